This design comes from an exercise in tuning for a short achievable clock period and few clock cycles on the open sky130 flow, not from production work. RTL that was checked went through simulation tests only; none was proved equivalent to the original. Runs are listed by start time; runs that overlapped did not see each other's results, and the first one shown may already differ from the original design. Not every run is shown, and edits may drop behaviour that the tests do not exercise. The RTL of run 1 was laid out without a check of its function.

==> flow/design.v <==
`timescale 1ns / 1ps
module ImmGen(
     input [31:7] din,
    input [2:0]  immsel,
    output reg [31:0] imm
    );
    always @(*) begin
        case(immsel)
            3'b000: imm = {{20{din[31]}} , din[31:20]};
            3'b100: imm = {{20{din[31]}} , din[31:25] , din[11:7]};
            3'b001: imm = {{20{din[31]}} , din[7] , din[30:25] , din[11:8] , 1'b0};
            3'b010: imm = {din[31:12] , 12'b0};
            3'b011: imm = {{12{din[31]}} , din[19:12] , din[20], din[30:21], 1'b0};
            3'b101: imm = {27'b0, din[24:20]};
            default: imm = {{20{din[31]}} , din[31:20]};
        endcase
    end
endmodule
`timescale 1ns / 1ps
module Module_ALU(
    input [31:0] dataA,
    input [31:0] dataB,
    input [3:0] ALU_Sel,
    output reg [31:0] result,
    output reg     bool
    );
    always @(*) begin
        case(ALU_Sel) 
            4'b0000:    result = dataA + dataB;
            4'b0001:    result = dataA - dataB;
            4'b0010:    result = dataA & dataB;
            4'b0011:     result = dataA | dataB;
            4'b0100:    result = dataA ^ dataB;
            4'b0101:    result = dataA << dataB[4:0];
            4'b0110:    result = dataA >> dataB[4:0];
            4'b0111:    result = $signed(dataA) >>> dataB[4:0];        
            default:     result = dataA + dataB;
        endcase
    end
    always @(*) begin
        case(ALU_Sel)
            4'b1000:    bool = (dataA == dataB);
            4'b1001:    bool = (dataA != dataB);
            4'b1010:    bool = ($signed(dataA) >= $signed(dataB));
            4'b1011:    bool = ($signed(dataA) < $signed(dataB));
            default:     bool = 1'b0;
        endcase
    end
endmodule
`timescale 1ns / 1ps
module Module_NPC(
    input [31:0] pc,
    input [31:0] offset,
    input br,
    input [31:0] regpc,
    input [2:0] op,
    output reg  [31:0] npc,
    output wire [31:0] pc4
    );
    assign pc4 = pc + 4;
    always@(*) begin
        case (op)
            3'b001: npc = pc4;
            3'b010:   begin
                if(br) npc = pc + offset;
                else   npc = pc4;
            end
            3'b011: npc = pc + offset;
            3'b100:     npc = regpc;
            default:           npc = pc4;
         endcase
    end
endmodule
`timescale 1ns / 1ps
module ProgramCounter(
    input  clk ,
    input  rst,
    input [31:0] imm_pc,         
    input  jmp,                 
    input  stall,              
    output reg [31:0] pc
    );
    wire [31:0] next_pc = jmp ? imm_pc : pc+4;
    always @(posedge clk or posedge rst) begin
        if(rst)           pc <= 0;
        else if(stall & ~jmp)   pc <= pc;
        else              pc <= next_pc;
    end
endmodule
`timescale 1ns / 1ps
module RegisterFile(
    input [4:0] rs1,
    input [4:0] rs2,
    input [4:0] rd,
    input       wen,
    input [31:0] wdata,
    input       rst,
    output [31:0] data1,
    output [31:0] data2,
    input clk
    );
    reg [31:0] registers [31:0];
    assign data1 = (rs1 == 5'b00000) ? 32'b0: registers[rs1];
    assign data2 = (rs2 == 5'b00000) ? 32'b0: registers[rs2];
    integer i;
    always@(posedge clk or posedge rst) begin
        if(rst) begin
            for(i = 0; i < 32; i = i + 1) begin
                registers[i] <= 32'b0;
            end
        end
        else if(wen)
            registers[rd] <= wdata;
    end
endmodule
`timescale 1ns / 1ps
module ControlLogic(
    input [31:0]     inst,
    output reg [2:0] npc_op,
    output reg      RegWEn,
    output reg [2:0] ImmSel,
    output reg [3:0] ALU_Sel,
    output reg       MemWEn,
    output reg       aluD2Sel,
    output reg [1:0] WBSel 
    );
    wire [6:0] opcode;
    wire [2:0] func3;
    wire [6:0] func7;
    assign opcode = inst[6:0];
    assign func7 = inst[31:25];
    assign func3 = inst[14:12];
    always @(*) begin
        npc_op = 3'b000; RegWEn = 1'b0; ImmSel = 3'b000; ALU_Sel = 4'b0000;
        MemWEn = 1'b0; aluD2Sel = 1'b0; WBSel = 2'b00;
        case(inst[6:0])
            7'b0110011: begin    
                case({inst[14:12],inst[31:25]})
                    10'b000_0000000:begin  npc_op = 3'b001;RegWEn = 1'b1; ImmSel = 3'b000;   ALU_Sel = 4'b0000;    MemWEn = 1'b0;    aluD2Sel = 1'b0;    WBSel = 2'b00;  end
                    10'b000_0100000:begin  npc_op = 3'b001;RegWEn = 1'b1; ImmSel = 3'b000;   ALU_Sel = 4'b0001;    MemWEn = 1'b0;    aluD2Sel = 1'b0;    WBSel = 2'b00;  end
                    10'b111_0000000:begin  npc_op = 3'b001;RegWEn = 1'b1; ImmSel = 3'b000;   ALU_Sel = 4'b0010;    MemWEn = 1'b0;    aluD2Sel = 1'b0;    WBSel = 2'b00;  end
                    10'b110_0000000:begin  npc_op = 3'b001;RegWEn = 1'b1; ImmSel = 3'b000;   ALU_Sel = 4'b0011 ;    MemWEn = 1'b0;    aluD2Sel = 1'b0;    WBSel = 2'b00;  end
                    10'b100_0000000:begin  npc_op = 3'b001;RegWEn = 1'b1; ImmSel = 3'b000;   ALU_Sel = 4'b0100;    MemWEn = 1'b0;    aluD2Sel = 1'b0;    WBSel = 2'b00;  end
                    10'b001_0000000:begin  npc_op = 3'b001;RegWEn = 1'b1; ImmSel = 3'b000;   ALU_Sel = 4'b0101;    MemWEn = 1'b0;    aluD2Sel = 1'b0;    WBSel = 2'b00;  end
                    10'b101_0000000:begin  npc_op = 3'b001;RegWEn = 1'b1; ImmSel = 3'b000;   ALU_Sel = 4'b0110;    MemWEn = 1'b0;    aluD2Sel = 1'b0;    WBSel = 2'b00;  end
                    10'b101_0100000:begin  npc_op = 3'b001;RegWEn = 1'b1; ImmSel = 3'b000;   ALU_Sel = 4'b0111;    MemWEn = 1'b0;    aluD2Sel = 1'b0;    WBSel = 2'b00;  end
                endcase
            end
            7'b0010011:begin   
                casez({inst[14:12],inst[31:25]})
                    10'b000_???????: begin  npc_op = 3'b001; RegWEn = 1'b1;  ImmSel = 3'b000;        ALU_Sel = 4'b0000;  MemWEn = 1'b0;  aluD2Sel = 1'b1; WBSel = 2'b00;  end
                    10'b111_???????: begin  npc_op = 3'b001; RegWEn = 1'b1;  ImmSel = 3'b000;        ALU_Sel = 4'b0010;  MemWEn = 1'b0;  aluD2Sel = 1'b1; WBSel = 2'b00;  end
                    10'b110_???????: begin  npc_op = 3'b001; RegWEn = 1'b1;  ImmSel = 3'b000;        ALU_Sel = 4'b0011 ;  MemWEn = 1'b0;  aluD2Sel = 1'b1; WBSel = 2'b00;  end
                    10'b100_???????: begin  npc_op = 3'b001; RegWEn = 1'b1;  ImmSel = 3'b000;        ALU_Sel = 4'b0100;  MemWEn = 1'b0;  aluD2Sel = 1'b1; WBSel = 2'b00;  end
                    10'b001_0000000:begin  npc_op = 3'b001; RegWEn = 1'b1; ImmSel = 3'b101;  ALU_Sel = 4'b0101;  MemWEn = 1'b0;  aluD2Sel = 1'b1; WBSel = 2'b00;  end
                    10'b101_0000000:begin  npc_op = 3'b001; RegWEn = 1'b1; ImmSel = 3'b101;  ALU_Sel = 4'b0110;  MemWEn = 1'b0;  aluD2Sel = 1'b1; WBSel = 2'b00;  end
                    10'b101_0100000:begin  npc_op = 3'b001; RegWEn = 1'b1; ImmSel = 3'b101;  ALU_Sel = 4'b0111;  MemWEn = 1'b0;  aluD2Sel = 1'b1; WBSel = 2'b00;  end
                endcase
            end
            7'b0000011: begin  
                case(inst[14:12])
                    3'b010: begin  npc_op =3'b001;  RegWEn = 1'b1;  ImmSel = 3'b000;   ALU_Sel = 4'b0000;   MemWEn = 1'b0;  aluD2Sel = 1'b1;  WBSel = 2'b01;   end
                endcase
            end
            7'b1100111: begin   
                case(inst[14:12])
                    3'b000: begin  npc_op = 3'b100; RegWEn = 1'b1;   ImmSel = 3'b000;  ALU_Sel = 4'b0000;  MemWEn = 1'b0; aluD2Sel = 1'b1; WBSel =  2'b10;  end    
                endcase
            end
            7'b0100011: begin   
                case(inst[14:12])
                    3'b010:begin npc_op = 3'b001; RegWEn = 1'b0;  ImmSel = 3'b100; ALU_Sel = 4'b0000; MemWEn = 1'b1;  aluD2Sel = 1'b1;    WBSel =  2'b00;  end
                endcase
            end
            7'b1100011:begin     
                case(inst[14:12])
                    3'b000: begin npc_op = 3'b010; RegWEn = 1'b0;   ImmSel = 3'b001;  ALU_Sel = 4'b1000;  MemWEn = 1'b0; aluD2Sel = 1'b0; WBSel =  2'b10;  end
                    3'b001: begin npc_op = 3'b010; RegWEn = 1'b0;   ImmSel = 3'b001;  ALU_Sel = 4'b1001;  MemWEn = 1'b0; aluD2Sel = 1'b0; WBSel =  2'b10;  end
                    3'b100: begin npc_op = 3'b010; RegWEn = 1'b0;   ImmSel = 3'b001;  ALU_Sel = 4'b1011;  MemWEn = 1'b0; aluD2Sel = 1'b0; WBSel =  2'b10;  end
                    3'b101: begin npc_op = 3'b010; RegWEn = 1'b0;   ImmSel = 3'b001;  ALU_Sel = 4'b1010;  MemWEn = 1'b0; aluD2Sel = 1'b0; WBSel =  2'b10;  end
                endcase
            end
            7'b0110111: begin   
                npc_op = 3'b001;  RegWEn = 1'b1;    ImmSel = 3'b010; ALU_Sel = 4'b0000;  MemWEn = 1'b0; aluD2Sel = 1'b0;  WBSel = 2'b11;
            end
            7'b1101111:begin    
                npc_op = 3'b011;  RegWEn = 1'b1;  ImmSel = 3'b011;  ALU_Sel = 4'b0000;    MemWEn = 1'b0;   aluD2Sel = 1'b0;  WBSel = 2'b10;
            end
            default: begin
                npc_op = 3'b000;        
                RegWEn = 1'b0;
                ImmSel = 3'b000;
                ALU_Sel = 4'b0000;
                MemWEn = 1'b0;                 
                aluD2Sel = 1'b0;
                WBSel = 2'b00;
            end
        endcase
    end
endmodule
`timescale 1ns / 1ps
module myCPU (
    input  wire         cpu_rst,
    input  wire         cpu_clk,
    output wire [13:0]  inst_addr,
    input  wire [31:0]  inst,
    output wire [31:0]  Bus_addr,
    input  wire [31:0]  Bus_rdata,
    output wire         Bus_we,
    output wire [31:0]  Bus_wdata
);
    wire  [4:0]        ID_rd, EX_rd, MEM_rd, WB_rd;                          
    wire  [31:0]       EX_d2RF, MEM_d2RF, WB_d2RF;                           
    wire  [31:0]       EX_ALUres, MEM_ALUres, WB_ALUres;
    wire               EX_ALUbool;
    wire  [31:0]       EX_pc4,    MEM_pc4, WB_pc4;
    wire  [31:0]       ID_imm, EX_imm, MEM_imm,WB_imm;
    wire  [31:0]       ID_regdata2, EX_regdata2, MEM_regdata2;           
    wire  [31:0]       ID_regdata1, EX_regdata1;  
    wire  [1:0]        ID_WBSel,  EX_WBSel,  MEM_WBSel, WB_WBSel;
    wire  [31:0]       IF_pc, ID_pc, EX_pc;                      
    wire [31:0] EX_npc;
    wire is_jump;
    wire pipeline_flush;                     
    wire pipeline_stop;
    wire  [31:0]       IF_inst, ID_inst;
    assign IF_inst = inst;                   
    wire [2:0]         ID_npc_op, EX_npc_op;                            
    wire               ID_RegWEn, EX_RegWEn, MEM_RegWEn, WB_RegWEn;           
    wire [2:0]         ID_ImmSel;                            
    wire  [3:0]        ID_ALU_Sel, EX_ALU_Sel;                
    wire               ID_MemWEn, EX_MemWEn, MEM_MemWEn;                     
    wire               ID_aluD2Sel, EX_aluD2Sel;             
    wire [1:0] WBSel;                                        
    wire [4:0] ID_rs1,ID_rs2;
    assign ID_rs1 = ID_inst[19:15];
    assign ID_rs2 = ID_inst[24:20];      
    ProgramCounter PC (
        .clk   (cpu_clk),
        .rst   (cpu_rst),
        .jmp   (is_jump),            
        .stall (pipeline_stop),
        .imm_pc(EX_npc),
        .pc    (IF_pc)
    );
       assign inst_addr = IF_pc[15:2];
    reg [63:0]  IF_ID_REG;         
    always @(posedge cpu_clk or posedge cpu_rst) begin
        if(cpu_rst)        IF_ID_REG <= 0;
        else if(pipeline_flush)    IF_ID_REG <= 0;
        else if(pipeline_stop)     IF_ID_REG <= IF_ID_REG;
        else                       IF_ID_REG <= {IF_inst, IF_pc};
    end
    assign ID_inst = IF_ID_REG[63:32];
    assign ID_pc = IF_ID_REG[31:0];
    RegisterFile RF (
        .rs1           (ID_inst[19:15]),
        .rs2           (ID_inst[24:20]),         
        .rd            (WB_rd),             
        .wen           (WB_RegWEn),                        
        .wdata         (WB_d2RF),              
        .rst           (cpu_rst),
        .clk           (cpu_clk),   
        .data1         (ID_regdata1),                                
        .data2         (ID_regdata2)                             
    );
    ImmGen ImmGenerator (
        .din          (ID_inst[31:7]),
        .immsel       (ID_ImmSel),            
        .imm          (ID_imm)             
    );
    ControlLogic Control (
        .inst          (ID_inst),
        .npc_op        (ID_npc_op),   
        .RegWEn        (ID_RegWEn),
        .ImmSel        (ID_ImmSel),
        .ALU_Sel       (ID_ALU_Sel),
        .MemWEn        (ID_MemWEn),
        .aluD2Sel      (ID_aluD2Sel),
        .WBSel         (ID_WBSel)
    );
    reg [154:0] ID_EX_REG;         
    always @(posedge cpu_clk or posedge cpu_rst) begin
        if(cpu_rst)          ID_EX_REG <= 0;
        else if(pipeline_flush || pipeline_stop)   ID_EX_REG <= 0;
        else                      ID_EX_REG <= {ID_inst[11:7], ID_WBSel, ID_aluD2Sel, ID_MemWEn, ID_ALU_Sel, ID_RegWEn, ID_npc_op, ID_inst[24:15], ID_imm, ID_regdata2, ID_regdata1, ID_pc };
    end 
    assign EX_pc               = ID_EX_REG[31:0];
    assign EX_regdata1         = ID_EX_REG[63:32];
    assign EX_regdata2         = ID_EX_REG[95:64];
    assign EX_imm              = ID_EX_REG[127:96];
    assign EX_npc_op           = ID_EX_REG[140:138];
    assign EX_RegWEn           = ID_EX_REG[141];
    assign EX_ALU_Sel          = ID_EX_REG[145:142];
    assign EX_MemWEn           = ID_EX_REG[146];
    assign EX_aluD2Sel         = ID_EX_REG[147];
    assign EX_WBSel            = ID_EX_REG[149:148];
    assign EX_rd               = ID_EX_REG[154:150];
    wire [31:0] aludata1;
    wire [31:0] aludata2;
    assign aludata1 = EX_regdata1;
    assign aludata2 = (EX_aluD2Sel == 1'b0)? EX_regdata2: EX_imm;
    Module_ALU alu (
        .dataA              (aludata1),          
        .dataB              (aludata2),          
        .ALU_Sel            (EX_ALU_Sel),         
        .result             (EX_ALUres),          
        .bool               (EX_ALUbool)           
    );
    Module_NPC NPC (
        .pc           (EX_pc),
        .offset       (EX_imm),          
        .br           (EX_ALUbool),             
        .regpc        (EX_ALUres),
        .op           (EX_npc_op),
        .npc          (EX_npc),
        .pc4          (EX_pc4)             
    );
    assign is_jump = (EX_npc!=EX_pc4);            
    assign pipeline_flush = is_jump;             
    wire rs1_ID_EX_hazard = (EX_rd == ID_rs1) & EX_RegWEn & EX_rd != 0;
    wire rs2_ID_EX_hazard = (EX_rd == ID_rs2) & EX_RegWEn & EX_rd != 0;
    wire rs1_ID_MEM_hazard = (MEM_rd == ID_rs1) & MEM_RegWEn & MEM_rd != 0;
    wire rs2_ID_MEM_hazard = (MEM_rd == ID_rs2) & MEM_RegWEn & MEM_rd != 0;
    wire rs1_ID_WB_hazard = (WB_rd == ID_rs1) & WB_RegWEn & WB_rd != 0;
    wire rs2_ID_WB_hazard = (WB_rd == ID_rs2) & WB_RegWEn & WB_rd !=0;
    assign  pipeline_stop = rs1_ID_EX_hazard | rs2_ID_EX_hazard | rs1_ID_MEM_hazard | rs2_ID_MEM_hazard |rs1_ID_WB_hazard |rs2_ID_WB_hazard;
    reg [136:0] EX_MEM_REG;                                    
    always@(posedge cpu_clk or posedge cpu_rst) begin
        if(cpu_rst)                EX_MEM_REG <= 0;
        else                      EX_MEM_REG <= {EX_rd, EX_MemWEn, EX_WBSel, EX_RegWEn, EX_pc4, EX_imm, EX_ALUres, EX_regdata2 };
    end
    assign MEM_regdata2      = EX_MEM_REG[31:0];
    assign MEM_ALUres        = EX_MEM_REG[63:32];
    assign MEM_imm           = EX_MEM_REG[95:64];
    assign MEM_pc4           = EX_MEM_REG[127:96];
    assign MEM_RegWEn        = EX_MEM_REG[128];
    assign MEM_WBSel         = EX_MEM_REG[130:129];
    assign MEM_MemWEn        =  EX_MEM_REG[131];
    assign MEM_rd            = EX_MEM_REG[136:132];
    assign  Bus_we = MEM_MemWEn;
    assign  Bus_wdata = MEM_regdata2;
    assign  Bus_addr = MEM_ALUres;
    reg [135:0] MEM_WB_REG;                                 
    always @(posedge cpu_clk or posedge cpu_rst) begin
        if(cpu_rst)            MEM_WB_REG <= 0;
        else                   MEM_WB_REG <={MEM_rd, MEM_WBSel, MEM_RegWEn, MEM_pc4, MEM_imm, MEM_ALUres, Bus_rdata };
    end
    wire [31:0] WB_Memrdata;
    reg [31:0] WB_data_W2RF;
    assign WB_ALUres = MEM_WB_REG[63:32];
    assign WB_imm = MEM_WB_REG[95:64];
    assign WB_Memrdata = MEM_WB_REG[31:0];
    assign WB_pc4 = MEM_WB_REG[127:96];
    assign WB_RegWEn = MEM_WB_REG[128];
    assign WB_WBSel = MEM_WB_REG[130:129];
    assign WB_rd = MEM_WB_REG[135:131];
    always @(*) begin
        case(WB_WBSel)
            2'b00:  WB_data_W2RF = WB_ALUres;
            2'b01:  WB_data_W2RF = WB_Memrdata;   
            2'b10: WB_data_W2RF = WB_pc4;          
            2'b11:  WB_data_W2RF = WB_imm;       
        endcase
    end
    assign WB_d2RF =  WB_data_W2RF;
endmodule
==> flow/run.sh <==
#!/bin/bash
# synth_recipe.tcl (not shown) runs the flow's synth.tcl, then flattens the netlist and writes it again
# the make line also repeats each setting of config.mk as NAME=value (left out here)
make -C /OpenROAD-flow-scripts/flow DESIGN_CONFIG=/design/flow/config.mk WORK_HOME=/design/flow/orfs CLKGATE_MAP_FILE= SYNTH_SCRIPT=/design/flow/synth_recipe.tcl finish
==> flow/config.mk <==
export PLATFORM = sky130hd
export DESIGN_NAME = myCPU
export DESIGN_NICKNAME = myCPU
export VERILOG_FILES = /design/flow/design.v
export SDC_FILE = /design/flow/constraint.sdc
export NUM_CORES = 4
export LEC_CHECK = 0
export CAP_MARGIN = 40
export CORE_MARGIN = 2
export CORE_UTILIZATION = 30
export PLACE_DENSITY = 0.5
export SLEW_MARGIN = 40
==> flow/constraint.sdc <==
create_clock -name core_clock -period 10.0 [get_ports {cpu_clk}]
set_input_delay 2.0000 -clock core_clock [delete_from_list [all_inputs] [get_ports {cpu_clk}]]
set_output_delay 2.0000 -clock core_clock [all_outputs]
set_load 0.01 [all_outputs]
==> results of run 1 <==
## cells by family (layout without fill, tap and decap cells)
family / count (synthesis) / count (layout) / share of synthesized area (%)
compound gates: 2927 / 2927 / 24.39
simple gates: 2515 / 2515 / 14.13
flops: 1506 / 1506 / 47.62
buf+inv: 987 / 992 / 5.154
mux: 322 / 322 / 5.099
fa+ha+maj: 134 / 134 / 2.147
xor+xnor: 132 / 132 / 1.461
other cells: 0 / 12 / 0
## sequential cells by signal, indices dropped and copies added (netlist names)
signal        cells
ID_EX_REG       145
EX_MEM_REG      137
PC.pc            32
RF.registers    992
IF_ID_REG        64
MEM_WB_REG      136
## worst min path at each step
stage,startpoint,endpoint,cells after the start
after floorplan,ID_EX_REG[148],EX_MEM_REG[129],0
after global placement,EX_MEM_REG[125],MEM_WB_REG[125],0
after detailed placement,EX_MEM_REG[111],MEM_WB_REG[111],0
after CTS,EX_MEM_REG[91],MEM_WB_REG[91],0
after global routing,EX_MEM_REG[91],MEM_WB_REG[91],0
final,EX_MEM_REG[91],MEM_WB_REG[91],0
## layer usage
layer | track usage (%) | up-vias
met5 | 0.1600 | -
met3 | 10.80 | 1613
li1 | - | 31060
met2 | 48.19 | 5618
met4 | 19.83 | 36
met1 | 40.74 | 38310
## synthesized netlist by cell type (131+ instances only)
master    number
nand2_1     1328
clkbuf_1     640
nand4_1      170
mux2i_1      215
a22oi_1      352
inv_1        176
nor3_1       209
nor2_1       376
dfrtp_1     1506
nand3_1      168
o21ai_0     1151
a221oi_1     274
a21oi_1      348
a22o_1       259
ha_1         131
## worst max-delay path: stages (launching register included)
cell and delay, ns:
dfrtp_4 0.77, buf_4 0.40, mux2i_4 0.30, buf_4 0.61, ha_1 0.42, nor4_1 0.30
nand4_1 0.40, nor2_1 0.47, mux2_2 0.44, or4_1 0.84, a21oi_2 0.48, o22ai_1 0.15
or4_1 0.51, or4_1 0.57, a2111oi_2 0.39, buf_4 0.22, nand3_4 0.29, buf_12 0.33
nor3_1 0.33
## cell type report
cell class / count / area [um2]
clock buffers: 263 / 5142
flip-flops and latches: 1506 / 37700
fillers: 26550 / 170000
clock inverters: 56 / 918.4
multi-input cells: 6030 / 38720
inverters: 180 / 679.4
repair buffers: 493 / 4711
well taps: 3515 / 4398
diodes: 12 / 30.03
## through the flow
stage	util, %	hold slack (ns)
3_5_place_dp	32.78	0.3347
2_1_floorplan	-	0.3312
6_report	35.19	0.3242
5_1_grt	35.18	0.3284
4_1_cts	35.10	0.3188
3_3_place_gp	32.46	0.3321
==> impl_metrics.toml, run 1 <==
[placement]
dp_hpwl_um = 293300
place_inst = 11720
place_area_mm2 = 0.08599
place_ws_ns = 1.730
gp_congestion = 1.022
io_buffers = 144

[worst_setup_path]
worst_ep_required_time_ns = 10.72
r2r_slack_ns = 1.45
rr_endpoint = "ID_EX_REG[48]"
critical_path_class = "register to register"
worstSetupStartpointType = "register"
cp_max_fo = 66
startpoint = "ID_EX_REG[147]"
reg2reg_depth = 18
endpoint = "ID_EX_REG[48]"
arrival_ns = 9.26
worstReg2RegStart = "ID_EX_REG[147]"
setup.worst_path.end_class = "register"

[run]
maxCapViolCount = 0

[outcome]
status = "complete, no violations"

[timing]
period_minus_slack_ns = 8.545
tightest_slew_ns = 0.9782
skew_ns = 0.07664
min_period_over_period_pct = 85.45
setup_viol = 0
max-slew-margin-rel_pct = 34.57
worst_slack_ns = 1.455
rsz0062_at_grt = "no"
finalHoldViolCount = 0
clock.fmax_ghz = 0.1170
drv_slew = 0
fin_setup_tns_ns = 0

[clock_network]
cts_sinks = 1506
holdBufCountCts = 0
cts_buffer_depth = 3
cts-root-buf = "clkbuf_16"
path_clk_slew_ns = 0.08
cts_resized = 0
htreeDepth = 4
tritoncts = "built"
clkLatencyLatePin_ns = 0.88
cts_made_buffers = 174
cts_setup_buffers = 0

[final_layout]
areaGrowthSynthToFinish_pct = 16.63
fin_area_mm2 = 0.09230
fin_nets = 8585
final_cell_mix = "dfrtp_1 (1499), nand2_1 (1304), o21ai_0 (1112), a22oi_1 (352), a21oi_1 (346)"
layout-drive-gt1-share_pct = 11.50
layout_commonest_cell = "dfrtp_1"
final_cells = 12060

[yosys]
synth_edf_count = 0
ys.flop_type = "dfrtp_1"
avgSynthCellArea_um2 = 9.285
synth_nets = 8723
ys_types = 99
synth.top_cell.area_share_pct = 47.62
synth.area.top_cells = "dfrtp_1 (48%), o21ai_0 (7.3%), nand2_1 (6.3%)"
synth_seq_cells = 1506
yosysSeqAreaShare_pct = 47.62
syn_inst = 8523
ys_async_sr_fraction_pct = 100.0
syn_area_mm2 = 0.07914
yosys.area.top_type = "dfrtp_1"
synth_warnings = 8

[detailed_routing]
drtAntennaViolNets = 0
drt-met1-wl_um = 171300
routed.top_layer = "met5"
dr_wl_met3_um = 52890
route.detailed.drc = 0
num_vias = 76630
drt_wl_total_um = 449900
wire_per_inst_um = 37.32
dr_wl_met2_um = 192200
firstDrtPassIters = 12
first_iter_violations = 11510
drt-vias-per-instance = 6.357

[floorplanning]
std_cell_rows = 188
core_region_area_mm2 = 0.2623
start_util_pct = 30.17
die_w_um = 517.6
chipHeight_um = 517.6
dieArea_mm2 = 0.2679
ios = 145

[global_routing]
track_usage_pct = 32.49
antenna_found_initial = 38
grt_max_degree = 152
grt_pass1_vias = 72210
grt_remaining_overflow = 0
grt_pass1_wl_um = 614700

[worst_hold_path]
min_path_type = "register to register"
Power of run 1 is not shown: the default activity estimate is doubtful for this run.
==> run 2: changes to the inputs <==
==> flow/design.v (replaced) <==
`timescale 1ns / 1ps
module myCPU (
    input  wire         cpu_rst,
    input  wire         cpu_clk,
    output wire [13:0]  inst_addr,
    input  wire [31:0]  inst,
    output wire [31:0]  Bus_addr,
    input  wire [31:0]  Bus_rdata,
    output wire         Bus_we,
    output wire [31:0]  Bus_wdata
);
    reg  [13:0] pc;
    reg  [31:0] x_a, x_b, x_s, x_c;    
    reg         x_a1, x_a2, x_b1, x_b2, x_s1, x_s2, x_sl;   
    reg         x_wen, x_ld, x_st, x_br, x_jalr;
    reg  [4:0]  x_rd;
    reg  [8:0]  x_op;                  
    reg  [2:0]  x_f3;
    reg         x_pred;
    reg  [13:0] x_alt;
    reg  [31:0] m_res, m_addr, m_sdata;
    reg         m_wen, m_ld, m_we;
    reg  [4:0]  m_rd;
    reg  [31:0] w_val;
    reg  [31:0] rf [1:31];
    wire [6:0] opc = inst[6:0];
    wire [4:0] rd  = inst[11:7];
    wire [2:0] f3  = inst[14:12];
    wire [4:0] rs1 = inst[19:15];
    wire [4:0] rs2 = inst[24:20];
    wire d_r    = (opc == 7'b0110011);
    wire d_i    = (opc == 7'b0010011);
    wire d_ld   = (opc == 7'b0000011);
    wire d_st   = (opc == 7'b0100011);
    wire d_br   = (opc == 7'b1100011);
    wire d_lui  = (opc == 7'b0110111);
    wire d_jal  = (opc == 7'b1101111);
    wire d_jalr = (opc == 7'b1100111);
    wire use1 = d_r | d_i | d_ld | d_st | d_br | d_jalr;
    wire use2 = d_r | d_br;
    wire d_wen = (d_r | d_i | d_ld | d_lui | d_jal | d_jalr) & (rd != 5'd0);
    wire [31:0] imm_i = {{20{inst[31]}}, inst[31:20]};
    wire [31:0] imm_s = {{20{inst[31]}}, inst[31:25], inst[11:7]};
    wire [13:0] off_b = {{4{inst[31]}}, inst[7], inst[30:25], inst[11:9]};
    wire [13:0] off_j = {inst[15:12], inst[20], inst[30:22]};
    wire [31:0] r1 = (rs1 == 5'd0) ? 32'd0 : rf[rs1];
    wire [31:0] r2 = (rs2 == 5'd0) ? 32'd0 : rf[rs2];
    wire [14:0] pc1  = {1'b0, pc} + 15'd1;
    wire [13:0] tg_b = pc + off_b;
    wire [13:0] tg_j = pc + off_j;
    wire        back = d_br & inst[31];
    wire        pred = d_jal | back;
    wire alu  = d_r | d_i;
    wire sh_r = (f3 == 3'b101);
    wire sub  = d_r & inst[30] & (f3 == 3'b000);
    wire [8:0] d_op;
    assign d_op[0] = (alu & (f3 == 3'b000) & ~sub) | d_ld | d_st;
    assign d_op[1] = sub;
    assign d_op[2] = alu & (f3 == 3'b111);
    assign d_op[3] = alu & (f3 == 3'b110);
    assign d_op[4] = alu & (f3 == 3'b100);
    assign d_op[5] = alu & (f3 == 3'b001);
    assign d_op[6] = alu & sh_r & ~inst[30];
    assign d_op[7] = alu & sh_r & inst[30];
    assign d_op[8] = d_lui | d_jal | d_jalr;
    wire [31:0] d_c = d_lui ? {inst[31:12], 12'd0} : {15'd0, pc1, 2'b00};
    wire hx1 = x_wen & (rs1 == x_rd);
    wire hx2 = x_wen & (rs2 == x_rd);
    wire hm1 = m_wen & (rs1 == m_rd);
    wire hm2 = m_wen & (rs2 == m_rd);
    wire stall = x_ld & ((use1 & hx1) | (use2 & hx2));
    wire        redir;
    wire [13:0] redir_pc;
    wire fvalid = ~redir & ~stall;
    always @(posedge cpu_clk or posedge cpu_rst) begin
        if (cpu_rst) begin
            pc <= 14'd0;
        end else if (redir) begin
            pc <= redir_pc;
        end else if (!stall) begin
            if (d_jal)     pc <= tg_j;
            else if (back) pc <= tg_b;
            else           pc <= pc1[13:0];
        end
    end
    assign inst_addr = pc;
    always @(posedge cpu_clk or posedge cpu_rst) begin
        if (cpu_rst) begin
            x_wen <= 1'b0; x_ld <= 1'b0; x_st <= 1'b0; x_br <= 1'b0; x_jalr <= 1'b0;
            x_a <= 32'd0; x_b <= 32'd0; x_s <= 32'd0; x_c <= 32'd0;
            x_a1 <= 1'b0; x_a2 <= 1'b0; x_b1 <= 1'b0; x_b2 <= 1'b0;
            x_s1 <= 1'b0; x_s2 <= 1'b0; x_sl <= 1'b0;
            x_rd <= 5'd0; x_op <= 9'd0; x_f3 <= 3'd0; x_pred <= 1'b0; x_alt <= 14'd0;
        end else begin
            x_wen  <= d_wen  & fvalid;
            x_ld   <= d_ld   & fvalid;
            x_st   <= d_st   & fvalid;
            x_br   <= d_br   & fvalid;
            x_jalr <= d_jalr & fvalid;
            x_a <= r1;
            x_b <= use2 ? r2 : (d_st ? imm_s : imm_i);
            x_s <= r2;
            x_c <= d_c;
            x_a1 <= hx1;
            x_a2 <= ~hx1 & hm1;
            x_b1 <= use2 & hx2;
            x_b2 <= use2 & ~hx2 & hm2;
            x_sl <= hx2 & x_ld;
            x_s1 <= hx2 & ~x_ld;
            x_s2 <= ~hx2 & hm2;
            x_rd <= rd;
            x_op <= d_op;
            x_f3 <= f3;
            x_pred <= back;
            x_alt <= back ? pc1[13:0] : tg_b;
        end
    end
    wire [31:0] a = x_a1 ? m_res : x_a2 ? w_val : x_a;
    wire [31:0] b = x_b1 ? m_res : x_b2 ? w_val : x_b;
    wire [31:0] s = x_sl ? Bus_rdata : x_s1 ? m_res : x_s2 ? w_val : x_s;
    wire [31:0] sum  = a + b;
    wire [31:0] diff = a - b;
    wire [31:0] sll  = a << b[4:0];
    wire [31:0] srl  = a >> b[4:0];
    wire [31:0] sra  = $signed(a) >>> b[4:0];
    wire [31:0] res = ({32{x_op[0]}} & sum)
                    | ({32{x_op[1]}} & diff)
                    | ({32{x_op[2]}} & (a & b))
                    | ({32{x_op[3]}} & (a | b))
                    | ({32{x_op[4]}} & (a ^ b))
                    | ({32{x_op[5]}} & sll)
                    | ({32{x_op[6]}} & srl)
                    | ({32{x_op[7]}} & sra)
                    | ({32{x_op[8]}} & x_c);
    wire eq = (a == b);
    wire lt = ($signed(a) < $signed(b));
    wire taken = (x_f3[2] ? lt : eq) ^ x_f3[0];
    assign redir    = (x_br & (taken ^ x_pred)) | x_jalr;
    assign redir_pc = x_jalr ? sum[15:2] : x_alt;
    always @(posedge cpu_clk or posedge cpu_rst) begin
        if (cpu_rst) begin
            m_res <= 32'd0; m_addr <= 32'd0; m_sdata <= 32'd0;
            m_wen <= 1'b0; m_ld <= 1'b0; m_we <= 1'b0; m_rd <= 5'd0;
        end else begin
            m_res   <= res;
            m_addr  <= sum;
            m_sdata <= s;
            m_wen   <= x_wen;
            m_ld    <= x_ld;
            m_we    <= x_st;
            m_rd    <= x_rd;
        end
    end
    assign Bus_addr  = m_addr;
    assign Bus_wdata = m_sdata;
    assign Bus_we    = m_we;
    wire [31:0] wdata = m_ld ? Bus_rdata : m_res;
    integer i;
    always @(posedge cpu_clk or posedge cpu_rst) begin
        if (cpu_rst) begin
            w_val <= 32'd0;
            for (i = 1; i < 32; i = i + 1) rf[i] <= 32'd0;
        end else begin
            w_val <= wdata;
            if (m_wen) rf[m_rd] <= wdata;
        end
    end
endmodule
==> impl_metrics.toml, run 2 <==
[detailed_routing]
drt-vias-per-instance = 6.311
firstDrtPassIters = 13
drt-met1-wl_um = 143800
routed.top_layer = "met5"
dr_wl_met2_um = 156200
drt_wl_total_um = 366600
num_vias = 67000
first_iter_violations = 11330
dr_wl_met3_um = 40950
wire_per_inst_um = 34.53
route.detailed.drc = 0
drtAntennaViolNets = 0

[timing]
finalHoldViolCount = 0
drv_slew = 0
max-slew-margin-rel_pct = 29.67
fin_setup_tns_ns = 0
period_minus_slack_ns = 5.952
tightest_slew_ns = 1.045
setup_viol = 0
clock.fmax_ghz = 0.1680
min_period_over_period_pct = 59.52
skew_ns = 0.03244
rsz0062_at_grt = "no"

[placement]
place_area_mm2 = 0.07463
gp_congestion = 1.016
io_buffers = 144
dp_hpwl_um = 232000

[yosys]
synth_xor_area_share_pct = 1.109
synth.top_cell.area_share_pct = 47.75
ys.flop_type = "dfrtp_1"
synthAdderAreaFrac_pct = 2.284
syn_inst = 7614
synth_edf_count = 0
synth_warnings = 2
ys_async_sr_fraction_pct = 100.0
synthSimpleGateAreaFrac_pct = 13.78
yosysSeqAreaShare_pct = 47.75
yosys.area.top_type = "dfrtp_1"
synth.top_cells.by_count = "dfrtp_1 (1311), a21oi_1 (922), nor2_1 (904), nand2_1 (777), clkbuf_1 (581)"
synth_nets = 7803
ys_types = 100
yosys-mux-area-fraction_pct = 4.127
synth_seq_cells = 1311
avgSynthCellArea_um2 = 9.023
synth.most_common_cell = "dfrtp_1"
syn_area_mm2 = 0.06870
synth.area.top_cells = "dfrtp_1 (48%), a21oi_1 (6.7%), nor2_1 (4.9%)"
synth_compound_area_share_pct = 26.21
synth_top_family_by_area = "compound AO/OA/AOI/OAI gates"

[clock_network]
cts_resized = 0
cts_made_buffers = 151
htreeDepth = 4
cts_buffer_depth = 3
clkLatencyLatePin_ns = 0.84
path_clk_slew_ns = 0.06
holdBufCountCts = 0
cts-root-buf = "clkbuf_16"
tritoncts = "built"
cts_setup_buffers = 0
cts_sinks = 1311

[final_layout]
largest-register = "rf"
fin_area_mm2 = 0.07993
final_cell_mix = "dfrtp_1 (1303), a21oi_1 (922), nor2_1 (831), nand2_1 (766), o21ai_0 (518)"
fin_nets = 7673
layout_commonest_cell = "dfrtp_1"
fillers = 23030
largest_reg_flops = 992
layout-drive-gt1-share_pct = 9.739
areaGrowthSynthToFinish_pct = 16.34

[worst_setup_path]
arrival_ns = 6.66
worstReg2RegStart = "x_b1"
r2r_slack_ns = 4.05
reg2reg_depth = 19
worst_ep_required_time_ns = 10.71
cp_max_fo = 63
worstSetupStartpointType = "register"
setup.worst_path.end_class = "register"
startpoint = "x_b1"
critical_path_class = "register to register"
rr_endpoint = "pc[13]"

[worst_hold_path]
min_to = "m_we"
hold_path_depth = 0
hp-start = "x_st"
min_path_type = "register to register"

[floorplanning]
chipHeight_um = 482.5
die_w_um = 482.5
std_cell_rows = 175
core_region_area_mm2 = 0.2275
dieArea_mm2 = 0.2329
start_util_pct = 30.20
ios = 145

[global_routing]
grt_pass1_vias = 63140
track_usage_pct = 30.77
antenna_found_initial = 22
grt_pass1_wl_um = 509300
grt_max_degree = 154
grt_remaining_overflow = 0

[run]
maxCapViolCount = 0

[outcome]
status = "complete, no violations"
## run 2: area by class of cell
cell class,instances,area (um2),share of cell area [%]
Antenna cell,10,25.02,0.03131
Clock buffer,208,4268,5.340
Clock inverter,59,720.7,0.9017
Inverter,153,578.1,0.7232
Multi-Input combinational cell,5462,33750,42.23
Sequential cell,1311,32820,41.06
Tap cell,3009,3765,4.710
Timing Repair Buffer,405,3995,4.999
## run 2: worst max path at each step
| stage | end | slack [ns] |
|---|---|---|
| floorplan | m_addr[0] | -10.13 |
| global placement | x_b[17] | 3.75 |
| detailed placement | x_b[12] | 3.79 |
| CTS | pc[9] | 4.09 |
| global route | pc[0] | 3.76 |
| finish | pc[13] | 4.05 |
## run 2: routing by layer
metal	vias up	global-route usage [%]
li1	27510	-
met1	32940	39.95
met2	5044	45.90
met3	1478	8.582
met4	24	17.26
met5	-	0.4902
## run 2: logic make-up (layout without fill, tap and decap cells)
logic type	after synthesis	after routing
adders and majority gates	123	123
muxes	279	279
AOI/OAI and AO/OA	2756	2756
DFF	1311	1311
xor gates and xnor gates	87	87
buffers and inverters	841	825
other	0	10
and+or+nand+nor	2217	2217
## run 2: critical path, cell delays in order (launching register included)
cell	delay [ns]
dfrtp_2	0.54
buf_4	0.46
nand2_1	0.10
o21a_2	0.13
buf_4	0.36
inv_2	0.11
buf_4	0.49
ha_1	0.28
inv_1	0.07
fa_1	0.43
nand2b_1	0.11
a21oi_1	0.09
o21ai_0	0.34
a211oi_2	0.16
or4_4	0.49
a211o_1	0.30
o211ai_2	0.20
mux2_4	0.46
nand3_2	0.30
o221a_1	0.32
## run 2: through the flow
step           hold WS (ns)  utilization [%]  setup WS, ns  cells
6_report             0.3973            35.13         4.048  10620
5_1_grt              0.3967            35.12         3.763  10610
4_1_cts              0.4062            35.00         4.087  10600
3_5_place_dp         0.3968            32.80         3.788  10330
3_3_place_gp         0.4078            32.46         3.750  10290
2_1_floorplan        0.3312                -        -10.13   7614
Testbench counts for the RTL of run 2, summed over its fixed seeds: cycles 123,878.
Power of run 2 is not shown: the default activity estimate is doubtful for this run.
==> run 3: changes to the inputs <==
==> flow/design.v (replaced) <==
`timescale 1ns / 1ps
module myCPU (
    input  wire         cpu_rst,
    input  wire         cpu_clk,
    output wire [13:0]  inst_addr,
    input  wire [31:0]  inst,
    output wire [31:0]  Bus_addr,
    input  wire [31:0]  Bus_rdata,
    output wire         Bus_we,
    output wire [31:0]  Bus_wdata
);
    reg  [13:0] pc;
    reg  [31:0] x_a, x_b, x_s, x_c;    
    reg         x_a1, x_b1, x_s1, x_sl;   
    reg         x_wen, x_ld, x_st, x_br, x_jalr;
    reg         x_kill;                
    reg  [4:0]  x_rd;
    reg  [8:0]  x_op;                  
    reg  [2:0]  x_f3;
    reg         x_pred;
    reg  [13:0] x_alt;
    reg         x_fwd;                 
    reg         x_dec;                 
    reg  [5:0]  x_bi;                  
    reg  [63:0] bht;
    reg         m_bu, m_bt;
    reg  [5:0]  m_bi;
    reg  [31:0] m_res, m_addr, m_sdata;
    reg         m_wen, m_ld, m_we;
    reg  [4:0]  m_rd;
    reg  [31:0] rf [1:31];
    wire [6:0] opc = inst[6:0];
    wire [4:0] rd  = inst[11:7];
    wire [2:0] f3  = inst[14:12];
    wire [4:0] rs1 = inst[19:15];
    wire [4:0] rs2 = inst[24:20];
    wire d_r    = (opc == 7'b0110011);
    wire d_i    = (opc == 7'b0010011);
    wire d_ld   = (opc == 7'b0000011);
    wire d_st   = (opc == 7'b0100011);
    wire d_br   = (opc == 7'b1100011);
    wire d_lui  = (opc == 7'b0110111);
    wire d_jal  = (opc == 7'b1101111);
    wire d_jalr = (opc == 7'b1100111);
    wire use1 = d_r | d_i | d_ld | d_st | d_br | d_jalr;
    wire use2 = d_r | d_br;
    wire d_wen = (d_r | d_i | d_ld | d_lui | d_jal | d_jalr) & (rd != 5'd0);
    wire [31:0] imm_i = {{20{inst[31]}}, inst[31:20]};
    wire [31:0] imm_s = {{20{inst[31]}}, inst[31:25], inst[11:7]};
    wire [13:0] off_b = {{4{inst[31]}}, inst[7], inst[30:25], inst[11:9]};
    wire [13:0] off_j = {inst[15:12], inst[20], inst[30:22]};
    wire [31:0] wdata;
    wire hm1 = m_wen & (rs1 == m_rd);
    wire hm2 = m_wen & (rs2 == m_rd);
    wire [31:0] r1 = hm1 ? wdata : (rs1 == 5'd0) ? 32'd0 : rf[rs1];
    wire [31:0] r2 = hm2 ? wdata : (rs2 == 5'd0) ? 32'd0 : rf[rs2];
    wire [14:0] pc1  = {1'b0, pc} + 15'd1;
    wire [13:0] tg_b = pc + off_b;
    wire [13:0] tg_j = pc + off_j;
    wire alu  = d_r | d_i;
    wire sh_r = (f3 == 3'b101);
    wire sub  = d_r & inst[30] & (f3 == 3'b000);
    wire [8:0] d_op;
    assign d_op[0] = (alu & (f3 == 3'b000) & ~sub) | d_ld | d_st;
    assign d_op[1] = sub;
    assign d_op[2] = alu & (f3 == 3'b111);
    assign d_op[3] = alu & (f3 == 3'b110);
    assign d_op[4] = alu & (f3 == 3'b100);
    assign d_op[5] = alu & (f3 == 3'b001);
    assign d_op[6] = alu & sh_r & ~inst[30];
    assign d_op[7] = alu & sh_r & inst[30];
    assign d_op[8] = d_lui | d_jal | d_jalr;
    wire [31:0] d_c = d_lui ? {inst[31:12], 12'd0} : {15'd0, pc1, 2'b00};
    wire xv  = ~x_kill;
    wire hx1 = xv & x_wen & (rs1 == x_rd);
    wire hx2 = xv & x_wen & (rs2 == x_rd);
    wire stall = x_ld & ((use1 & hx1) | (use2 & hx2));
    wire        ctr_z, ctr_n;          
    wire        lp1  = hx1 & x_dec & (rs2 == 5'd0);    
    wire        lp2  = hx2 & x_dec & (rs1 == 5'd0);    
    wire        lcnd = f3[2] ? (lp1 ? ctr_n : ~ctr_z & ~ctr_n) : ctr_z;
    wire        pbr  = d_br & ((lp1 | lp2) ? (lcnd ^ f3[0]) : (inst[31] | bht[pc[5:0]]));
    wire        jp   = d_jalr & hx1 & x_op[8];
    wire [13:0] tg_r = x_c[15:2] + imm_i[15:2];
    wire        d_dec = d_i & (f3 == 3'b000) & (inst[31:20] == 12'hfff);
    wire        redir;
    wire [13:0] redir_pc;
    wire [13:0] f_next = stall ? pc : d_jal ? tg_j : jp ? tg_r : pbr ? tg_b : pc1[13:0];
    wire        jr_v = ~x_kill & x_jalr;
    wire [13:0] pc_t = jr_v ? sum[15:2] : (br_v & ~x_pred) ? x_alt : f_next;
    wire [13:0] pc_n = jr_v ? sum[15:2] : (br_v &  x_pred) ? x_alt : f_next;
    always @(posedge cpu_clk or posedge cpu_rst) begin
        if (cpu_rst) pc <= 14'd0;
        else         pc <= taken ? pc_t : pc_n;
    end
    assign inst_addr = pc;
    always @(posedge cpu_clk or posedge cpu_rst) begin
        if (cpu_rst) begin
            x_wen <= 1'b0; x_ld <= 1'b0; x_st <= 1'b0; x_br <= 1'b0; x_jalr <= 1'b0;
            x_kill <= 1'b1;
            x_rd <= 5'd0; x_op <= 9'd0; x_f3 <= 3'd0; x_pred <= 1'b0; x_alt <= 14'd0;
            x_fwd <= 1'b0; x_bi <= 6'd0; x_dec <= 1'b0;
        end else begin
            x_kill <= redir;
            x_wen  <= d_wen  & ~stall;
            x_ld   <= d_ld   & ~stall;
            x_st   <= d_st   & ~stall;
            x_br   <= d_br   & ~stall;
            x_jalr <= d_jalr & ~stall & ~jp;
            x_dec  <= d_dec;
            x_rd <= rd;
            x_op <= d_op;
            x_f3 <= f3;
            x_pred <= pbr;
            x_alt <= pbr ? pc1[13:0] : tg_b;
            x_fwd <= ~inst[31];
            x_bi <= pc[5:0];
        end
    end
    always @(posedge cpu_clk) begin
        x_a <= r1;
        x_b <= use2 ? r2 : (d_st ? imm_s : imm_i);
        x_s <= r2;
        x_c <= d_c;
        x_a1 <= hx1;
        x_b1 <= use2 & hx2;
        x_sl <= hx2 & x_ld;
        x_s1 <= hx2 & ~x_ld;
    end
    wire [31:0] a = x_a1 ? m_res : x_a;
    wire [31:0] b = x_b1 ? m_res : x_b;
    wire [31:0] s = x_sl ? Bus_rdata : x_s1 ? m_res : x_s;
    assign ctr_z = x_a1 ? (m_res == 32'd1) : (x_a == 32'd1);
    assign ctr_n = x_a1 ? (m_res[31] | (m_res == 32'd0)) : (x_a[31] | (x_a == 32'd0));
    function [31:0] ks_add;
        input [31:0] a, b;
        input        ci;
        reg   [31:0] p, g, h;
        integer i, d;
        begin
            h = a ^ b; p = h; g = a & b;
            g[0] = g[0] | (p[0] & ci);
            for (d = 1; d < 32; d = d * 2)
                for (i = 31; i >= d; i = i - 1) begin
                    g[i] = g[i] | (p[i] & g[i-d]);
                    p[i] = p[i] & p[i-d];
                end
            ks_add = h ^ {g[30:0], ci};
        end
    endfunction
    function ks_lt;
        input [31:0] a, b;
        reg   [31:0] x, y, p, g;
        integer i, d;
        begin
            x = a ^ 32'h80000000; y = ~(b ^ 32'h80000000);
            p = x ^ y; g = x & y;
            g[0] = g[0] | p[0];
            for (d = 1; d < 32; d = d * 2)
                for (i = 31; i >= d; i = i - 1) begin
                    g[i] = g[i] | (p[i] & g[i-d]);
                    p[i] = p[i] & p[i-d];
                end
            ks_lt = ~g[31];
        end
    endfunction
    wire [31:0] sum_xx = ks_add(x_a, x_b, 1'b0);
    wire [31:0] sum_mx = ks_add(m_res, x_b, 1'b0);
    wire [31:0] sum_xm = ks_add(x_a, m_res, 1'b0);
    wire [31:0] sum_mm = {m_res[30:0], 1'b0};
    wire [31:0] sum = x_a1 ? (x_b1 ? sum_mm : sum_mx) : (x_b1 ? sum_xm : sum_xx);
    wire [31:0] dif_xx = ks_add(x_a, ~x_b, 1'b1);
    wire [31:0] dif_mx = ks_add(m_res, ~x_b, 1'b1);
    wire [31:0] dif_xm = ks_add(x_a, ~m_res, 1'b1);
    wire [31:0] diff = x_a1 ? (x_b1 ? 32'd0 : dif_mx) : (x_b1 ? dif_xm : dif_xx);
    wire [31:0] sll  = a << b[4:0];
    wire [31:0] srl  = a >> b[4:0];
    wire [31:0] sra  = $signed(a) >>> b[4:0];
    wire [31:0] res = ({32{x_op[0]}} & sum)
                    | ({32{x_op[1]}} & diff)
                    | ({32{x_op[2]}} & (a & b))
                    | ({32{x_op[3]}} & (a | b))
                    | ({32{x_op[4]}} & (a ^ b))
                    | ({32{x_op[5]}} & sll)
                    | ({32{x_op[6]}} & srl)
                    | ({32{x_op[7]}} & sra)
                    | ({32{x_op[8]}} & x_c);
    wire eq_xx = (x_a == x_b);
    wire eq_mx = (m_res == x_b);
    wire eq_xm = (x_a == m_res);
    wire lt_xx = ks_lt(x_a, x_b);
    wire lt_mx = ks_lt(m_res, x_b);
    wire lt_xm = ks_lt(x_a, m_res);
    wire eq = x_a1 ? (x_b1 | eq_mx) : (x_b1 ? eq_xm : eq_xx);
    wire lt = x_a1 ? (~x_b1 & lt_mx) : (x_b1 ? lt_xm : lt_xx);
    wire taken = (x_f3[2] ? lt : eq) ^ x_f3[0];
    wire br_v = ~x_kill & x_br;
    assign redir    = (br_v & (taken ^ x_pred)) | (~x_kill & x_jalr);
    assign redir_pc = x_jalr ? sum[15:2] : x_alt;
    always @(posedge cpu_clk or posedge cpu_rst) begin
        if (cpu_rst) begin
            m_bu <= 1'b0; m_bt <= 1'b0; m_bi <= 6'd0;
            bht <= 64'd0;
        end else begin
            m_bu <= br_v & x_fwd;
            m_bt <= taken;
            m_bi <= x_bi;
            if (m_bu) bht[m_bi] <= m_bt;
        end
    end
    always @(posedge cpu_clk or posedge cpu_rst) begin
        if (cpu_rst) begin
            m_wen <= 1'b0; m_ld <= 1'b0; m_we <= 1'b0; m_rd <= 5'd0;
        end else begin
            m_wen   <= x_wen & ~x_kill;
            m_ld    <= x_ld & ~x_kill;
            m_we    <= x_st & ~x_kill;
            m_rd    <= x_rd;
        end
    end
    always @(posedge cpu_clk) begin
        m_res   <= res;
        m_addr  <= sum;
        m_sdata <= s;
    end
    assign Bus_addr  = m_addr;
    assign Bus_wdata = m_sdata;
    assign Bus_we    = m_we;
    assign wdata = m_ld ? Bus_rdata : m_res;
    integer i;
    always @(posedge cpu_clk or posedge cpu_rst) begin
        if (cpu_rst) begin
            for (i = 1; i < 32; i = i + 1) rf[i] <= 32'd0;
        end else begin
            if (m_wen) rf[m_rd] <= wdata;
        end
    end
endmodule
==> flow/flow/run.sh (new file) <==
#!/bin/bash
set -o pipefail
bash standard.sh SETUP_SLACK_MARGIN=7 > standard.log 2>&1
==> flow/standard.sh (new file) <==
#!/bin/bash
# synth_recipe.tcl (not shown) runs the flow's synth.tcl, then flattens the netlist and writes it again
# the make line also repeats each setting of config.mk as NAME=value (left out here)
make -C /OpenROAD-flow-scripts/flow DESIGN_CONFIG=/design/flow/config.mk WORK_HOME=/design/flow/orfs CLKGATE_MAP_FILE= SYNTH_SCRIPT=/design/flow/synth_recipe.tcl "${@:-finish}"
--- a/flow/config.mk
+++ b/flow/config.mk
@@ -6,4 +6,5 @@
 export NUM_CORES = 4
 export LEC_CHECK = 0
+export ABC_CLOCK_PERIOD_IN_PS = 2000
 export CAP_MARGIN = 40
 export CORE_MARGIN = 2
removed: flow/run.sh
==> impl_metrics.toml, run 3 <==
[final_layout]
areaGrowthSynthToFinish_pct = 41.50
fin_nets = 10280
fillers = 24980
largest_reg_flops = 992
final_cell_mix = "dfrtp_1 (1113), nor2_1 (932), a21oi_1 (924), nand2_1 (753), o21ai_0 (644)"
layout-drive-gt1-share_pct = 29.00
largestRegisters = "rf (992), bht (64)"
largest-register = "rf"
layout_commonest_cell = "dfrtp_1"

[yosys]
yosys.area.top_type = "dfrtp_1"
ys.flop_type = "dfrtp_1"
synth_edf_count = 0
syn_area_mm2 = 0.07879
ys_types = 98
syn_inst = 9116
synth_seq_cells = 1357
synth.top_cells.by_count = "dfrtp_1 (1130), nor2_1 (1038), a21oi_1 (991), o21ai_0 (797), nand2_1 (780)"
yosys-mux-area-fraction_pct = 3.992
synth.top_cell.area_share_pct = 35.89
synth_top_family_by_area = "compound AO/OA/AOI/OAI gates"
ys_async_sr_fraction_pct = 83.35
synth_compound_area_share_pct = 26.84
synth.most_common_cell = "dfrtp_1"
synth_xor_area_share_pct = 2.823
synthSimpleGateAreaFrac_pct = 14.79
avgSynthCellArea_um2 = 8.643
synthAdderAreaFrac_pct = 4.913
yosysSeqAreaShare_pct = 41.66
synth_warnings = 2
synth_nets = 9486
synth.area.top_cells = "dfrtp_1 (36%), a21oi_1 (6.3%), dfxtp_1 (5.7%)"

[floorplanning]
chipHeight_um = 516.5
start_util_pct = 30.10
dieArea_mm2 = 0.2668
core_region_area_mm2 = 0.2618
ios = 145
die_w_um = 516.5
std_cell_rows = 188

[outcome]
status = "complete, no violations"

[detailed_routing]
drt-vias-per-instance = 6.544
first_iter_violations = 16110
wire_per_inst_um = 37.73
firstDrtPassIters = 14
num_vias = 88920
route.detailed.drc = 0
drt_wl_total_um = 512700
drtAntennaViolNets = 0

[timing]
drv_slew = 0
clock.fmax_ghz = 0.2352
tightest_slew_ns = 0.9867
rsz0062_at_grt = "yes"
worst_slack_ns = 5.749
min_period_over_period_pct = 42.51
max-slew-margin-rel_pct = 34.22
setup_viol = 0
finalHoldViolCount = 0
period_minus_slack_ns = 4.251
skew_ns = 0.05719

[clock_network]
tritoncts = "built"
path_clk_slew_ns = 0.07
cts_buffer_depth = 3
htreeDepth = 4
cts-root-buf = "clkbuf_16"
cts_sinks = 1357
cts_made_buffers = 160
clkLatencyLatePin_ns = 0.88

[worst_setup_path]
critical_path_class = "input port to register"
cp_max_fo = 7
setup.worst_path.end_class = "register"
worst_ep_required_time_ns = 10.72
arrival_ns = 4.98
worstSetupStartpointType = "input port"

[placement]
gp_congestion = 1.009
place_ws_ns = 3.337
dp_hpwl_um = 279100
io_buffers = 144

[global_routing]
track_usage_pct = 36.70
grt_pass1_wl_um = 682700
grt_remaining_overflow = 0
grt_pass1_vias = 82120
antenna_found_initial = 48
grt_max_degree = 93

[worst_hold_path]
min_path_type = "register to register"

[run]
maxCapViolCount = 0
## run 3: cell types whose count changed after synthesis, sizes merged, moves of 94 or more
cell	previous run	this run
dfrtp	1311	1130
a22oi	375	554
o21ai	563	803
dfxtp	0	226
inv	151	258
nor2	905	1039
xnor2	55	186
nand3	115	209
ha	119	295
## run 3: cells by family after synthesis
| kind of cell | after synthesis |
|---|---|
| XOR/XNOR | 254 |
| AO/OA/AOI/OAI | 3290 |
| adder cells (fa/ha/maj) | 304 |
| buffers and inverters | 1017 |
| flip-flops | 1357 |
| AND/OR/NAND/NOR | 2623 |
| multiplexers | 271 |
## run 3: final cells by class
| cell class | instances | area (um2) | area share, % |
|---|---|---|---|
| Inverter | 260 | 1041 | 0.9337 |
| Clock inverter | 73 | 1085 | 0.9729 |
| Timing Repair inverter | 1 | 5.005 | 0.004489 |
| Sequential cell | 1357 | 33110 | 29.69 |
| Tap cell | 3515 | 4398 | 3.945 |
| Timing Repair Buffer | 1377 | 17510 | 15.71 |
| Clock buffer | 220 | 4561 | 4.090 |
| Antenna cell | 37 | 92.59 | 0.08304 |
| Multi-Input combinational cell | 6748 | 49700 | 44.57 |
## run 3: final timing paths
kind,to,cells after the start,from,slack (ns)
setup / recovery,x_b[11],17,inst[20],5.75
min in group asynchronous,rf[22][10],2,cpu_rst,1.59
hold reg to reg,m_bi[0],0,x_bi[0],0.34
hold / removal,m_bi[0],0,x_bi[0],0.34
setup reg to reg,pc[9],13,x_b[17],5.94
max in group asynchronous,x_wen,6,cpu_rst,7.06
## run 3: what timing repair did
action                                  4_1_cts  5_1_grt
hold endpoints to repair                      0        0
cloned                                       88       20
endpoints found under the setup margin     1068      991
resized for setup                          2157      567
pin swaps                                   450      380
buffers inserted                            642      195
hold buffers                                  0        0
## run 3: per-stage QoR
step	hold slack (ns)	setup TNS, ns	cells	util [%]	area, um2
6_report	0.3378	0	13590	42.59	111500
5_1_grt	0.3641	0	13560	42.56	111400
4_1_cts	0.3445	0	13330	40.74	106700
3_5_place_dp	0.3428	0	12310	32.75	85750
3_3_place_gp	0.3335	0	12260	32.38	84780
2_1_floorplan	0.3312	-8602.18	9116	-	78890
## run 3: worst max-delay path, stage by stage
cell and delay, ns:
buf_16 0.12, buf_4 0.13, buf_6 0.11, buf_8 0.13
nand3b_1 0.16, buf_6 0.14, buf_6 0.09, nor2_4 0.08
buf_12 0.14, clkbuf_16 0.15, a22o_1 0.25, a221oi_2 0.27
nand3_1 0.15, or4_4 0.58, o2111ai_2 0.12, o21ai_2 0.10
o21ba_2 0.22
## run 3: per-layer routing
metal	track usage, %	vias up	share of wire, %
met5	1.658	-	0.22
met4	31.02	36	11
met3	17.76	2855	15
met2	51.31	7935	40
met1	41.63	42990	34
li1	-	35110	-
Testbench counts for the RTL of run 3, summed over its fixed seeds: cycles 118,465.
Power of run 3 is not shown: the default activity estimate is doubtful for this run.
==> run 4: changes to the inputs <==
--- a/flow/design.v
+++ b/flow/design.v
@@ -10,6 +10,53 @@
     output wire [31:0]  Bus_wdata
 );
+    function [31:0] ks_add;
+        input [31:0] a, b;
+        input        ci;
+        reg   [31:0] p, g, h;
+        integer i, d;
+        begin
+            h = a ^ b; p = h; g = a & b;
+            g[0] = g[0] | (p[0] & ci);
+            for (d = 1; d < 32; d = d * 2)
+                for (i = 31; i >= d; i = i - 1) begin
+                    g[i] = g[i] | (p[i] & g[i-d]);
+                    p[i] = p[i] & p[i-d];
+                end
+            ks_add = h ^ {g[30:0], ci};
+        end
+    endfunction
+    function [13:0] ks_add14;
+        input [13:0] a, b;
+        reg   [13:0] p, g, h;
+        integer i, d;
+        begin
+            h = a ^ b; p = h; g = a & b;
+            for (d = 1; d < 14; d = d * 2)
+                for (i = 13; i >= d; i = i - 1) begin
+                    g[i] = g[i] | (p[i] & g[i-d]);
+                    p[i] = p[i] & p[i-d];
+                end
+            ks_add14 = h ^ {g[12:0], 1'b0};
+        end
+    endfunction
+    function ks_lt;
+        input [31:0] a, b;
+        reg   [31:0] x, y, p, g;
+        integer i, d;
+        begin
+            x = a ^ 32'h80000000; y = ~(b ^ 32'h80000000);
+            p = x ^ y; g = x & y;
+            g[0] = g[0] | p[0];
+            for (d = 1; d < 32; d = d * 2)
+                for (i = 31; i >= d; i = i - 1) begin
+                    g[i] = g[i] | (p[i] & g[i-d]);
+                    p[i] = p[i] & p[i-d];
+                end
+            ks_lt = ~g[31];
+        end
+    endfunction
     reg  [13:0] pc;
-    reg  [31:0] x_a, x_b, x_s, x_c;    
+    reg  [31:0] x_a, x_r2, x_imm, x_c;    
+    reg         x_uimm;                
     reg         x_a1, x_b1, x_s1, x_sl;   
     reg         x_wen, x_ld, x_st, x_br, x_jalr;
@@ -21,6 +68,6 @@
     reg  [13:0] x_alt;
     reg         x_fwd;                 
+    reg  [5:0]  x_bi;                  
     reg         x_dec;                 
-    reg  [5:0]  x_bi;                  
     reg  [63:0] bht;
     reg         m_bu, m_bt;
@@ -29,5 +76,17 @@
     reg         m_wen, m_ld, m_we;
     reg  [4:0]  m_rd;
-    reg  [31:0] rf [1:31];
+    reg  [31:0] rf  [1:31];
+    wire [31:0] rfn [1:31];
+    wire [31:0] wdata;
+    genvar gi;
+    generate
+        for (gi = 1; gi < 32; gi = gi + 1) begin : regs
+            assign rfn[gi] = (m_wen && m_rd == gi) ? wdata : rf[gi];
+            always @(posedge cpu_clk or posedge cpu_rst) begin
+                if (cpu_rst) rf[gi] <= 32'd0;
+                else         rf[gi] <= rfn[gi];
+            end
+        end
+    endgenerate
     wire [6:0] opc = inst[6:0];
     wire [4:0] rd  = inst[11:7];
@@ -50,12 +109,16 @@
     wire [13:0] off_b = {{4{inst[31]}}, inst[7], inst[30:25], inst[11:9]};
     wire [13:0] off_j = {inst[15:12], inst[20], inst[30:22]};
-    wire [31:0] wdata;
-    wire hm1 = m_wen & (rs1 == m_rd);
-    wire hm2 = m_wen & (rs2 == m_rd);
-    wire [31:0] r1 = hm1 ? wdata : (rs1 == 5'd0) ? 32'd0 : rf[rs1];
-    wire [31:0] r2 = hm2 ? wdata : (rs2 == 5'd0) ? 32'd0 : rf[rs2];
+    reg  [31:0] r1, r2;
+    integer k;
+    always @(*) begin
+        r1 = 32'd0; r2 = 32'd0;
+        for (k = 1; k < 32; k = k + 1) begin
+            r1 = r1 | ({32{rs1 == k}} & rfn[k]);
+            r2 = r2 | ({32{rs2 == k}} & rfn[k]);
+        end
+    end
     wire [14:0] pc1  = {1'b0, pc} + 15'd1;
-    wire [13:0] tg_b = pc + off_b;
-    wire [13:0] tg_j = pc + off_j;
+    wire [13:0] tg_b = ks_add14(pc, off_b);
+    wire [13:0] tg_j = ks_add14(pc, off_j);
     wire alu  = d_r | d_i;
     wire sh_r = (f3 == 3'b101);
@@ -80,17 +143,20 @@
     wire        lp2  = hx2 & x_dec & (rs1 == 5'd0);    
     wire        lcnd = f3[2] ? (lp1 ? ctr_n : ~ctr_z & ~ctr_n) : ctr_z;
-    wire        pbr  = d_br & ((lp1 | lp2) ? (lcnd ^ f3[0]) : (inst[31] | bht[pc[5:0]]));
+    wire        lpt  = lcnd ^ f3[0];
+    wire        spt  = inst[31] | bht[pc[5:0]];
+    wire        pbr  = d_br & ((lp1 | lp2) ? lpt : spt);
     wire        jp   = d_jalr & hx1 & x_op[8];
-    wire [13:0] tg_r = x_c[15:2] + imm_i[15:2];
+    wire [13:0] tg_r = ks_add14(x_c[15:2], imm_i[15:2]);
     wire        d_dec = d_i & (f3 == 3'b000) & (inst[31:20] == 12'hfff);
+    wire [13:0] f_st = d_jal ? tg_j : (d_br & spt) ? tg_b : pc1[13:0];
+    wire [13:0] f_next = stall ? pc :
+                         jp ? tg_r :
+                         (d_br & (lp1 | lp2)) ? (lpt ? tg_b : pc1[13:0]) :
+                         f_st;
     wire        redir;
     wire [13:0] redir_pc;
-    wire [13:0] f_next = stall ? pc : d_jal ? tg_j : jp ? tg_r : pbr ? tg_b : pc1[13:0];
-    wire        jr_v = ~x_kill & x_jalr;
-    wire [13:0] pc_t = jr_v ? sum[15:2] : (br_v & ~x_pred) ? x_alt : f_next;
-    wire [13:0] pc_n = jr_v ? sum[15:2] : (br_v &  x_pred) ? x_alt : f_next;
     always @(posedge cpu_clk or posedge cpu_rst) begin
         if (cpu_rst) pc <= 14'd0;
-        else         pc <= taken ? pc_t : pc_n;
+        else         pc <= redir ? redir_pc : f_next;
     end
     assign inst_addr = pc;
@@ -119,57 +185,27 @@
     end
     always @(posedge cpu_clk) begin
-        x_a <= r1;
-        x_b <= use2 ? r2 : (d_st ? imm_s : imm_i);
-        x_s <= r2;
-        x_c <= d_c;
-        x_a1 <= hx1;
-        x_b1 <= use2 & hx2;
-        x_sl <= hx2 & x_ld;
-        x_s1 <= hx2 & ~x_ld;
-    end
-    wire [31:0] a = x_a1 ? m_res : x_a;
-    wire [31:0] b = x_b1 ? m_res : x_b;
-    wire [31:0] s = x_sl ? Bus_rdata : x_s1 ? m_res : x_s;
+        x_a   <= r1;
+        x_r2  <= r2;
+        x_imm <= d_st ? imm_s : imm_i;
+        x_uimm <= ~use2;
+        x_c   <= d_c;
+        x_a1  <= hx1;
+        x_b1  <= use2 & hx2;
+        x_sl  <= hx2 & x_ld;
+        x_s1  <= hx2 & ~x_ld;
+    end
+    wire [31:0] bp = x_uimm ? x_imm : x_r2;
+    wire [31:0] a  = x_a1 ? m_res : x_a;
+    wire [31:0] b  = x_b1 ? m_res : bp;
+    wire [31:0] s  = x_sl ? Bus_rdata : x_s1 ? m_res : x_r2;
     assign ctr_z = x_a1 ? (m_res == 32'd1) : (x_a == 32'd1);
     assign ctr_n = x_a1 ? (m_res[31] | (m_res == 32'd0)) : (x_a[31] | (x_a == 32'd0));
-    function [31:0] ks_add;
-        input [31:0] a, b;
-        input        ci;
-        reg   [31:0] p, g, h;
-        integer i, d;
-        begin
-            h = a ^ b; p = h; g = a & b;
-            g[0] = g[0] | (p[0] & ci);
-            for (d = 1; d < 32; d = d * 2)
-                for (i = 31; i >= d; i = i - 1) begin
-                    g[i] = g[i] | (p[i] & g[i-d]);
-                    p[i] = p[i] & p[i-d];
-                end
-            ks_add = h ^ {g[30:0], ci};
-        end
-    endfunction
-    function ks_lt;
-        input [31:0] a, b;
-        reg   [31:0] x, y, p, g;
-        integer i, d;
-        begin
-            x = a ^ 32'h80000000; y = ~(b ^ 32'h80000000);
-            p = x ^ y; g = x & y;
-            g[0] = g[0] | p[0];
-            for (d = 1; d < 32; d = d * 2)
-                for (i = 31; i >= d; i = i - 1) begin
-                    g[i] = g[i] | (p[i] & g[i-d]);
-                    p[i] = p[i] & p[i-d];
-                end
-            ks_lt = ~g[31];
-        end
-    endfunction
-    wire [31:0] sum_xx = ks_add(x_a, x_b, 1'b0);
-    wire [31:0] sum_mx = ks_add(m_res, x_b, 1'b0);
+    wire [31:0] sum_xx = ks_add(x_a, bp, 1'b0);
+    wire [31:0] sum_mx = ks_add(m_res, bp, 1'b0);
     wire [31:0] sum_xm = ks_add(x_a, m_res, 1'b0);
     wire [31:0] sum_mm = {m_res[30:0], 1'b0};
     wire [31:0] sum = x_a1 ? (x_b1 ? sum_mm : sum_mx) : (x_b1 ? sum_xm : sum_xx);
-    wire [31:0] dif_xx = ks_add(x_a, ~x_b, 1'b1);
-    wire [31:0] dif_mx = ks_add(m_res, ~x_b, 1'b1);
+    wire [31:0] dif_xx = ks_add(x_a, ~x_r2, 1'b1);
+    wire [31:0] dif_mx = ks_add(m_res, ~x_r2, 1'b1);
     wire [31:0] dif_xm = ks_add(x_a, ~m_res, 1'b1);
     wire [31:0] diff = x_a1 ? (x_b1 ? 32'd0 : dif_mx) : (x_b1 ? dif_xm : dif_xx);
@@ -186,9 +222,9 @@
                     | ({32{x_op[7]}} & sra)
                     | ({32{x_op[8]}} & x_c);
-    wire eq_xx = (x_a == x_b);
-    wire eq_mx = (m_res == x_b);
+    wire eq_xx = (x_a == x_r2);
+    wire eq_mx = (m_res == x_r2);
     wire eq_xm = (x_a == m_res);
-    wire lt_xx = ks_lt(x_a, x_b);
-    wire lt_mx = ks_lt(m_res, x_b);
+    wire lt_xx = ks_lt(x_a, x_r2);
+    wire lt_mx = ks_lt(m_res, x_r2);
     wire lt_xm = ks_lt(x_a, m_res);
     wire eq = x_a1 ? (x_b1 | eq_mx) : (x_b1 ? eq_xm : eq_xx);
@@ -196,6 +232,7 @@
     wire taken = (x_f3[2] ? lt : eq) ^ x_f3[0];
     wire br_v = ~x_kill & x_br;
-    assign redir    = (br_v & (taken ^ x_pred)) | (~x_kill & x_jalr);
-    assign redir_pc = x_jalr ? sum[15:2] : x_alt;
+    wire jr_v = ~x_kill & x_jalr;
+    assign redir    = (br_v & (taken ^ x_pred)) | jr_v;
+    assign redir_pc = jr_v ? sum[15:2] : x_alt;
     always @(posedge cpu_clk or posedge cpu_rst) begin
         if (cpu_rst) begin
@@ -228,11 +265,3 @@
     assign Bus_we    = m_we;
     assign wdata = m_ld ? Bus_rdata : m_res;
-    integer i;
-    always @(posedge cpu_clk or posedge cpu_rst) begin
-        if (cpu_rst) begin
-            for (i = 1; i < 32; i = i + 1) rf[i] <= 32'd0;
-        end else begin
-            if (m_wen) rf[m_rd] <= wdata;
-        end
-    end
 endmodule
==> flow/flow/run.sh (replaced) <==
#!/bin/bash
bash standard.sh SETUP_SLACK_MARGIN=7 finish > standard.log 2>&1
--- a/flow/config.mk
+++ b/flow/config.mk
@@ -6,8 +6,7 @@
 export NUM_CORES = 4
 export LEC_CHECK = 0
-export ABC_CLOCK_PERIOD_IN_PS = 2000
 export CAP_MARGIN = 40
 export CORE_MARGIN = 2
-export CORE_UTILIZATION = 30
-export PLACE_DENSITY = 0.5
+export CORE_UTILIZATION = 20
+export PLACE_DENSITY = 0.35
 export SLEW_MARGIN = 40
==> impl_metrics.toml, run 4 <==
[final_layout]
largest_reg_flops = 992
largest-register = "rf"
final_cells = 17110
regArea_mm2 = 0.03267
final_cell_mix = "dfrtp_1 (1112), buf_4 (1043), inv_1 (1021), nand2_1 (982), nor2_1 (733)"
multiInputGateArea_mm2 = 0.05135
layout_commonest_cell = "dfrtp_1"
largestRegisters = "rf (992), bht (64)"
fin_util_pct = 31.37
areaGrowthSynthToFinish_pct = 55.96
fin_nets = 11840
layout-drive-gt1-share_pct = 34.04
fillers = 41790
fin_area_mm2 = 0.1265

[worst_setup_path]
critPathMaxStageDelay_ns = 0.55
critical_path_class = "register to register"
rr_endpoint = "m_res[21]"
critPathBufInv = 2
worstSetupStartpointType = "register"
reg2reg_depth = 15
arrival_ns = 4.85
path_cells = "clkinvlp_4, buf_6, o21ai_4, ha_4, a21o_1, a21o_1, a21oi_4, o2111ai_4, nand3_2, nand2_1, xor2_1, mux4_2, nand2_2, nand3_4, or3_4"
worstReg2RegStart = "x_r2[7]"
worst_ep_required_time_ns = 10.77
r2r_slack_ns = 5.92
path_common_cell = "a21o_1"
setup.worst_path.end_class = "register"
path_delay_family = "compound AO/OA/AOI/OAI gates"
slowest_stage = "mux4_2"
cp_max_fo = 5

[placement]
place_area_mm2 = 0.09149
gp_congestion = 0.9588
io_buffers = 144
place_inst = 15200
dp_hpwl_um = 382600

[global_routing]
grt_pass1_vias = 88930
track_usage_pct = 31.49
grt_remaining_overflow = 0
antenna_found_initial = 100
grt_max_degree = 144
grt_pass1_wl_um = 867300

[clock_network]
tritoncts = "built"
clkLatencyLatePin_ns = 0.99
htreeDepth = 4
cts_sinks = 1338
path_clk_slew_ns = 0.06
cts_buffer_depth = 4
cts-root-buf = "clkbuf_16"
cts_made_buffers = 181

[yosys]
avgSynthCellArea_um2 = 8.174
ys_async_sr_fraction_pct = 84.53
yosysSeqAreaShare_pct = 40.01
synth.most_common_cell = "dfrtp_1"
ys.flop_type = "dfrtp_1"
syn_inst = 9921
synth_nets = 10290
synth.area.top_cells = "dfrtp_1 (35%), o21ai_0 (6.3%), dfxtp_1 (5.1%)"
synth_seq_cells = 1338
synth_warnings = 2
synth_edf_count = 0
synth.top_cell.area_share_pct = 34.87
synth.top_cells.by_count = "dfrtp_1 (1130), nand2_1 (1102), inv_1 (1055), o21ai_0 (1018), nor2_1 (846)"
ys_types = 106
syn_area_mm2 = 0.08110
yosys.area.top_type = "dfrtp_1"

[outcome]
status = "complete, no violations"

[worst_hold_path]
min_path_type = "register to register"
hold_path_depth = 0
hp-start = "x_bi[4]"
min_to = "m_bi[4]"

[floorplanning]
chipHeight_um = 640.8
ios = 145
start_util_pct = 20.11
std_cell_rows = 233
core_region_area_mm2 = 0.4032
die_w_um = 640.8
dieArea_mm2 = 0.4106

[detailed_routing]
firstDrtPassIters = 11
drtAntennaViolNets = 0
wire_per_inst_um = 40.51
num_vias = 99180
drt_wl_total_um = 693200
route.detailed.drc = 0
first_iter_violations = 15390
drt-vias-per-instance = 5.796

[timing]
skew_ns = 0.1288
max-slew-margin-rel_pct = 32.38
period_minus_slack_ns = 4.077
clock.fmax_ghz = 0.2453
tightest_slew_ns = 1.012
finalHoldViolCount = 0
min_period_over_period_pct = 40.77
setup_viol = 0
rsz0062_at_grt = "yes"
fin_setup_tns_ns = 0
drv_slew = 0

[run]
maxCapViolCount = 0
==> run 4: cell types whose count changed after synthesis, sizes merged, moves of 71 or more <==
cell and change:
a21o +71, a21oi -324, a221o +77, a22o -143, a22oi -493, clkbuf -98, inv +808, nand2 +323
nand3 -107, nor2 -192, o21ai +226, o22ai +612
==> run 4: worst max-delay path by stage <==
| stage | endpoint | slack (ns) | start | cells after the start |
|---|---|---|---|---|
| 3_5_place_dp | x_r2[4] | 3.79 | inst[23] | 9 |
| 2_1_floorplan | bht[0] | -7.61 | cpu_rst | 1 |
| 4_1_cts | pc[13] | 5.97 | inst[10] | 13 |
| 6_report | m_res[21] | 5.92 | x_r2[7] | 15 |
| 5_1_grt | pc[13] | 5.87 | inst[25] | 14 |
| 3_3_place_gp | x_r2[4] | 3.79 | inst[23] | 9 |
==> run 4: timing repair <==
| action | 4_1_cts | 5_1_grt |
|---|---|---|
| setup endpoints to repair | 1351 | 724 |
| buffers inserted | 956 | 389 |
| hold buffers | 0 | 0 |
| hold endpoints to repair | 0 | 0 |
| gates resized for setup | 2955 | 976 |
| pin swaps | 402 | 357 |
| cloned | 117 | 27 |
==> run 4: per-stage QoR <==
stage               setup slack (ns)  hold WS (ns)
floorplan                     -7.610        0.3312
global placement               3.792        0.3321
detailed placement             3.789        0.3347
CTS                            5.968        0.3465
global route                   5.868        0.3530
finish                         5.923        0.3456
==> run 4: logic make-up after synthesis <==
| logic type | after synthesis | share of synthesized area [%] |
|---|---|---|
| AOI/OAI and AO/OA | 3271 | 25.09 |
| xor gates and xnor gates | 226 | 2.458 |
| adders and majority gates | 301 | 4.727 |
| buffers and inverters | 1756 | 8.259 |
| DFF | 1338 | 40.01 |
| muxes | 336 | 4.798 |
| and+or+nand+nor | 2693 | 14.66 |
==> run 4: routing by layer <==
metal / global-route usage, % / share of wire [%] / vias to the layer above
li1: - / - / 38550
met2: 45.59 / 41 / 8439
met4: 23.58 / 9.6 / 72
met1: 37.43 / 37 / 49240
met3: 12.36 / 13 / 2884
met5: 0.08271 / 0.23 / -
==> run 4: cell type report <==
class / count / area share (%)
Antenna cell: 91 / 0.1800
Clock buffer: 269 / 4.239
Clock inverter: 62 / 0.5817
Inverter: 1072 / 3.254
Multi-Input combinational cell: 6842 / 40.60
Sequential cell: 1338 / 25.83
Tap cell: 5405 / 5.347
Timing Repair Buffer: 2032 / 19.96
Timing Repair inverter: 2 / 0.008903
Testbench counts for the RTL of run 4, summed over its fixed seeds: cycles 118,465.
Power of run 4 is not shown: the default activity estimate is doubtful for this run.
==> run 5: changes to the inputs <==
--- a/flow/design.v
+++ b/flow/design.v
@@ -119,6 +119,6 @@
     end
     wire [14:0] pc1  = {1'b0, pc} + 15'd1;
-    wire [13:0] tg_b = ks_add14(pc, off_b);
-    wire [13:0] tg_j = ks_add14(pc, off_j);
+    wire [13:0] tg_b = pc + off_b;
+    wire [13:0] tg_j = pc + off_j;
     wire alu  = d_r | d_i;
     wire sh_r = (f3 == 3'b101);
@@ -147,5 +147,5 @@
     wire        pbr  = d_br & ((lp1 | lp2) ? lpt : spt);
     wire        jp   = d_jalr & hx1 & x_op[8];
-    wire [13:0] tg_r = ks_add14(x_c[15:2], imm_i[15:2]);
+    wire [13:0] tg_r = x_c[15:2] + imm_i[15:2];
     wire        d_dec = d_i & (f3 == 3'b000) & (inst[31:20] == 12'hfff);
     wire [13:0] f_st = d_jal ? tg_j : (d_br & spt) ? tg_b : pc1[13:0];
@@ -201,9 +201,13 @@
     assign ctr_z = x_a1 ? (m_res == 32'd1) : (x_a == 32'd1);
     assign ctr_n = x_a1 ? (m_res[31] | (m_res == 32'd0)) : (x_a[31] | (x_a == 32'd0));
-    wire [31:0] sum_xx = ks_add(x_a, bp, 1'b0);
-    wire [31:0] sum_mx = ks_add(m_res, bp, 1'b0);
+    wire [31:0] agu_x = ks_add(x_a, x_imm, 1'b0);
+    wire [31:0] agu_m = ks_add(m_res, x_imm, 1'b0);
+    wire [31:0] agu = x_a1 ? agu_m : agu_x;
+    wire [31:0] sum_xx = ks_add(x_a, x_r2, 1'b0);
+    wire [31:0] sum_mx = ks_add(m_res, x_r2, 1'b0);
     wire [31:0] sum_xm = ks_add(x_a, m_res, 1'b0);
     wire [31:0] sum_mm = {m_res[30:0], 1'b0};
-    wire [31:0] sum = x_a1 ? (x_b1 ? sum_mm : sum_mx) : (x_b1 ? sum_xm : sum_xx);
+    wire [31:0] sum_r = x_a1 ? (x_b1 ? sum_mm : sum_mx) : (x_b1 ? sum_xm : sum_xx);
+    wire [31:0] sum = x_uimm ? agu : sum_r;
     wire [31:0] dif_xx = ks_add(x_a, ~x_r2, 1'b1);
     wire [31:0] dif_mx = ks_add(m_res, ~x_r2, 1'b1);
@@ -234,5 +238,5 @@
     wire jr_v = ~x_kill & x_jalr;
     assign redir    = (br_v & (taken ^ x_pred)) | jr_v;
-    assign redir_pc = jr_v ? sum[15:2] : x_alt;
+    assign redir_pc = jr_v ? agu[15:2] : x_alt;
     always @(posedge cpu_clk or posedge cpu_rst) begin
         if (cpu_rst) begin
@@ -258,5 +262,5 @@
     always @(posedge cpu_clk) begin
         m_res   <= res;
-        m_addr  <= sum;
+        m_addr  <= agu;
         m_sdata <= s;
     end
==> flow/flow/run.sh (replaced) <==
#!/bin/bash
bash standard.sh SETUP_SLACK_MARGIN=6.6 finish > standard.log 2>&1
--- a/flow/config.mk
+++ b/flow/config.mk
@@ -8,5 +8,5 @@
 export CAP_MARGIN = 40
 export CORE_MARGIN = 2
-export CORE_UTILIZATION = 20
-export PLACE_DENSITY = 0.35
+export CORE_UTILIZATION = 30
+export PLACE_DENSITY = 0.5
 export SLEW_MARGIN = 40
==> impl_metrics.toml, run 5 <==
[floorplanning]
std_cell_rows = 194
start_util_pct = 30.23
die_w_um = 535.1
dieArea_mm2 = 0.2863
chipHeight_um = 535.1
ios = 145
core_region_area_mm2 = 0.2799

[final_layout]
regArea_mm2 = 0.03267
areaGrowthSynthToFinish_pct = 32.98
final_cell_mix = "dfrtp_1 (1111), inv_1 (1102), nand2_1 (1028), nor2_1 (862), o21ai_0 (727)"
final_cells = 14970
multiInputGateArea_mm2 = 0.05144
largestRegisters = "rf (992), bht (64)"
largest_reg_flops = 992
largest-register = "rf"
fin_nets = 11480
layout_commonest_cell = "dfrtp_1"
fillers = 27860
layout-drive-gt1-share_pct = 23.45

[timing]
min_period_over_period_pct = 38.73
finalHoldViolCount = 0
setup_viol = 0
period_minus_slack_ns = 3.873
max-slew-margin-rel_pct = 33.09
drv_slew = 0
tightest_slew_ns = 0.9931
clock.fmax_ghz = 0.2582
rsz0062_at_grt = "yes"
skew_ns = 0.08717

[yosys]
yosysSeqAreaShare_pct = 38.35
synth_nets = 10870
ys.flop_type = "dfrtp_1"
ys_types = 108
ys_async_sr_fraction_pct = 84.53
synth.top_cells.by_count = "inv_1 (1131), dfrtp_1 (1130), nand2_1 (1110), nor2_1 (932), o21ai_0 (919)"
avgSynthCellArea_um2 = 8.107
synth.most_common_cell = "inv_1"
synth.top_cell.area_share_pct = 33.42
synth_seq_cells = 1338
synth_edf_count = 0
yosys.area.top_type = "dfrtp_1"
synth_warnings = 2
syn_inst = 10440
syn_area_mm2 = 0.08462
synth.area.top_cells = "dfrtp_1 (33%), o21ai_0 (5.4%), ha_1 (5.2%)"

[placement]
place_inst = 13950
io_buffers = 144
dp_hpwl_um = 346300
gp_congestion = 1.053

[clock_network]
clkLatencyLatePin_ns = 0.89
cts_buffer_depth = 4
path_clk_slew_ns = 0.06
cts_sinks = 1338
holdBufCountCts = 0
cts-root-buf = "clkbuf_16"
tritoncts = "built"
cts_made_buffers = 167
htreeDepth = 4

[run]
maxCapViolCount = 0

[worst_setup_path]
path_common_cell = "buf_6"
cp_max_fo = 4
critPathMaxStageDelay_ns = 0.50
arrival_ns = 4.64
worstSetupStartpointType = "register"
setup.worst_path.end_class = "register"
critical_path_class = "register to register"
worst_ep_required_time_ns = 10.77
slowest_stage = "dfxtp_4"
path_cells = "clkinvlp_4, buf_6, ha_4, nand2b_4, a221oi_4, o2111a_2, o21ai_4, a21oi_2, buf_6, a311oi_1, buf_4, o41ai_4, mux2_4, a211oi_4, a2111oi_4, o21ai_1"

[global_routing]
track_usage_pct = 35.71
antenna_found_initial = 55
grt_pass1_wl_um = 717700
grt_pass1_vias = 86150
grt_remaining_overflow = 0
grt_max_degree = 144

[detailed_routing]
firstDrtPassIters = 13
num_vias = 96220
drtAntennaViolNets = 0
first_iter_violations = 16640
drt_wl_total_um = 560300
drt-vias-per-instance = 6.427
wire_per_inst_um = 37.42
route.detailed.drc = 0

[worst_hold_path]
min_path_type = "register to register"

[outcome]
status = "complete, no violations"
-- run 5: cell type report --
type / count / share of cell area (%)
Timing Repair Buffer: 1163 / 12.02
Multi-Input combinational cell: 7239 / 45.72
Clock inverter: 71 / 0.8062
Sequential cell: 1338 / 29.04
Clock buffer: 225 / 4.265
Inverter: 1137 / 3.850
Tap cell: 3724 / 4.141
Antenna cell: 74 / 0.1646
-- run 5: logic make-up (layout without fill, tap and decap cells) --
family / count (synthesis) / in the layout / synth area share (%)
AO/OA/AOI/OAI: 3350 / 3350 / 24.72
AND/OR/NAND/NOR: 2853 / 2856 / 14.91
buffers and inverters: 1864 / 2596 / 8.456
flip-flops: 1338 / 1338 / 38.35
multiplexers: 378 / 378 / 5.057
adder cells (fa/ha/maj): 365 / 365 / 5.495
XOR/XNOR: 290 / 290 / 3.024
other: 0 / 74 / 0
-- run 5: timing repair --
item | 4_1_cts | 5_1_grt
endpoints found under the setup margin | 403 | 322
endpoints found under the hold margin | 0 | 0
pin swaps | 210 | 219
cloned | 32 | 40
gates resized for setup | 1776 | 748
setup buffers | 300 | 270
-- run 5: per-layer routing --
layer | vias up | GRT usage, % | share of wire, %
met1 | 46590 | 43.90 | 36
met2 | 8466 | 51.29 | 40
met5 | - | 0.5996 | 0.15
met3 | 2897 | 12.90 | 14
met4 | 40 | 25.77 | 9.9
li1 | 38230 | - | -
-- run 5: worst max-delay path, delay by kind of cell (launching register included) --
| kind | cells | cell delay (ns) |
|---|---|---|
| multiplexers | 1 | 0.35 |
| buffers and inverters | 4 | 0.70 |
| AO/OA/AOI/OAI | 9 | 1.77 |
| adder cells (fa/ha/maj) | 1 | 0.24 |
| flip-flops | 1 | 0.50 |
| AND/OR/NAND/NOR | 1 | 0.15 |
-- run 5: stage by stage --
step	util (%)	worst slack (ns)	cell area [um2]	TNS [ns]	hold slack [ns]
final	40.21	6.127	112500	0	0.3468
after global routing	40.15	6.106	112400	0	0.3574
after CTS	37.92	6.294	106100	0	0.3478
after detailed placement	32.86	3.886	91950	0	0.3347
after global placement	32.72	3.478	91570	0	0.3354
after floorplan	-	-7.610	84730	-8602.18	0.3312
-- run 5: path summary, 6_finish.rpt --
check / startpoint / end / slack, ns / cells after the start
worst min register to register: x_bi[1] / m_bi[1] / 0.35 / 0
worst max-delay path: x_r2[1] / m_res[31] / 6.13 / 16
worst min-delay path: x_bi[1] / m_bi[1] / 0.35 / 0
max in group asynchronous: cpu_rst / rf[28][18] / 6.83 / 6
min in group asynchronous: cpu_rst / rf[17][8] / 1.48 / 3
worst max register to register: x_r2[1] / m_res[31] / 6.13 / 16
Testbench counts for the RTL of run 5, summed over its fixed seeds: cycles 118,465.
Power of run 5 is not shown: the default activity estimate is doubtful for this run.

## separate check: timing with driven ports
The results above use ideal ports. As a check the final layouts listed here were re-extracted and re-timed, cells and wires unchanged.
Step 1 sets driving cells, clkbuf_16 on the clock port and buf_2 on the other inputs (assumed; they add their load-dependent delay and slew).
Step 2, shift: input delay + t, output delay - t, t = (earliest + latest rising clock arrival at the registers) / 2. This alone moves slack from input paths to output paths.
a / b / c = ideal ports / drivers / drivers and shift; a / b = the first two.
run | t (ns) | setup slack, ns | worst setup path after step 2 | worst register clock-pin slew, ns | worst data-port slew with drivers (ns)
run 1 | 0.939 | 1.455 / 1.455 / 1.455 | register to register | 0.08 / 0.08 | 0.07
run 2 | 0.921 | 4.048 / 4.048 / 3.735 | input to register | 0.07 / 0.07 | 0.19
run 3 | 0.952 | 5.749 / 5.790 / 4.839 | input to register | 0.07 / 0.07 | 0.11
run 4 | 1.046 | 5.923 / 5.923 / 5.043 | input to register | 0.07 / 0.07 | 0.17
run 5 | 0.954 | 6.127 / 6.127 / 5.243 | input to register | 0.08 / 0.08 | 0.12
After both steps every run listed still meets setup and hold. The setup slack of run 3, which loses most, moves by +0.041 ns with the drivers and by -0.910 ns with both steps.
